This design comes from an exercise in tuning for small area on the open sky130 flow, not from production work. The RTL was checked by simulation tests, not by an equivalence proof against the original design. Order is by start time. A run may have started before the one above it ended, and the first run may already hold edits. Not every run is shown, and edits may drop behaviour that the tests do not exercise. No activity file was given, so power comes from the tool's default toggle rates.

### design/flow/config.mk
export PLATFORM = sky130hd
export DESIGN_NAME = ahb_ic_wrap
export DESIGN_NICKNAME = ahb_ic_wrap
export VERILOG_FILES = /design/flow/design.v
export SDC_FILE = /design/flow/constraint.sdc
export NUM_CORES = 8
export LEC_CHECK = 0
export CAP_MARGIN = 20
export CORE_AREA = 10 10 690 690
export DIE_AREA = 0 0 700 700
export SLEW_MARGIN = 20
### design/flow/design.v
module ahb_ic (
  input  wire          hclk,
  input  wire          hresetn,
  input  wire [127:0]  hmaster_m,
  input  wire [7:0]    htrans_m,
  input  wire [127:0]  haddr_m,
  input  wire [11:0]   hsize_m,
  input  wire [127:0]  hwdata_m,
  input  wire [3:0]    hwrite_m,
  output reg  [127:0]  hrdata_m,
  output reg  [3:0]    hready_m,
  output reg  [3:0]    hresp_m,
  output reg  [2:0]    hsel_s,
  output reg  [50:0]   haddr_lo_s,     
  output reg  [95:0]   hmaster_s,
  output reg  [8:0]    hsize_s,
  output reg  [2:0]    hwrite_s,
  output reg  [95:0]   hwdata_s,
  input  wire [95:0]   hrdata_s,
  input  wire [2:0]    hready_s,
  input  wire [2:0]    hresp_s
);
  function automatic in_win(input integer s, input [31:0] a);
    case (s)
      0:       in_win = (a[31:16] == 16'h0000);
      1:       in_win = (a[31:17] == 15'h1000);
      default: in_win = (a[31:16] == 16'h4002);
    endcase
  endfunction
  reg  [11:0] lat;        
  reg  [11:0] dsel;       
  reg  [11:0] sel;        
  reg  [11:0] req;
  reg  [67:0] h_addr;     
  reg  [15:0] h_mid;      
  reg  [11:0] h_size;     
  reg  [3:0]  h_write;
  reg  [3:0]  any_lat;
  reg  [67:0]  e_addr;
  reg  [127:0] e_mid;
  reg  [11:0]  e_size;
  reg  [3:0]   e_write;
  integer s, m;
  reg hpm;
  always @* begin
    for (m = 0; m < 4; m = m + 1) begin
      any_lat[m] = 1'b0;
      if (m != 0)
        any_lat[m] = lat[m] | lat[4+m] | lat[8+m];
      hready_m[m] = ~any_lat[m];
      for (s = 0; s < 3; s = s + 1)
        if (dsel[s*4+m] & ~hready_s[s]) hready_m[m] = 1'b0;
      if (m != 0 && any_lat[m]) begin
        e_addr[m*17 +: 17] = h_addr[m*17 +: 17];
        e_mid[m*32 +: 32]  = {28'b0, h_mid[m*4 +: 4]};
        e_size[m*3 +: 3]   = h_size[m*3 +: 3];
        e_write[m]         = h_write[m];
      end
      else begin
        e_addr[m*17 +: 17] = haddr_m[m*32 +: 17];
        e_mid[m*32 +: 32]  = hmaster_m[m*32 +: 32];
        e_size[m*3 +: 3]   = hsize_m[m*3 +: 3];
        e_write[m]         = hwrite_m[m];
      end
    end
    for (s = 0; s < 3; s = s + 1) begin
      hpm = 1'b0;
      for (m = 0; m < 4; m = m + 1) begin
        if (m == 0)
          req[s*4+m] = in_win(s, haddr_m[m*32 +: 32]) & htrans_m[m*2+1];
        else
          req[s*4+m] = lat[s*4+m] | (in_win(s, haddr_m[m*32 +: 32]) & htrans_m[m*2+1] & hready_m[m]);
        sel[s*4+m] = req[s*4+m] & ~hpm & hready_s[s];
        hpm = hpm | sel[s*4+m];
      end
    end
    for (s = 0; s < 3; s = s + 1) begin
      hsel_s[s]               = 1'b0;
      haddr_lo_s[s*17 +: 17]  = 17'b0;
      hmaster_s[s*32 +: 32]   = 32'b0;
      hsize_s[s*3 +: 3]       = 3'b0;
      hwrite_s[s]             = 1'b0;
      hwdata_s[s*32 +: 32]    = 32'b0;
      for (m = 0; m < 4; m = m + 1) begin
        hsel_s[s]              = hsel_s[s]              | sel[s*4+m];
        haddr_lo_s[s*17 +: 17] = haddr_lo_s[s*17 +: 17] | ({17{sel[s*4+m]}} & e_addr[m*17 +: 17]);
        hmaster_s[s*32 +: 32]  = hmaster_s[s*32 +: 32]  | ({32{sel[s*4+m]}} & e_mid[m*32 +: 32]);
        hsize_s[s*3 +: 3]      = hsize_s[s*3 +: 3]      | ({3{sel[s*4+m]}}  & e_size[m*3 +: 3]);
        hwrite_s[s]            = hwrite_s[s]            | (sel[s*4+m] & e_write[m]);
        hwdata_s[s*32 +: 32]   = hwdata_s[s*32 +: 32]   | ({32{dsel[s*4+m]}} & hwdata_m[m*32 +: 32]);
      end
      if (s != 1) haddr_lo_s[s*17+16] = 1'b0;
    end
    for (m = 0; m < 4; m = m + 1) begin
      hrdata_m[m*32 +: 32] = 32'b0;
      hresp_m[m]           = 1'b0;
      for (s = 0; s < 3; s = s + 1) begin
        hrdata_m[m*32 +: 32] = hrdata_m[m*32 +: 32] | ({32{dsel[s*4+m]}} & hrdata_s[s*32 +: 32]);
        hresp_m[m]           = hresp_m[m] | (dsel[s*4+m] & hresp_s[s]);
      end
    end
  end
  integer rs, rm;
  always @(posedge hclk or negedge hresetn) begin
    if (hresetn == 1'b0) begin
      lat  <= 12'b0;
      dsel <= 12'b0;
    end
    else begin
      for (rs = 0; rs < 3; rs = rs + 1)
        for (rm = 0; rm < 4; rm = rm + 1) begin
          lat[rs*4+rm] <= (rm != 0) & req[rs*4+rm] & ~sel[rs*4+rm];
          dsel[rs*4+rm] <= sel[rs*4+rm] | (dsel[rs*4+rm] & ~hready_s[rs]);
        end
    end
  end
  always @(posedge hclk) begin
    for (rm = 1; rm < 4; rm = rm + 1)
      if (hready_m[rm]) begin
        h_addr[rm*17 +: 17] <= haddr_m[rm*32 +: 17];
        h_mid[rm*4 +: 4]    <= hmaster_m[rm*32 +: 4];
        h_size[rm*3 +: 3]   <= hsize_m[rm*3 +: 3];
        h_write[rm]         <= hwrite_m[rm];
      end
  end
endmodule
module transmonitor #(
  parameter [31:0] BASE  = 32'h2000_0000,
  parameter        ABITS = 17)
 (
  input   wire        hclk,
  input   wire        hresetn,
  input   wire [31:0] hmaster_m,
  input   wire        hsel_m,
  input   wire [16:0] haddr_lo_m,
  input   wire [2:0]  hsize_m,
  input   wire [31:0] hwdata_m,
  input   wire        hwrite_m,
  output  wire        hready_m,
  output  wire        hresp_m,
  output wire        hsel_s,
  output wire [31:0] haddr_s,
  output wire [31:0] hmaster_s,
  output wire [ 2:0] hsize_s,
  output wire [31:0] hwdata_s,
  output wire        hwrite_s,
  input  wire        hready_s,
  input  wire        hresp_s,
  input   wire [63:0] apumid,
  input   wire [63:0] apuaddr,
  input   wire [63:0] apumask,
  input   wire [63:0] apuperm,
  input   wire [63:0] dpumid,
  input   wire [63:0] dpuaddr,
  input   wire [63:0] dpudata,
  input   wire [63:0] dpumask,
  input   wire [63:0] dpuamask
);
  reg              hready_loc;
  reg              hresp_loc;
  reg [31:0]       hmaster_m_d;
  reg [ABITS-1:0]  haddr_m_d;
  reg [2:0]        hsize_m_d;
  wire dpu_check_d = ~hready_loc & ~hresp_loc;
  wire [31:0] haddr_full   = BASE | haddr_lo_m[ABITS-1:0];
  wire [31:0] haddr_full_d = BASE | haddr_m_d;
  assign hready_m = hready_s & hready_loc;
  assign hresp_m  = hresp_s  | hresp_loc;
  function automatic le32(input [31:0] x, input [31:0] b);
    integer k;
    reg e;
    begin
      e = 1'b1;
      for (k = 0; k < 32; k = k + 1)
        e = (~x[k] & b[k]) | (~x[k] & e) | (b[k] & e);
      le32 = e;
    end
  endfunction
  wire priv = ~|hmaster_m[31:1];
  reg  apu_hit;
  reg  dpu_hit;
  integer i;
  always @* begin
    apu_hit = 1'b0;
    for (i = 0; i < 2; i = i + 1)
      if ((apumid[i*32 +: 32] == hmaster_m) &&
          le32(haddr_full, apuaddr[i*32 +: 32] | apumask[i*32 +: 32]) &&
          le32(apuaddr[i*32 +: 32] & ~apumask[i*32 +: 32], haddr_full) &&
          (hwrite_m ? apuperm[i*32+1] : apuperm[i*32]))
        apu_hit = 1'b1;
    dpu_hit = 1'b0;
    for (i = 0; i < 2; i = i + 1)
      if ((dpumid[i*32 +: 32] == hmaster_m_d) &&
          ((hwdata_m & ~dpumask[i*32 +: 32]) == dpudata[i*32 +: 32]) &&
          le32(haddr_full_d, dpuaddr[i*32 +: 32] | dpuamask[i*32 +: 32]) &&
          le32(dpuaddr[i*32 +: 32] & ~dpuamask[i*32 +: 32], haddr_full_d))
        dpu_hit = 1'b1;
  end
  wire apu_err   = hsel_m & ~priv & ~apu_hit;
  wire dpu_check = hsel_m & ~priv & apu_hit & hwrite_m;
  wire pass      = hsel_m & (priv | (apu_hit & ~hwrite_m));
  wire dpu_err   = dpu_check_d & dpu_hit;
  wire dpu_pass  = dpu_check_d & ~dpu_hit;
  assign hsel_s    = pass | dpu_pass;
  assign haddr_s   = ({32{pass}} & haddr_full) | ({32{dpu_pass}} & haddr_full_d);
  assign hmaster_s = ({32{pass}} & hmaster_m)  | ({32{dpu_pass}} & hmaster_m_d);
  assign hsize_s   = ({3{pass}}  & hsize_m)    | ({3{dpu_pass}}  & hsize_m_d);
  assign hwrite_s  = (pass & hwrite_m) | dpu_pass;
  assign hwdata_s  = hwdata_m & {32{~apu_err & ~dpu_check & hready_m & ~hresp_m}};
  always @(posedge hclk or negedge hresetn) begin
    if (hresetn == 1'b0) begin
      hready_loc <= 1'b1;
      hresp_loc  <= 1'b0;
    end
    else if (apu_err | dpu_err) begin
      hready_loc <= 1'b0;
      hresp_loc  <= 1'b1;
    end
    else if (dpu_check) begin
      hready_loc <= 1'b0;
      hresp_loc  <= 1'b0;
    end
    else begin
      hready_loc <= 1'b1;
      hresp_loc  <= hresp_loc & ~hready_loc;
    end
  end
  always @(posedge hclk) begin
    hmaster_m_d <= hmaster_m;
    haddr_m_d   <= haddr_lo_m[ABITS-1:0];
    hsize_m_d   <= hsize_m;
  end
endmodule
module ahb_ic_wrap (
  input  wire           hclk,
  input  wire [127:0]   hmaster_m,
  input  wire [7:0]     htrans_m,
  input  wire [15:0]    hprot_m,
  input  wire [127:0]   haddr_m,
  input  wire [11:0]    hsize_m,
  input  wire [127:0]   hwdata_m,
  input  wire [3:0]     hwrite_m,
  output wire [127:0]   hrdata_m,
  output wire [3:0]     hready_m,
  output wire [3:0]     hresp_m,
  output wire [2:0]     hsel_s,
  output wire [95:0]    haddr_s,
  output wire [95:0]    hmaster_s,
  output wire [8:0]     hsize_s,
  output wire [2:0]     hwrite_s,
  output wire [95:0]    hwdata_s,
  input  wire [95:0]    hrdata_s,
  input  wire [2:0]     hready_s,
  input  wire [2:0]     hresp_s,
  input  wire [127:0]   apumid,
  input  wire [127:0]   apuaddr,
  input  wire [127:0]   apumask,
  input  wire [127:0]   apuperm,
  input  wire [127:0]   dpumid,
  input  wire [127:0]   dpuaddr,
  input  wire [127:0]   dpudata,
  input  wire [127:0]   dpumask,
  input  wire [127:0]   dpuamask,
  input  wire           hresetn
);
wire [2:0]   hsel_x;
wire [50:0]  haddr_lo_x;
wire [95:0]  hmaster_x;
wire [8:0]   hsize_x;
wire [2:0]   hwrite_x;
wire [95:0]  hwdata_x;
wire [2:0]   hready_x;
wire [2:0]   hresp_x;
ahb_ic u_ahb_ic_inst (
  .hclk       (hclk),
  .hresetn    (hresetn),
  .hmaster_m  (hmaster_m),
  .htrans_m   (htrans_m),
  .haddr_m    (haddr_m),
  .hsize_m    (hsize_m),
  .hwdata_m   (hwdata_m),
  .hwrite_m   (hwrite_m),
  .hrdata_m   (hrdata_m),
  .hready_m   (hready_m),
  .hresp_m    (hresp_m),
  .hsel_s     (hsel_x),
  .haddr_lo_s (haddr_lo_x),
  .hmaster_s  (hmaster_x),
  .hsize_s    (hsize_x),
  .hwrite_s   (hwrite_x),
  .hwdata_s   (hwdata_x),
  .hrdata_s   (hrdata_s),
  .hready_s   (hready_x),
  .hresp_s    (hresp_x)
);
assign hsel_s[0]          = hsel_x[0];
assign haddr_s[0 +: 32]   = {16'b0, haddr_lo_x[0 +: 16]};
assign hmaster_s[0 +: 32] = hmaster_x[0 +: 32];
assign hsize_s[0 +: 3]    = hsize_x[0 +: 3];
assign hwrite_s[0]        = hwrite_x[0];
assign hwdata_s[0 +: 32]  = hwdata_x[0 +: 32];
assign hready_x[0]        = hready_s[0];
assign hresp_x[0]         = hresp_s[0];
genvar s;
generate
  for (s = 1; s < 3; s = s + 1) begin : g_mon
    transmonitor #(
      .BASE  (s == 1 ? 32'h2000_0000 : 32'h4002_0000),
      .ABITS (s == 1 ? 17 : 16)
    ) u_transmonitor_inst (
      .hclk       (hclk),
      .hresetn    (hresetn),
      .hmaster_m  (hmaster_x[s*32 +: 32]),
      .hsel_m     (hsel_x[s]),
      .haddr_lo_m (haddr_lo_x[s*17 +: 17]),
      .hsize_m    (hsize_x[s*3 +: 3]),
      .hwdata_m   (hwdata_x[s*32 +: 32]),
      .hwrite_m   (hwrite_x[s]),
      .hready_m   (hready_x[s]),
      .hresp_m    (hresp_x[s]),
      .hsel_s     (hsel_s[s]),
      .haddr_s    (haddr_s[s*32 +: 32]),
      .hmaster_s  (hmaster_s[s*32 +: 32]),
      .hsize_s    (hsize_s[s*3 +: 3]),
      .hwdata_s   (hwdata_s[s*32 +: 32]),
      .hwrite_s   (hwrite_s[s]),
      .hready_s   (hready_s[s]),
      .hresp_s    (hresp_s[s]),
      .apumid     (apumid  [(s-1)*64 +: 64]),
      .apuaddr    (apuaddr [(s-1)*64 +: 64]),
      .apumask    (apumask [(s-1)*64 +: 64]),
      .apuperm    (apuperm [(s-1)*64 +: 64]),
      .dpumid     (dpumid  [(s-1)*64 +: 64]),
      .dpuaddr    (dpuaddr [(s-1)*64 +: 64]),
      .dpudata    (dpudata [(s-1)*64 +: 64]),
      .dpumask    (dpumask [(s-1)*64 +: 64]),
      .dpuamask   (dpuamask[(s-1)*64 +: 64])
    );
  end
endgenerate
endmodule
### design/flow/run.sh
#!/bin/bash
# synth_recipe.tcl (not shown) runs the flow's synth.tcl, then flattens the netlist and writes it again
# the make line also repeats each setting of config.mk as NAME=value (left out here)
make -C /OpenROAD-flow-scripts/flow DESIGN_CONFIG=/design/flow/config.mk WORK_HOME=/design/flow/orfs CLKGATE_MAP_FILE= SYNTH_SCRIPT=/design/flow/synth_recipe.tcl finish
### design/flow/constraint.sdc
create_clock -name core_clock -period 20.0 [get_ports {hclk}]
set_input_delay 4.0000 -clock core_clock [delete_from_list [all_inputs] [get_ports {hclk}]]
set_output_delay 4.0000 -clock core_clock [all_outputs]
set_load 0.01 [all_outputs]
==> impl_metrics.tcl, run 1 <==
set metrics [dict create \
    area_growth_pct 105 \
    die_w_um 700 \
    crit_cells 21 \
    overflow 0 \
    ff2ff_setup_slack_ns 11.92 \
    die_h_um 700 \
    post-cts-setup-buffers 0 \
    via_per_inst 3.78 \
    max_cap_violations 0 \
    crit_required_ns 16.00 \
    yosysSeqAreaShare 0.170 \
    hpwl_um 459000 \
    worst_setup_path_start_kind "input port" \
    final_util 0.129 \
    finalNetCount 7605 \
    vias 46700 \
    synth_flop_cell "dfxtp_1" \
    dpl_cell_area_mm2 0.0578 \
    avgRoutedWirePerCell_um 41.2 \
    start_util 0.0631 \
    p_sw_frac 0.326 \
    cts_made_buffers 34 \
    critical-path-top-delay-family "buffers and inverters" \
    drt_wl_total_um 508000 \
    power_mw 1.72 \
    io_buffers 1934 \
    skew_ns 0.0818 \
    grt_pass1_wl_um 606000 \
    layout_commonest_cell "clkdlybuf4s50_1" \
    crit_type "in2out" \
    postCtsHoldBufs 0 \
    timing.fmax_mhz 57.6 \
    layout_common_cells "1931 x clkdlybuf4s50_1, 349 x nor2_1, 340 x inv_1, 271 x nand2_1, 268 x buf_4" \
    critPathMaxStageDelay_ns 1.08 \
    worstReg2RegEnd "g_mon[1].u_transmonitor_inst.hready_loc$_DFF_PN1_" \
    crit_path_end_kind "primary output" \
    route.detailed.drc 0 \
    fin_ws_ns 2.64 \
    cp_num_buf_inv 8 \
    first_pass_iters 13 \
    finalSetupViolCount 0 \
    avgSynthCellArea_um2 7.35 \
    fillers 53200 \
    power.density_mw_per_mm2 28.9 \
    slew_headroom 0.114 \
    ys_warn_count 3 \
    drtAntennaViolNets 0 \
    min_period_ns 17.36 \
    drtIter0Drc 6995 \
    synth_area_leader_cell "edfxtp_1" \
    cpMostUsedCell "buf_4" \
    clkPwrFrac 0.406 \
    synth_edf_count 75 \
    cp_slowest_cell "clkdlybuf4s50_1" \
    grt_usage 0.196 \
    pre_cts_ws_ns 2.51 \
    fin_area_mm2 0.0596 \
    hp-class "reg2reg" \
    p_sw_mw 0.561 \
    antenna_found_initial 339 \
    post-route-period-util 0.868 \
    hold_violations 0 \
    layoutNonFillerInstCount 12300 \
    status "finished clean" \
    power_frac_comb 0.339 \
    whs_ns 0.604 \
    pwr-share-seq 0.255 \
    ir_worst_vdd_v 0.0000587 \
    ys_ff_latch 203 \
    synth_cells 3951 \
    h-tree-depth 2 \
    boundaryPins 2119 \
    netlist_area_mm2 0.0290 \
    grt_max_degree 48 \
    cts_resized 0 \
    p_leak_nw 20.7 \
    ys_types 103 \
    cp.arrival_ns 13.36 \
    grt_pass1_vias 44500 \
    crit_path_end "haddr_s[94]" \
    reg2regPathDepth 19 \
    cp-startpoint "hready_s[1]" \
    clk_path_buf_depth 3 \
    clock_latency_ns 0.68 \
    num_rows 249 \
    finalSetupTns_ns 0 \
    cts_root_buffer "clkbuf_16" \
    clk_pin_slew_ns 0.06 \
    drv_slew 0 \
    post-place-cells 12000 \
    yosysTopAreaCellShare 0.0775 \
    core_mm2 0.460 \
    p_int_mw 1.16 \
    crit_chain "clkdlybuf4s50_1, a21bo_2, nand4_1, clkinv_1, a41oi_2, buf_4, and4_2, buf_4, nand3_1, nand2_1, xor2_1, buf_4, or4_1, nor4_2, buf_4, nand4b_1, o32a_1, a21oi_4, buf_4, or2_2, clkdlybuf4s50_1" \
    drive_gt1_frac 0.0950 \
    cts_tree "built" \
    synthTopCellsByArea "edfxtp_1 7.8%, dfxtp_1 7.1%, xnor2_1 6.8%" \
    dieArea_mm2 0.490 \
    cts_sinks 203 \
    rsz0062_at_grt "false" \
    async_reset_ff_frac 0.123 \
    cp_max_fo 15 \
    tightest_slew_ns 1.31 \
    place_congestion 0.962 \
    r2r_start "u_ahb_ic_inst.lat[5]$_DFF_PN0_" \
]
[worst reg2reg max path, stage by stage (launching register included)]
cell,delay [ns]
dfrtp_1,0.45
nor3_4,0.40
buf_4,0.33
nand4_1,0.65
clkinv_1,0.78
a31o_2,0.73
buf_4,0.37
nor2_2,0.09
a311oi_4,0.79
buf_4,0.38
nand2_1,0.07
a2111oi_0,0.42
nand3_1,0.14
nor3_2,0.61
o311ai_0,0.32
o32a_1,0.37
buf_4,0.21
nor2b_4,0.20
buf_4,0.39
a21oi_1,0.28
[cell families after synthesis]
| kind of cell | Yosys count | synth area share |
|---|---|---|
| adder cells (fa/ha/maj) | 37 | 0.0128 |
| XOR/XNOR | 373 | 0.112 |
| flip-flops | 203 | 0.170 |
| AO/OA/AOI/OAI | 1220 | 0.342 |
| buffers and inverters | 652 | 0.0931 |
| other | 1 | 0.000129 |
| multiplexers | 75 | 0.0259 |
| AND/OR/NAND/NOR | 1390 | 0.244 |
[cell usage after synthesis, drive strengths merged (15+ instances only)]
master	number
a32o	36
or3	24
o21ai	125
nor2b	41
o22ai	73
nand4	83
a21oi	68
a2111oi	19
o221ai	54
or2	20
a211oi	25
a222oi	176
nor3	110
dfxtp	103
o2111ai	20
a22oi	129
xnor2	226
nand3	69
a32oi	26
xor2	147
nand2	276
dfrtp	23
a221oi	112
nor2	386
and2	35
mux2i	73
o31ai	15
and3	20
edfxtp	75
clkbuf	174
or4	21
a221o	23
nor4	162
nand2b	100
inv	341
a31oi	16
maj3	37
a22o	134
o211ai	22
buf	134
[sequential cells by signal, summed over array words and instances, names as in the netlist, named ones only]
register and cells:
g_mon.u_transmonitor_inst.haddr_m_d 33, g_mon.u_transmonitor_inst.hmaster_m_d 64, g_mon.u_transmonitor_inst.hready_loc 2, g_mon.u_transmonitor_inst.hresp_loc 2, g_mon.u_transmonitor_inst.hsize_m_d 6, u_ahb_ic_inst.dsel 11
u_ahb_ic_inst.h_addr 51, u_ahb_ic_inst.h_mid 12, u_ahb_ic_inst.h_size 9, u_ahb_ic_inst.h_write 3, u_ahb_ic_inst.lat 9
[power groups by stage]
stage / combinational (mW) / sequential [mW] / clock [mW]
after CTS: 0.579 / 0.439 / 0.731
after floorplan: 0.126 / 0.447 / 0
after global routing: 0.613 / 0.439 / 0.734
after detailed placement: 0.575 / 0.448 / 0
final: 0.585 / 0.439 / 0.700
after global placement: 0.575 / 0.447 / 0
[final cells by class]
cell class	instances	area, µm²	area share
diodes	247	618	0.0104
clock buffers	45	953	0.0160
clock inverters	16	241	0.00405
inverters	344	1290	0.0217
multi-input cells	3139	22400	0.376
flip-flops and latches	203	4990	0.0837
well taps	6149	7690	0.129
repair buffers	2203	21400	0.359
[worst min-delay path by stage]
stage / from / to / slack [ns] / cells past startpoint
2_1_floorplan: u_ahb_ic_inst.dsel[1]$_DFF_PN0_ / u_ahb_ic_inst.dsel[1]$_DFF_PN0_ / 0.48 / 2
3_3_place_gp: g_mon[1].u_transmonitor_inst.hready_loc$_DFF_PN1_ / g_mon[1].u_transmonitor_inst.hresp_loc$_DFF_PN0_ / 0.59 / 1
3_5_place_dp: g_mon[1].u_transmonitor_inst.hready_loc$_DFF_PN1_ / g_mon[1].u_transmonitor_inst.hresp_loc$_DFF_PN0_ / 0.61 / 1
4_1_cts: g_mon[1].u_transmonitor_inst.hready_loc$_DFF_PN1_ / g_mon[1].u_transmonitor_inst.hresp_loc$_DFF_PN0_ / 0.62 / 1
5_1_grt: g_mon[2].u_transmonitor_inst.hready_loc$_DFF_PN1_ / g_mon[2].u_transmonitor_inst.hresp_loc$_DFF_PN0_ / 0.66 / 1
6_report: g_mon[1].u_transmonitor_inst.hready_loc$_DFF_PN1_ / g_mon[1].u_transmonitor_inst.hresp_loc$_DFF_PN0_ / 0.60 / 1
[metal layers]
metal  track usage  vias to the layer above  share of wire
met2         0.316                     3531           0.45
met5             0                        -         0.0015
met3        0.0753                      860           0.11
met1         0.232                    22700           0.39
met4        0.0787                      112          0.048
li1              -                    19500              -
==> inputs of run 2 (changes only) <==
==> design/flow/flow/run.sh (new file) <==
#!/bin/bash
# Own layout flow:
#  1. the standard synthesis (bash standard.sh synth);
#  2. its combinational logic re-mapped for area with Yosys/ABC (reabc.tcl, area.abc); every
#     register keeps its instance name and cell type;
#  3. the standard layout from there on, with 1x buffers (buf_1) on the ports.
# Each tool's output goes to a log of its own in the work folder.
set -euo pipefail
W=$(pwd)
R=$W/orfs/results/$FLOW_PLATFORM/ahb_ic_wrap/base
YOSYS=yosys
[[ -x $FLOW_HOME/../tools/install/yosys/bin/yosys ]] && YOSYS=$FLOW_HOME/../tools/install/yosys/bin/yosys

bash standard.sh synth > $W/1_synth_standard.log 2>&1

cp $R/1_2_yosys.v $W/1_2_yosys_standard.v
export REABC_LIB=$FLOW_HOME/platforms/$FLOW_PLATFORM/lib/sky130_fd_sc_hd__tt_025C_1v80.lib
export REABC_IN=$W/1_2_yosys_standard.v
export REABC_OUT=$W/1_2_yosys_reabc.v
export REABC_SCRIPT=$W/flow/area.abc
export REABC_STAT=$W/1_2_reabc_stat.txt
DONT_USE_CELLS="sky130_fd_sc_hd__probe_p_8 sky130_fd_sc_hd__probec_p_8 sky130_fd_sc_hd__lpflow_*" \
  $YOSYS -c $W/flow/reabc.tcl > $W/1_2_reabc.log 2>&1
cp $REABC_OUT $R/1_2_yosys.v

bash standard.sh "BUFFER_PORTS_ARGS=-buffer_cell sky130_fd_sc_hd__buf_1" finish > $W/2_finish.log 2>&1
==> design/flow/flow/area.abc (new file) <==
&get -n
&st
&syn2
&dch
&nf -R 1000
&st
&syn2
&dch
&nf -R 1000
&put
==> design/flow/flow/reabc.tcl (new file) <==
# Re-map the combinational logic of the standard synthesis for area. Registers (their instance
# names and cell types) are kept exactly as the standard synthesis made them.
yosys -import
set lib $::env(REABC_LIB)
read_liberty -ignore_miss_func $lib
read_verilog $::env(REABC_IN)
hierarchy -top $::env(FLOW_TOP)
setattr -mod -set keep_hierarchy 1 sky130_fd_sc_hd__df* sky130_fd_sc_hd__edf* sky130_fd_sc_hd__sdf* sky130_fd_sc_hd__dl*
flatten
opt_clean
set dont_use {}
foreach c $::env(DONT_USE_CELLS) { lappend dont_use -dont_use $c }
abc -script $::env(REABC_SCRIPT) -liberty $lib {*}$dont_use
setundef -zero
splitnets
opt_clean -purge
hilomap -singleton -hicell sky130_fd_sc_hd__conb_1 HI -locell sky130_fd_sc_hd__conb_1 LO
insbuf -buf sky130_fd_sc_hd__buf_4 A X
# left out here: clean up, hide names made inside functions
tee -o $::env(REABC_STAT) stat -liberty $lib
select -module $::env(FLOW_TOP)
write_verilog -noattr -nohex -nodec -selected $::env(REABC_OUT)
==> design/flow/standard.sh (new file) <==
#!/bin/bash
# synth_recipe.tcl (not shown) runs the flow's synth.tcl, then flattens the netlist and writes it again
# the make line also repeats each setting of config.mk as NAME=value (left out here)
make -C /OpenROAD-flow-scripts/flow DESIGN_CONFIG=/design/flow/config.mk WORK_HOME=/design/flow/orfs CLKGATE_MAP_FILE= SYNTH_SCRIPT=/design/flow/synth_recipe.tcl "${@:-finish}"
removed: design/flow/run.sh
==> run 2 against run 1 <==
Effect of this change: die area unchanged; sequential power about the same; first-iteration DRC count up 5.9%; sequential cell count unchanged; clock skew down 0.036 ns; critical path depth up 9.
==> impl_metrics.tcl, run 2 <==
set metrics [dict create \
    h-tree-depth 2 \
    core_mm2 0.460 \
    antenna_found_initial 244 \
    fillers 54400 \
    max_cap_violations 0 \
    rsz0062_at_grt "false" \
    cp_slowest_cell "a21oi_4" \
    cts_sinks 203 \
    cts_resized 0 \
    largest_reg_flops 64 \
    use_met1 0.219 \
    overflow 0 \
    status "finished clean" \
    cts_made_buffers 39 \
    ys_warn_count 3 \
    hold_violations 0 \
    crit_required_ns 16.00 \
    ff2ff_setup_slack_ns 11.25 \
    dieArea_mm2 0.490 \
    num_rows 249 \
    drive_gt1_frac 0.101 \
    boundaryPins 2119 \
    route.detailed.drc 0 \
    avgRoutedWirePerCell_um 40.4 \
    postCtsHoldBufs 0 \
    p_leak_nw 14.3 \
    cts_root_buffer "clkbuf_16" \
    clk_pin_slew_ns 0.05 \
    start_util 0.0571 \
    netlist_area_mm2 0.0263 \
    cp_max_fo 34 \
    skew_ns 0.0458 \
    layout_commonest_cell "buf_1" \
    slew_headroom 0.152 \
    grt_pass1_wl_um 590000 \
    whs_ns 0.587 \
    regMostFlops "g_mon.u_transmonitor_inst.hmaster_m_d" \
    drtAntennaViolNets 0 \
    io_buffers 1934 \
    drv_slew 0 \
    reg_top3 "g_mon.u_transmonitor_inst.hmaster_m_d x64, u_ahb_ic_inst.h_addr x51, g_mon.u_transmonitor_inst.haddr_m_d x33" \
    reg2regPathDepth 26 \
    min_period_ns 17.42 \
    ir_worst_vdd_v 0.0000591 \
    hp-class "reg2reg" \
    cpMostUsedCell "buf_4" \
    finalNetCount 7604 \
    worst_setup_path_start_kind "input port" \
    finalSetupTns_ns 0 \
    clock_latency_ns 0.70 \
    r2r_start "g_mon[1].u_transmonitor_inst.hready_loc$_DFF_PN1_" \
    place_congestion 1.02 \
    cts_tree "built" \
    grt_pass1_vias 43900 \
    post-cts-setup-buffers 0 \
    via_per_inst 3.80 \
    clk_path_buf_depth 3 \
    timing.fmax_mhz 57.4 \
    post-route-period-util 0.871 \
    gr-usage-met2 0.314 \
    crit_path_end_kind "primary output" \
    area_growth_pct 78.9 \
    first_pass_iters 13 \
    hpwl_um 446000 \
    vias 46800 \
    die_w_um 700 \
    busiest_layer "met2" \
    crit_type "in2out" \
    drtIter0Drc 7410 \
    use_met3 0.0689 \
    grt_usage 0.191 \
    avgSynthCellArea_um2 7.14 \
    worstReg2RegEnd "g_mon[1].u_transmonitor_inst.hready_loc$_DFF_PN1_" \
    drt_wl_total_um 497000 \
    cp.arrival_ns 13.42 \
    critPathMaxStageDelay_ns 0.77 \
    cp-startpoint "hready_s[1]" \
    finalSetupViolCount 0 \
    die_h_um 700 \
    layout_common_cells "1845 x buf_1, 447 x nand2_1, 377 x nor2_1, 337 x clkinv_1, 298 x buf_4" \
    crit_path_end "hwdata_s[43]" \
    hp-start "g_mon[2].u_transmonitor_inst.hready_loc$_DFF_PN1_" \
    power.density_mw_per_mm2 33.8 \
    grt_max_degree 58 \
    synth_cells 3684 \
    tightest_slew_ns 1.27 \
]
run 2: critical path, delay by kind of cell:
kind / cells / cell delay (ns)
buf+inv: 10 / 2.55
compound gates: 5 / 1.76
simple gates: 15 / 4.60
run 2: worst min path at each step:
stage / to / cells after the start
after floorplan: g_mon[2].u_transmonitor_inst.hresp_loc$_DFF_PN0_ / 1
after global placement: g_mon[2].u_transmonitor_inst.hresp_loc$_DFF_PN0_ / 1
after detailed placement: g_mon[2].u_transmonitor_inst.hresp_loc$_DFF_PN0_ / 1
after CTS: g_mon[2].u_transmonitor_inst.hresp_loc$_DFF_PN0_ / 1
after global routing: g_mon[2].u_transmonitor_inst.hresp_loc$_DFF_PN0_ / 1
final: g_mon[2].u_transmonitor_inst.hresp_loc$_DFF_PN0_ / 1
run 2: cell type report:
class | count | area [µm²] | area share
Inverter | 336 | 1260 | 0.0268
Clock buffer | 47 | 1060 | 0.0225
Tap cell | 6149 | 7690 | 0.164
Clock inverter | 25 | 320 | 0.00681
Antenna cell | 198 | 495 | 0.0105
Multi-Input combinational cell | 3141 | 21000 | 0.446
Sequential cell | 203 | 4990 | 0.106
Timing Repair Buffer | 2203 | 10300 | 0.218
run 2: per-layer routing:
layer,part of all wire,up-vias
met5,0.0013,-
met4,0.058,98
met3,0.10,789
met2,0.46,3690
met1,0.38,22800
li1,-,19400
run 2: through the flow:
step	cells	total power [mW]	utilization	instance area, µm²	worst slack [ns]
final	12300	1.59	0.102	47000	2.58
after floorplan	3727	0.550	-	26500	4.47
after global routing	12200	1.66	0.102	46900	1.96
after CTS	12100	1.63	0.101	46500	2.31
after detailed placement	12000	0.798	0.0981	45200	2.34
after global placement	12000	0.795	0.0980	45100	1.91
run 2: power breakdown:
| part | switching [mW] | internal [mW] |
|---|---|---|
| Sequential | 0.00200 | 0.437 |
| Clock | 0.337 | 0.456 |
| Combinational | 0.235 | 0.125 |
==> inputs of run 3 (changes only) <==
--- a/design/flow/flow/run.sh
+++ b/design/flow/flow/run.sh
@@ -5,3 +5,4 @@
 #     register keeps its instance name and cell type;
-#  3. the standard layout from there on, with 1x buffers (buf_1) on the ports.
+#  3. the standard layout from there on, with 1x buffers (buf_1) on the ports and pins one
+#     routing track apart (so the die can be small).
 # Each tool's output goes to a log of its own in the work folder.
@@ -25,2 +26,3 @@
 
-bash standard.sh "BUFFER_PORTS_ARGS=-buffer_cell sky130_fd_sc_hd__buf_1" finish > $W/2_finish.log 2>&1
+bash standard.sh "BUFFER_PORTS_ARGS=-buffer_cell sky130_fd_sc_hd__buf_1" \
+  "PLACE_PINS_ARGS=-min_distance 1 -min_distance_in_tracks" finish > $W/2_finish.log 2>&1
--- a/design/flow/config.mk
+++ b/design/flow/config.mk
@@ -8,4 +8,4 @@
 export CAP_MARGIN = 20
-export CORE_AREA = 10 10 690 690
-export DIE_AREA = 0 0 700 700
+export CORE_AREA = 10 10 390 390
+export DIE_AREA = 0 0 400 400
 export SLEW_MARGIN = 20
==> run 3 against run 2 <==
Effect of this change: the run now fails in global routing; synthesized area unchanged; synthesized cell count unchanged.
==> impl_metrics.tcl, run 3 <==
set metrics [dict create \
    start_util 0.183 \
    post-cts-setup-buffers 0 \
    num_rows 139 \
    cts_made_buffers 34 \
    synth_cells 3684 \
    tool.error "[ERROR GRT-0116] Global routing finished with congestion. Check the congestion regions in the DRC Viewer." \
    netlist_area_mm2 0.0263 \
    h-tree-depth 2 \
    postCtsHoldBufs 0 \
    lastStage "global routing" \
    die_h_um 400 \
    grt_pass1_vias 46200 \
    place_congestion 1.14 \
    grt_max_degree 65 \
    cts_root_buffer "clkbuf_16" \
    pre_cts_ws_ns 3.28 \
    hpwl_um 263000 \
    clk_path_buf_depth 3 \
    io_buffers 1934 \
    grt_pass1_wl_um 428000 \
    status "aborted with a tool error" \
    die_w_um 400 \
    grt_usage 0.394 \
    overflow 12 \
    ys_warn_count 3 \
    avgSynthCellArea_um2 7.14 \
    cts_resized 0 \
    boundaryPins 2119 \
]
## run 3: power by group through the flow
stage,Combinational (mW),Clock [mW],Sequential (mW)
floorplan,0.103,0,0.447
CTS,0.306,0.651,0.439
global placement,0.300,0,0.447
detailed placement,0.304,0,0.447
## run 3: through the flow
| stage | instance area [µm²] | total power, mW | hold slack [ns] | std cells | util |
|---|---|---|---|---|---|
| 4_1_cts | 38600 | 1.40 | 0.543 | 7753 | 0.269 |
| 3_5_place_dp | 37400 | 0.751 | 0.535 | 7692 | 0.261 |
| 3_3_place_gp | 37400 | 0.747 | 0.519 | 7692 | 0.261 |
| 2_1_floorplan | 26500 | 0.550 | 0.492 | 3727 | - |
## run 3: worst max path at each step
stage                     slack, ns            to         from  cells after the start
after CTS                      3.24  hwdata_s[37]  hready_s[0]                     28
after floorplan                4.47   haddr_s[94]  haddr_m[26]                     20
after detailed placement       3.28  hwdata_s[37]  hready_s[0]                     28
after global placement         3.35  hwdata_s[37]  hready_s[0]                     28
## run 3: per-layer routing
| layer | overflow | global-route usage |
|---|---|---|
| met1 | 0 | 0.417 |
| met2 | 5 | 0.565 |
| met3 | 0 | 0.201 |
| met4 | 7 | 0.352 |
| met5 | 0 | 0.0635 |
==> inputs of run 4 (changes only) <==
--- a/design/flow/config.mk
+++ b/design/flow/config.mk
@@ -9,2 +9,3 @@
 export CORE_AREA = 10 10 390 390
+export CTS_BUF_LIST = sky130_fd_sc_hd__clkbuf_4
 export DIE_AREA = 0 0 400 400
==> run 4 against run 3 <==
Effect of this change: the run again fails in global routing; synthesized cell count unchanged; synthesized area unchanged.
==> impl_metrics.tcl, run 4 <==
set metrics [dict create \
    status "aborted with a tool error" \
    lastStage "global routing" \
    tool.error "[ERROR GRT-0116] Global routing finished with congestion. Check the congestion regions in the DRC Viewer." \
    grt_pass1_vias 46400 \
    place_congestion 1.14 \
    cts_root_buffer "clkbuf_4" \
    start_util 0.183 \
    post-cts-setup-buffers 0 \
    synth_cells 3684 \
    die_w_um 400 \
    avgSynthCellArea_um2 7.14 \
    postCtsHoldBufs 0 \
    cts_made_buffers 73 \
    h-tree-depth 3 \
    boundaryPins 2119 \
    grt_usage 0.395 \
    netlist_area_mm2 0.0263 \
    io_buffers 1934 \
    ys_warn_count 3 \
    overflow 11 \
    pre_cts_ws_ns 3.28 \
    clk_path_buf_depth 3 \
    num_rows 139 \
    cts_resized 0 \
    die_h_um 400 \
    grt_max_degree 65 \
    grt_pass1_wl_um 427000 \
    hpwl_um 263000 \
]
[run 4: worst max path at each step]
stage | to | start | depth (start not counted)
3_5_place_dp | hwdata_s[37] | hready_s[0] | 28
2_1_floorplan | haddr_s[94] | haddr_m[26] | 20
3_3_place_gp | hwdata_s[37] | hready_s[0] | 28
4_1_cts | hwdata_s[37] | hready_s[0] | 28
[run 4: power by group through the flow]
stage               Clock [mW]  Combinational (mW)  Sequential (mW)
CTS                      0.522               0.306            0.439
floorplan                    0               0.103            0.447
global placement             0               0.300            0.447
detailed placement           0               0.304            0.447
[run 4: metal layers]
metal  GRT usage  GRT overflow
met1       0.413             0
met2       0.558            10
met3       0.205             0
met4       0.373             1
met5      0.0608             0
[run 4: per-stage QoR]
stage / hold WS (ns) / instance area, µm² / instances
2_1_floorplan: 0.492 / 26500 / 3727
3_3_place_gp: 0.519 / 37400 / 7692
3_5_place_dp: 0.535 / 37400 / 7692
4_1_cts: 0.543 / 38400 / 7821
==> inputs of run 5 (changes only) <==
--- a/design/flow/flow/run.sh
+++ b/design/flow/flow/run.sh
@@ -6,3 +6,4 @@
 #  3. the standard layout from there on, with 1x buffers (buf_1) on the ports and pins one
-#     routing track apart (so the die can be small).
+#     routing track apart (so the die can be small), and no wider-spaced routing rule on the
+#     clock net, whose pin has other pins one track away.
 # Each tool's output goes to a log of its own in the work folder.
@@ -27,2 +28,3 @@
 bash standard.sh "BUFFER_PORTS_ARGS=-buffer_cell sky130_fd_sc_hd__buf_1" \
-  "PLACE_PINS_ARGS=-min_distance 1 -min_distance_in_tracks" finish > $W/2_finish.log 2>&1
+  "PLACE_PINS_ARGS=-min_distance 1 -min_distance_in_tracks" \
+  "CTS_ARGS=-sink_clustering_enable -repair_clock_nets -buf_list sky130_fd_sc_hd__clkbuf_4 -apply_ndr none" finish > $W/2_finish.log 2>&1
==> design/flow/flow/area.abc (replaced) <==
&get -n
&st
&syn2
&dch
&nf -R 1000
&put
mfs2 -W 4
&get -n
&st
&syn2
&dch
&nf -R 1000
&st
&syn2
&dch
&nf -R 1000
&put
--- a/design/flow/config.mk
+++ b/design/flow/config.mk
@@ -8,5 +8,5 @@
 export CAP_MARGIN = 20
-export CORE_AREA = 10 10 390 390
+export CORE_AREA = 10 10 470 470
 export CTS_BUF_LIST = sky130_fd_sc_hd__clkbuf_4
-export DIE_AREA = 0 0 400 400
+export DIE_AREA = 0 0 480 480
 export SLEW_MARGIN = 20
==> run 5 against run 4 <==
Effect of this change: the run now finishes clean; synthesized cell count is 3.1% lower; synthesized area is 2.4% lower.
==> impl_metrics.tcl, run 5 <==
set metrics [dict create \
    boundaryPins 2119 \
    ff2ff_setup_slack_ns 11.71 \
    ir_worst_vdd_v 0.0000392 \
    core_mm2 0.210 \
    skew_ns 0.111 \
    dpl_cell_area_mm2 0.0382 \
    cts_sinks 203 \
    area_growth_pct 54.3 \
    max_cap_violations 0 \
    layout_commonest_cell "buf_1" \
    drtIter0Drc 7723 \
    place_congestion 1.11 \
    timing.fmax_mhz 60.6 \
    largest_reg_flops 64 \
    crit_path_end_kind "primary output" \
    drt_wl_total_um 313000 \
    cp_slowest_cell "o221a_1" \
    regMostFlops "g_mon.u_transmonitor_inst.hmaster_m_d" \
    pre_cts_ws_ns 3.51 \
    avgRoutedWirePerCell_um 35.5 \
    cts_tree "built" \
    clock_latency_ns 1.03 \
    min_period_ns 16.49 \
    tightest_slew_ns 1.29 \
    grt_pass1_wl_um 397000 \
    hold_violations 0 \
    clk_path_buf_depth 3 \
    drv_slew 0 \
    status "finished clean" \
    power.density_mw_per_mm2 31.6 \
    hpwl_um 267000 \
    crit_required_ns 16.00 \
    power_mw 1.25 \
    grt_usage 0.250 \
    fin_ws_ns 3.51 \
    die_w_um 480 \
    reg_top3 "g_mon.u_transmonitor_inst.hmaster_m_d x64, u_ahb_ic_inst.h_addr x51, g_mon.u_transmonitor_inst.haddr_m_d x33" \
    cp_max_fo 32 \
    p_leak_nw 12.7 \
    netlist_area_mm2 0.0257 \
    fin_area_mm2 0.0396 \
    cts_root_buffer "clkbuf_4" \
    crit_type "in2out" \
    antenna_found_initial 206 \
    postCtsHoldBufs 0 \
    cts_made_buffers 69 \
    drtAntennaViolNets 0 \
    worstReg2RegEnd "g_mon[1].u_transmonitor_inst.hready_loc$_DFF_PN1_" \
    hp-start "g_mon[1].u_transmonitor_inst.hready_loc$_DFF_PN1_" \
    first_pass_iters 14 \
    dieArea_mm2 0.230 \
    synth_cells 3571 \
    finalSetupTns_ns 0 \
    die_h_um 480 \
    num_rows 168 \
    slew_headroom 0.131 \
    grt_max_degree 55 \
    via_per_inst 5.15 \
    cts_resized 0 \
    min_to "g_mon[1].u_transmonitor_inst.hresp_loc$_DFF_PN0_" \
    drive_gt1_frac 0.0670 \
    h-tree-depth 3 \
    critPathMaxStageDelay_ns 0.65 \
    whs_path_depth 1 \
    overflow 0 \
    start_util 0.122 \
    post-cts-setup-buffers 0 \
    cp.arrival_ns 12.49 \
    post-route-period-util 0.824 \
    grt_pass1_vias 42900 \
    r2r_start "g_mon[2].u_transmonitor_inst.hready_loc$_DFF_PN1_" \
    avgSynthCellArea_um2 7.18 \
    rsz0062_at_grt "false" \
    finalSetupViolCount 0 \
    route.detailed.drc 0 \
    clk_pin_slew_ns 0.06 \
    hp-class "reg2reg" \
    worst_setup_path_start_kind "input port" \
    finalNetCount 7450 \
    cpMostUsedCell "buf_4" \
    io_buffers 1934 \
    reg2regPathDepth 26 \
    vias 45500 \
    ys_warn_count 3 \
    layout_common_cells "1933 x buf_1, 404 x nand2_1, 373 x clkinv_1, 358 x nor2_1, 309 x o21ai_0" \
]
-- run 5: area by class of cell --
cell class              instances  area [µm²]
inverters                     363        1360
flip-flops and latches        203        4990
fillers                     24600      170000
well taps                    2805        3510
multi-input cells            3001       19600
repair buffers               2132        8750
clock buffers                  98         736
clock inverters                21         124
diodes                        213         533
-- run 5: stage by stage --
stage                     utilization  hold slack [ns]  cells
final                           0.189            0.565   8836
after global routing            0.188            0.581   8756
after CTS                       0.186            0.568   8620
after detailed placement        0.182            0.550   8501
after floorplan                     -            0.504   3614
after global placement          0.182            0.542   8501
-- run 5: how the worst max path moves through the flow --
stage	startpoint	end	slack, ns
floorplan	haddr_m[22]	haddr_s[94]	3.79
global route	hready_s[2]	hwdata_s[47]	3.03
CTS	hready_s[2]	hwdata_s[34]	3.46
finish	hready_s[2]	hwdata_s[34]	3.51
global placement	hready_s[2]	hwdata_s[61]	3.60
detailed placement	hready_s[2]	hwdata_s[47]	3.51
-- run 5: layer usage --
metal,GRT usage,up-vias,share of wire
li1,-,18800,-
met1,0.268,21100,0.34
met2,0.393,4266,0.44
met3,0.0818,1286,0.11
met4,0.219,36,0.11
met5,0.0139,-,0.0011
-- run 5: worst max-delay path, delay by kind of cell --
family / cells / cell delay [ns]
buffers and inverters: 6 / 1.80
AO/OA/AOI/OAI: 8 / 1.91
AND/OR/NAND/NOR: 15 / 4.31
adder cells (fa/ha/maj): 1 / 0.37
-- run 5: power by group --
part	leakage [nW]	internal, mW	switching (mW)	total (mW)
sequential	1.94	0.436	0.00199	0.438
combinational	10.3	0.122	0.197	0.318
clock	0.514	0.238	0.254	0.492
==> inputs of run 6 (changes only) <==
==> design/flow/flow/run.sh (replaced) <==
#!/bin/bash
# Own layout flow:
#  1. the standard synthesis (bash standard.sh synth);
#  2. its combinational logic re-mapped for area with Yosys/ABC (reabc.tcl), once per script in
#     abc/, keeping the smallest result; every register keeps its instance name and cell type;
#  3. the standard layout from there on, with 1x buffers (buf_1) on the ports and pins one
#     routing track apart (so the die can be small), and no wider-spaced routing rule on the
#     clock net, whose pin has other pins one track away; clock tree sinks clustered by 10 and
#     no dummy loads.
# Each tool's output goes to a log of its own in the work folder.
set -euo pipefail
W=$(pwd)
R=$W/orfs/results/$FLOW_PLATFORM/ahb_ic_wrap/base
YOSYS=yosys
[[ -x $FLOW_HOME/../tools/install/yosys/bin/yosys ]] && YOSYS=$FLOW_HOME/../tools/install/yosys/bin/yosys

bash standard.sh synth > $W/1_synth_standard.log 2>&1

cp $R/1_2_yosys.v $W/1_2_yosys_standard.v
export REABC_LIB=$FLOW_HOME/platforms/$FLOW_PLATFORM/lib/sky130_fd_sc_hd__tt_025C_1v80.lib
export REABC_IN=$W/1_2_yosys_standard.v
# one re-mapping per ABC script in flow/abc, in parallel; the smallest is kept
for s in $W/flow/abc/*.abc; do
  n=$(basename $s .abc)
  REABC_SCRIPT=$s REABC_OUT=$W/1_2_reabc_$n.v REABC_STAT=$W/1_2_reabc_$n.stat \
  DONT_USE_CELLS="sky130_fd_sc_hd__probe_p_8 sky130_fd_sc_hd__probec_p_8 sky130_fd_sc_hd__lpflow_*" \
    $YOSYS -c $W/flow/reabc.tcl > $W/1_2_reabc_$n.log 2>&1 &
done
wait
best=""; best_area=""
for s in $W/flow/abc/*.abc; do
  n=$(basename $s .abc)
  a=$(awk '/Chip area for top module/ {print $NF}' $W/1_2_reabc_$n.stat 2>/dev/null || true)
  [[ -n "$a" && -s $W/1_2_reabc_$n.v ]] || continue
  echo "$n $a" >> $W/1_2_reabc_areas.txt
  if [[ -z "$best" ]] || awk -v a=$a -v b=$best_area 'BEGIN {exit !(a < b)}'; then best=$n; best_area=$a; fi
done
[[ -n "$best" ]]
echo "kept $best $best_area" >> $W/1_2_reabc_areas.txt
cp $W/1_2_reabc_$best.v $R/1_2_yosys.v

bash standard.sh "BUFFER_PORTS_ARGS=-buffer_cell sky130_fd_sc_hd__buf_1" \
  "PLACE_PINS_ARGS=-min_distance 1 -min_distance_in_tracks" \
  "CTS_ARGS=-sink_clustering_enable -repair_clock_nets -buf_list sky130_fd_sc_hd__clkbuf_4 -apply_ndr none -sink_clustering_size 10 -sink_clustering_max_diameter 60 -dont_use_dummy_load" finish > $W/2_finish.log 2>&1
==> design/flow/flow/abc/s1.abc (new file) <==
&get -n
&st
&syn2
&dch
&nf -R 1000
&st
&syn2
&dch
&nf -R 1000
&put
==> design/flow/flow/abc/s2.abc (new file) <==
&get -n
&st
&syn2
&dch
&nf -R 1000
&st
&syn2
&dch
&nf -R 1000
&st
&syn2
&dch
&nf -R 1000
&st
&syn2
&dch
&nf -R 1000
&put
==> design/flow/flow/abc/s3.abc (new file) <==
&get -n
&st
&syn2
&dch
&nf -R 1000
&put
mfs2 -W 4
&get -n
&st
&syn2
&dch
&nf -R 1000
&st
&syn2
&dch
&nf -R 1000
&put
==> design/flow/flow/abc/s4.abc (new file) <==
&get -n
&st
&syn2
&dch
&nf -R 1000
&put
mfs2 -W 6 -M 5000
&get -n
&st
&syn2
&dch
&nf -R 1000
&st
&syn2
&dch
&nf -R 1000
&put
==> design/flow/flow/abc/s5.abc (new file) <==
&get -n
&st
&syn2
&dch
&nf -R 1000
&put
mfs2 -W 10 -M 10000
&get -n
&st
&syn2
&dch
&nf -R 1000
&st
&syn2
&dch
&nf -R 1000
&put
==> design/flow/flow/abc/s6.abc (new file) <==
&get -n
&st
&syn2
&synch2
&dch
&nf -R 1000
&st
&syn2
&synch2
&dch
&nf -R 1000
&st
&syn2
&synch2
&dch
&nf -R 1000
&put
--- a/design/flow/config.mk
+++ b/design/flow/config.mk
@@ -9,3 +9,2 @@
 export CORE_AREA = 10 10 470 470
-export CTS_BUF_LIST = sky130_fd_sc_hd__clkbuf_4
 export DIE_AREA = 0 0 480 480
removed: design/flow/flow/area.abc
==> run 6 against run 5 <==
Effect of this change: largest cell class unchanged; fmax is 2.6% lower; final cell count decreased by 1.3%; non-clock buffer count fell by 24; still clean; combinational power shrank 2%; synthesized cell count shrank 1.1%; highest routed layer unchanged.
==> impl_metrics.tcl, run 6 <==
set metrics [dict create \
    post-route-period-util 0.846 \
    cts_sinks 203 \
    die_w_um 480 \
    p_sw_mw 0.389 \
    ir_worst_vdd_v 0.0000441 \
    area_growth_pct 52.5 \
    finalNetCount 7358 \
    postCtsHoldBufs 0 \
    reg_top3 "g_mon.u_transmonitor_inst.hmaster_m_d x64, u_ahb_ic_inst.h_addr x51, g_mon.u_transmonitor_inst.haddr_m_d x33" \
    grt_usage 0.250 \
    cp.arrival_ns 12.92 \
    grt_max_degree 60 \
    timing.fmax_mhz 59.1 \
    p_sw_frac 0.375 \
    antenna_found_initial 305 \
    h-tree-depth 2 \
    cp_slowest_cell "or3_2" \
    fin_ws_ns 3.08 \
    pre_cts_ws_ns 2.77 \
    grt_pass1_vias 42000 \
    overflow 0 \
    clkPwrFrac 0.276 \
    vias 44500 \
    drt_wl_total_um 314000 \
    rsz0062_at_grt "false" \
    drive_gt1_frac 0.0557 \
    max_cap_violations 0 \
    crit_required_ns 16.00 \
    multi_input_area_mm2 0.0193 \
    crit_type "in2out" \
    synth_cells 3532 \
    route.detailed.drc 0 \
    clk_pin_slew_ns 0.07 \
    worst_setup_path_start_kind "input port" \
    hp-class "reg2reg" \
    power.density_mw_per_mm2 26.8 \
    drtIter0Drc 7299 \
    critPathMaxStageDelay_ns 0.89 \
    post-cts-setup-buffers 0 \
    hold_violations 0 \
    regMostFlops "g_mon.u_transmonitor_inst.hmaster_m_d" \
    crit_path_end_kind "primary output" \
    cp_num_buf_inv 5 \
    avgSynthCellArea_um2 7.19 \
    avgRoutedWirePerCell_um 36.0 \
    fillers 24800 \
    io_buffers 1934 \
    p_int_mw 0.647 \
    hpwl_um 269000 \
    place_congestion 1.09 \
    cts_resized 0 \
    largest_reg_flops 64 \
    final_util 0.184 \
    min_period_ns 16.92 \
    die_h_um 480 \
    drv_slew 0 \
    p_leak_nw 12.2 \
    drtAntennaViolNets 0 \
    post-place-cells 8440 \
    slew_headroom 0.0822 \
    cts_made_buffers 40 \
    start_util 0.121 \
    cp_max_fo 33 \
    clk_path_buf_depth 3 \
    cts_tree "built" \
    critical-path-top-delay-family "simple AND/OR/NAND/NOR gates" \
    first_pass_iters 12 \
    layout_common_cells "1933 x buf_1, 437 x nor2_1, 371 x clkinv_1, 306 x nand2_1, 278 x a222oi_1" \
    power_frac_comb 0.301 \
    num_rows 168 \
    skew_ns 0.141 \
    cts_root_buffer "clkbuf_4" \
    crit_chain "buf_1, nand2_1, nand2_1, and4_2, buf_4, nand4_1, nor2_1, o21ai_4, nor2_4, buf_4, a221oi_4, buf_4, a222oi_1, nand4_1, nor4_1, nand2_1, nor4_1, a32oi_1, nand2b_1, and2_2, or3_2, nor2_1, buf_1" \
    pwr-share-seq 0.423 \
    ys_warn_count 3 \
    clock_latency_ns 0.94 \
    status "finished clean" \
    netlist_area_mm2 0.0254 \
    finalSetupTns_ns 0 \
    regArea_mm2 0.00498 \
    layout_commonest_cell "buf_1" \
    via_per_inst 5.10 \
    power_mw 1.04 \
    boundaryPins 2119 \
    layoutNonFillerInstCount 8724 \
    tightest_slew_ns 1.36 \
    core_mm2 0.210 \
    finalSetupViolCount 0 \
    grt_pass1_wl_um 397000 \
    dieArea_mm2 0.230 \
]
==> run 6: metal layers <==
metal / vias up / track usage / part of all wire
met5: - / 0.0172 / 0.0021
met4: 100 / 0.232 / 0.11
met3: 1235 / 0.0910 / 0.11
met2: 3823 / 0.383 / 0.43
met1: 20800 / 0.264 / 0.34
li1: 18600 / - / -
==> run 6: path summary, 6_finish.rpt <==
path	from	to	slack [ns]	cells after the start
max	hready_s[1]	hwdata_s[54]	3.08	23
min	g_mon[1].u_transmonitor_inst.hready_loc$_DFF_PN1_	g_mon[1].u_transmonitor_inst.hready_loc$_DFF_PN1_	0.56	2
max reg2reg	g_mon[2].u_transmonitor_inst.hready_loc$_DFF_PN1_	g_mon[1].u_transmonitor_inst.hready_loc$_DFF_PN1_	11.62	20
min reg2reg	g_mon[1].u_transmonitor_inst.hready_loc$_DFF_PN1_	g_mon[1].u_transmonitor_inst.hready_loc$_DFF_PN1_	0.56	2
max in group asynchronous	hresetn	u_ahb_ic_inst.dsel[11]$_DFF_PN0_	16.15	1
min in group asynchronous	hresetn	u_ahb_ic_inst.lat[7]$_DFF_PN0_	3.17	1
==> run 6: final cells by class <==
class,instances,share of cell area
antenna,243,0.0157
clock buffer,40,0.00776
inverter,371,0.0360
multi-input combinational,2954,0.500
sequential,203,0.129
tap,2805,0.0907
timing repair buffer,2108,0.222
==> run 6: tightest hold or removal path, cell delays in order (launching register included) <==
cell and delay [ns]:
dfstp_2 0.40, nor2_1 0.09, a21oi_1 0.07
==> run 6: power by group through the flow <==
stage	Combinational, mW	Clock, mW	Sequential [mW]
final	0.312	0.286	0.438
after global routing	0.338	0.309	0.439
after CTS	0.304	0.298	0.438
after detailed placement	0.302	0	0.447
after global placement	0.302	0	0.447
after floorplan	0.101	0	0.447
==> run 6: through the flow <==
stage	instance area [µm²]	hold WS, ns
after detailed placement	37800	0.558
after CTS	38100	0.564
after global placement	37800	0.547
final	38700	0.562
after global routing	38600	0.616
after floorplan	25500	0.513
==> inputs of run 7 (changes only) <==
--- a/design/flow/flow/run.sh
+++ b/design/flow/flow/run.sh
@@ -7,3 +7,3 @@
 #     routing track apart (so the die can be small), and no wider-spaced routing rule on the
-#     clock net, whose pin has other pins one track away; clock tree sinks clustered by 10 and
+#     clock net, whose pin has other pins one track away; clock tree sinks clustered by 8 and
 #     no dummy loads.
@@ -43,2 +43,2 @@
   "PLACE_PINS_ARGS=-min_distance 1 -min_distance_in_tracks" \
-  "CTS_ARGS=-sink_clustering_enable -repair_clock_nets -buf_list sky130_fd_sc_hd__clkbuf_4 -apply_ndr none -sink_clustering_size 10 -sink_clustering_max_diameter 60 -dont_use_dummy_load" finish > $W/2_finish.log 2>&1
+  "CTS_ARGS=-sink_clustering_enable -repair_clock_nets -buf_list sky130_fd_sc_hd__clkbuf_4 -apply_ndr none -sink_clustering_size 8 -sink_clustering_max_diameter 50 -dont_use_dummy_load" finish > $W/2_finish.log 2>&1
==> run 7 against run 6 <==
Effect of this change: register-to-register slack got worse by 0.14 ns; critical endpoint is now hwdata_s[37]; clock power grew 3%; critical path type unchanged; critical path depth is the same; routed wire length shrank 0.11%; highest routed layer unchanged; sequential cell count unchanged; combinational power hardly changed; fmax is 0.68% lower.
==> impl_metrics.tcl, run 7 <==
set metrics [dict create \
    status "finished clean" \
    finalSetupTns_ns 0 \
    core_mm2 0.210 \
    crit_chain "buf_1, nand2_1, nand2_1, and4_2, buf_4, nand4_1, nor2_1, o21ai_4, nor2_4, buf_4, a221oi_4, buf_4, a222oi_1, nand4_1, nor4_1, nand2_1, nor4_1, a32oi_1, nand2b_1, and2_2, or3_2, nor2_1, buf_1" \
    grt_pass1_wl_um 396000 \
    finalNetCount 7363 \
    io_buffers 1934 \
    grt_pass1_vias 42100 \
    cts_sinks 203 \
    drtAntennaViolNets 0 \
    ys_warn_count 3 \
    power.density_mw_per_mm2 27.0 \
    worst_setup_path_start_kind "input port" \
    drtIter0Drc 7270 \
    dieArea_mm2 0.230 \
    antenna_found_initial 294 \
    grt_max_degree 60 \
    reg_top3 "g_mon.u_transmonitor_inst.hmaster_m_d x64, u_ahb_ic_inst.h_addr x51, g_mon.u_transmonitor_inst.haddr_m_d x33" \
    cp.arrival_ns 13.04 \
    fillers 24800 \
    place_congestion 1.09 \
    r2r_start "g_mon[2].u_transmonitor_inst.hready_loc$_DFF_PN1_" \
    skew_ns 0.202 \
    crit_type "in2out" \
    critPathMaxStageDelay_ns 0.87 \
    regMostFlops "g_mon.u_transmonitor_inst.hmaster_m_d" \
    clk_path_buf_depth 3 \
    hpwl_um 269000 \
    clock_latency_ns 0.99 \
    layout_common_cells "1933 x buf_1, 437 x nor2_1, 371 x clkinv_1, 306 x nand2_1, 278 x a222oi_1" \
    route.detailed.drc 0 \
    grt_usage 0.249 \
    clk_pin_slew_ns 0.08 \
    vias 44700 \
    layout_commonest_cell "buf_1" \
    avgRoutedWirePerCell_um 35.9 \
    synth_cells 3532 \
    max_cap_violations 0 \
    ff2ff_setup_slack_ns 11.48 \
    start_util 0.121 \
    boundaryPins 2119 \
    post-route-period-util 0.852 \
    area_growth_pct 52.7 \
    cts_made_buffers 45 \
    cp_slowest_cell "or3_2" \
    cp-startpoint "hready_s[1]" \
    rsz0062_at_grt "false" \
    finalSetupViolCount 0 \
    avgSynthCellArea_um2 7.19 \
    tightest_slew_ns 1.26 \
    cts_tree "built" \
    cp_max_fo 33 \
    crit_path_end "hwdata_s[37]" \
    slew_headroom 0.152 \
    drive_gt1_frac 0.0563 \
    multi_input_area_mm2 0.0193 \
    worstReg2RegEnd "g_mon[1].u_transmonitor_inst.hready_loc$_DFF_PN1_" \
    cts_resized 0 \
    via_per_inst 5.13 \
    crit_required_ns 16.00 \
    timing.fmax_mhz 58.7 \
    final_util 0.185 \
    hp-class "reg2reg" \
    postCtsHoldBufs 0 \
    post-cts-setup-buffers 0 \
    regArea_mm2 0.00498 \
    h-tree-depth 2 \
    min_period_ns 17.04 \
    overflow 0 \
    crit_path_end_kind "primary output" \
    ir_worst_vdd_v 0.0000346 \
    drt_wl_total_um 313000 \
    die_w_um 480 \
    p_leak_nw 12.2 \
    die_h_um 480 \
    reg2regPathDepth 20 \
    first_pass_iters 19 \
    hold_violations 0 \
    drv_slew 0 \
    netlist_area_mm2 0.0254 \
    num_rows 168 \
    cts_root_buffer "clkbuf_4" \
    largest_reg_flops 64 \
]
[run 7: worst min path at each step]
stage | depth (start not counted) | start | end | slack (ns)
2_1_floorplan | 2 | g_mon[1].u_transmonitor_inst.hready_loc$_DFF_PN1_ | g_mon[1].u_transmonitor_inst.hready_loc$_DFF_PN1_ | 0.51
3_3_place_gp | 2 | g_mon[1].u_transmonitor_inst.hready_loc$_DFF_PN1_ | g_mon[1].u_transmonitor_inst.hready_loc$_DFF_PN1_ | 0.55
3_5_place_dp | 2 | g_mon[1].u_transmonitor_inst.hready_loc$_DFF_PN1_ | g_mon[1].u_transmonitor_inst.hready_loc$_DFF_PN1_ | 0.56
4_1_cts | 2 | g_mon[1].u_transmonitor_inst.hready_loc$_DFF_PN1_ | g_mon[1].u_transmonitor_inst.hready_loc$_DFF_PN1_ | 0.57
5_1_grt | 2 | g_mon[1].u_transmonitor_inst.hready_loc$_DFF_PN1_ | g_mon[1].u_transmonitor_inst.hready_loc$_DFF_PN1_ | 0.62
6_report | 2 | g_mon[1].u_transmonitor_inst.hready_loc$_DFF_PN1_ | g_mon[1].u_transmonitor_inst.hready_loc$_DFF_PN1_ | 0.56
[run 7: worst max-delay path: cells and delay by family]
kind / cells / cell delay [ns]
AOI/OAI and AO/OA: 4 / 1.22
buffers and inverters: 5 / 1.57
and+or+nand+nor: 14 / 6.03
[run 7: layer usage]
| metal | wire length (µm) | vias to the layer above | share of wire | track usage |
|---|---|---|---|---|
| li1 | - | 18600 | - | - |
| met1 | 107000 | 20800 | 0.34 | 0.264 |
| met2 | 135000 | 3907 | 0.43 | 0.380 |
| met3 | 35300 | 1269 | 0.11 | 0.0893 |
| met4 | 35600 | 108 | 0.11 | 0.239 |
| met5 | 707 | - | 0.0023 | 0.0174 |
[run 7: area by class of cell]
cell class,instances,share of cell area
tap,2805,0.0906
timing repair buffer,2108,0.222
multi-input combinational,2954,0.499
clock buffer,45,0.00872
inverter,371,0.0359
sequential,203,0.128
antenna,241,0.0156
[run 7: stage by stage]
step           hold WS [ns]  worst slack [ns]  area [µm²]  std cells  power [mW]
2_1_floorplan         0.513              3.28       25500       3575       0.547
3_3_place_gp          0.547              2.86       37800       8439       0.749
3_5_place_dp          0.558              2.77       37800       8440       0.750
4_1_cts               0.565              2.76       38100       8485        1.05
5_1_grt               0.617              2.41       38600       8666        1.10
6_report              0.563              2.96       38800       8727        1.04
[run 7: where the power goes]
group	switching [mW]	internal [mW]
Sequential	0.00206	0.436
Combinational	0.191	0.120
Clock	0.193	0.101
==> inputs of run 8 (changes only) <==
==> design/flow/flow/abc/s7.abc (new file) <==
&get -n
&st
&syn2
&dch
&nf -R 1000
&put
mfs2 -W 6 -M 5000
&get -n
&st
&syn2
&dch
&nf -R 1000
&put
mfs2 -W 6 -M 5000
&get -n
&st
&syn2
&dch
&nf -R 1000
&st
&syn2
&dch
&nf -R 1000
&put
==> run 8 against run 7 <==
Effect of this change: still clean; hold slack worse by 0.029 ns; via count up 0.51%; final cell count up 0.17%; cell area down 0.20%; fmax up 2.2%; synthesized area down 0.35%; first-iteration DRC count up 2.4%; clock skew up 0.019 ns; die area unchanged; non-clock buffer count up 6; clock power up 7.5%; utilization about the same; highest routed layer unchanged.
==> impl_metrics.tcl, run 8 <==
set metrics [dict create \
    status "finished clean" \
    grt_usage 0.253 \
    worst_setup_path_start_kind "input port" \
    layoutNonFillerInstCount 8742 \
    p_leak_nw 12.3 \
    regMostFlops "g_mon.u_transmonitor_inst.hmaster_m_d" \
    layout_common_cells "1933 x buf_1, 442 x nor2_1, 377 x clkinv_1, 347 x nand2_1, 306 x o21ai_0" \
    netlist_area_mm2 0.0253 \
    hpwl_um 270000 \
    finalNetCount 7404 \
    clk_path_buf_depth 3 \
    largest_reg_flops 64 \
    power.density_mw_per_mm2 27.6 \
    post-cts-setup-buffers 0 \
    num_rows 168 \
    route.detailed.drc 0 \
    pre_cts_ws_ns 3.35 \
    tightest_slew_ns 1.44 \
    fin_area_mm2 0.0387 \
    dieArea_mm2 0.230 \
    area_growth_pct 52.9 \
    ff2ff_setup_slack_ns 11.69 \
    clock_latency_ns 0.96 \
    overflow 0 \
    cts_resized 0 \
    antenna_found_initial 249 \
    grt_pass1_wl_um 402000 \
    timing.fmax_mhz 60.0 \
    clk_pin_slew_ns 0.05 \
    first_pass_iters 15 \
    power_mw 1.07 \
    hp-class "reg2reg" \
    crit_required_ns 16.00 \
    via_per_inst 5.14 \
    cts_tree "built" \
    grt_max_degree 68 \
    dpl_cell_area_mm2 0.0377 \
    min_period_ns 16.67 \
    vias 45000 \
    place_congestion 1.09 \
    fillers 24700 \
    post-place-cells 8473 \
    io_buffers 1934 \
    layout_commonest_cell "buf_1" \
    drv_slew 0 \
    ir_worst_vdd_v 0.0000349 \
    die_w_um 480 \
    cts_sinks 203 \
    avgRoutedWirePerCell_um 36.3 \
    cp_max_fo 29 \
    rsz0062_at_grt "false" \
    finalSetupViolCount 0 \
    drt_wl_total_um 318000 \
    reg_top3 "g_mon.u_transmonitor_inst.hmaster_m_d x64, u_ahb_ic_inst.h_addr x51, g_mon.u_transmonitor_inst.haddr_m_d x33" \
    synth_cells 3561 \
    max_cap_violations 0 \
    die_h_um 480 \
    multi_input_area_mm2 0.0192 \
    crit_type "in2out" \
    skew_ns 0.222 \
    start_util 0.120 \
    h-tree-depth 2 \
    final_util 0.184 \
    core_mm2 0.210 \
    post-route-period-util 0.834 \
    whs_ns 0.533 \
    drtIter0Drc 7441 \
    cts_root_buffer "clkbuf_4" \
    slew_headroom 0.0422 \
    postCtsHoldBufs 0 \
    avgSynthCellArea_um2 7.10 \
    ys_warn_count 3 \
    cts_made_buffers 51 \
    finalSetupTns_ns 0 \
    regArea_mm2 0.00496 \
    boundaryPins 2119 \
    hold_violations 0 \
    fin_ws_ns 3.33 \
    grt_pass1_vias 42500 \
    crit_path_end_kind "primary output" \
    drtAntennaViolNets 0 \
    drive_gt1_frac 0.0571 \
    cp.arrival_ns 12.67 \
]
==> run 8: power by group <==
group / internal [mW] / switching (mW)
Sequential: 0.436 / 0.00195
Combinational: 0.120 / 0.191
Clock: 0.114 / 0.203
==> run 8: critical path: stages <==
cell and delay, ns:
buf_1 0.09, nor4_1 0.40, nand4bb_1 0.34, nor3_1 1.02, a21oi_1 0.52, and2_0 0.40, and3_1 0.25, buf_4 0.27
a222oi_1 0.54, a21boi_2 0.84, xnor2_1 0.17, nor4_2 1.00, o2111ai_1 0.22, a21oi_1 0.21, a32o_1 0.42, nor2b_2 0.71
nor2_4 0.08, buf_4 0.28, o21ai_0 0.48, buf_1 0.31
==> run 8: path summary, 6_finish.rpt <==
| kind | start | to | cells after the start |
|---|---|---|---|
| max | haddr_m[31] | hmaster_s[45] | 20 |
| min | u_ahb_ic_inst.dsel[9]$_DFF_PN0_ | u_ahb_ic_inst.dsel[9]$_DFF_PN0_ | 2 |
| max reg2reg | g_mon[2].u_transmonitor_inst.hready_loc$_DFF_PN1_ | g_mon[1].u_transmonitor_inst.hready_loc$_DFF_PN1_ | 20 |
| min reg2reg | u_ahb_ic_inst.dsel[9]$_DFF_PN0_ | u_ahb_ic_inst.dsel[9]$_DFF_PN0_ | 2 |
| max in group asynchronous | hresetn | g_mon[1].u_transmonitor_inst.hresp_loc$_DFF_PN0_ | 1 |
| min in group asynchronous | hresetn | u_ahb_ic_inst.lat[2]$_DFF_PN0_ | 1 |
==> run 8: cell type report <==
type | count | area share
multi-input combinational | 2976 | 0.497
timing repair buffer | 2114 | 0.224
sequential | 203 | 0.128
tap | 2805 | 0.0908
inverter | 378 | 0.0367
antenna | 215 | 0.0139
clock buffer | 51 | 0.00990
==> run 8: metal layers <==
| metal | vias to the layer above | share of wire | global-route usage |
|---|---|---|---|
| li1 | 18600 | - | - |
| met3 | 1252 | 0.10 | 0.0783 |
| met2 | 3827 | 0.44 | 0.392 |
| met5 | - | 0.0015 | 0.00186 |
| met1 | 21200 | 0.35 | 0.280 |
| met4 | 74 | 0.10 | 0.219 |
==> inputs of run 9 (changes only) <==
--- a/design/flow/flow/run.sh
+++ b/design/flow/flow/run.sh
@@ -8,3 +8,3 @@
 #     clock net, whose pin has other pins one track away; clock tree sinks clustered by 8 and
-#     no dummy loads.
+#     no dummy loads; cells on paths with slack downsized after global routing (RECOVER_POWER).
 # Each tool's output goes to a log of its own in the work folder.
@@ -43,2 +43,3 @@
   "PLACE_PINS_ARGS=-min_distance 1 -min_distance_in_tracks" \
-  "CTS_ARGS=-sink_clustering_enable -repair_clock_nets -buf_list sky130_fd_sc_hd__clkbuf_4 -apply_ndr none -sink_clustering_size 8 -sink_clustering_max_diameter 50 -dont_use_dummy_load" finish > $W/2_finish.log 2>&1
+  "CTS_ARGS=-sink_clustering_enable -repair_clock_nets -buf_list sky130_fd_sc_hd__clkbuf_4 -apply_ndr none -sink_clustering_size 8 -sink_clustering_max_diameter 50 -dont_use_dummy_load" \
+  RECOVER_POWER=100 finish > $W/2_finish.log 2>&1
==> run 9 against run 8 <==
Effect of this change: now fails the layout checks on max-capacitance violations, max-slew violations; die area is the same; clock power is essentially flat; cell area shrank 0.86%; sequential share of layout area increased by 0.11 points; via count grew 0.23%; critical path type unchanged; global-route usage did not move; clock skew is 0.025 ns lower; synthesized cell count did not move; largest cell class unchanged; power hardly changed.
==> impl_metrics.tcl, run 9 <==
set metrics [dict create \
    place_congestion 1.09 \
    postCtsHoldBufs 0 \
    critical-path-top-delay-family "simple AND/OR/NAND/NOR gates" \
    cts_sinks 203 \
    fillers 24800 \
    overflow 0 \
    cp_num_buf_inv 6 \
    clock_latency_ns 0.98 \
    cts_tree "built" \
    area_growth_pct 51.6 \
    start_util 0.120 \
    hp-class "reg2reg" \
    power_mw 1.06 \
    netlist_area_mm2 0.0253 \
    dieArea_mm2 0.230 \
    drv_slew 253 \
    min_period_ns 18.29 \
    ff2ff_setup_slack_ns 9.85 \
    crit_type "in2out" \
    hold_violations 0 \
    final_util 0.183 \
    rsz0062_at_grt "false" \
    clk_path_buf_depth 3 \
    crit_path_end_kind "primary output" \
    post-cts-setup-buffers 0 \
    via_per_inst 5.15 \
    layout_common_cells "1868 x buf_1, 444 x nor2_1, 377 x clkinv_1, 347 x nand2_1, 308 x o21ai_0" \
    drtAntennaViolNets 0 \
    antenna_found_initial 250 \
    timing.fmax_mhz 54.7 \
    pre_cts_ws_ns 3.35 \
    cp_slowest_cell "clkbuf_1" \
    boundaryPins 2119 \
    critPathMaxStageDelay_ns 0.88 \
    layout_commonest_cell "buf_1" \
    grt_usage 0.253 \
    post-route-period-util 0.915 \
    reg_top3 "g_mon.u_transmonitor_inst.hmaster_m_d x64, u_ahb_ic_inst.h_addr x51, g_mon.u_transmonitor_inst.haddr_m_d x33" \
    cpMostUsedCell "nand2_1" \
    core_mm2 0.210 \
    cp_max_fo 52 \
    largest_reg_flops 64 \
    avgRoutedWirePerCell_um 36.4 \
    num_rows 168 \
    drive_gt1_frac 0.0425 \
    cts_resized 0 \
    hpwl_um 270000 \
    io_buffers 1934 \
    first_pass_iters 17 \
    whs_ns 0.530 \
    drt_wl_total_um 318000 \
    cp.arrival_ns 14.29 \
    regMostFlops "g_mon.u_transmonitor_inst.hmaster_m_d" \
    status "finished with violations" \
    drtIter0Drc 7226 \
    max_cap_violations 15 \
    finalSetupTns_ns 0 \
    h-tree-depth 2 \
    grt_max_degree 68 \
    crit_required_ns 16.00 \
    route.detailed.drc 0 \
    so_faults "max-capacitance violations, max-slew violations" \
    skew_ns 0.197 \
    grt_pass1_wl_um 402000 \
    worst_setup_path_start_kind "input port" \
    ys_warn_count 3 \
    fin_ws_ns 1.71 \
    die_h_um 480 \
    finalSetupViolCount 0 \
    ir_worst_vdd_v 0.0000347 \
    clk_pin_slew_ns 0.05 \
    crit_cells 26 \
    whs_path_depth 2 \
    vias 45100 \
    synth_cells 3561 \
    cts_root_buffer "clkbuf_4" \
    finalNetCount 7404 \
    die_w_um 480 \
    tightest_slew_ns 3.08 \
    cts_made_buffers 51 \
    reg2regPathDepth 25 \
    grt_pass1_vias 42500 \
    p_leak_nw 12.1 \
    power.density_mw_per_mm2 27.8 \
    slew_headroom -1.07 \
    avgSynthCellArea_um2 7.10 \
]
[run 9: per-layer routing]
layer / track usage / wire length, µm
met1: 0.280 / 112000
met2: 0.392 / 140000
met3: 0.0783 / 33200
met4: 0.219 / 32100
met5: 0.00186 / 444
[run 9: stage by stage]
stage                     instance area [µm²]  cells
after floorplan                         25500   3604
after global placement                  37700   8472
after detailed placement                37700   8473
after CTS                               38100   8524
after global routing                    38200   8677
final                                   38300   8746
[run 9: cell type report]
class / instances / area [µm²] / share of cell area
repair buffers: 2114 / 8400 / 0.219
well taps: 2805 / 3510 / 0.0915
clock buffers: 51 / 383 / 0.00999
diodes: 219 / 548 / 0.0143
multi-input cells: 2976 / 19100 / 0.499
inverters: 378 / 1420 / 0.0370
flip-flops and latches: 203 / 4960 / 0.129
[run 9: final timing paths]
| check | startpoint | end |
|---|---|---|
| min in group asynchronous | hresetn | u_ahb_ic_inst.lat[2]$_DFF_PN0_ |
| hold reg to reg | u_ahb_ic_inst.dsel[9]$_DFF_PN0_ | u_ahb_ic_inst.dsel[9]$_DFF_PN0_ |
| setup / recovery | hready_s[2] | haddr_s[77] |
| hold / removal | u_ahb_ic_inst.dsel[9]$_DFF_PN0_ | u_ahb_ic_inst.dsel[9]$_DFF_PN0_ |
| max in group asynchronous | hresetn | async pin |
| setup reg to reg | g_mon[2].u_transmonitor_inst.hready_loc$_DFF_PN1_ | g_mon[1].u_transmonitor_inst.hready_loc$_DFF_PN1_ |
[run 9: power by group]
group	internal [mW]	switching, mW
sequential	0.436	0.00194
clock	0.114	0.202
combinational	0.120	0.191
[run 9: worst min-delay path: stages (launching register included)]
cell	delay [ns]
dfrtp_2	0.37
nand2_1	0.07
nand2_1	0.06
==> inputs of run 10 (changes only) <==
--- a/design/flow/flow/run.sh
+++ b/design/flow/flow/run.sh
@@ -7,4 +7,4 @@
 #     routing track apart (so the die can be small), and no wider-spaced routing rule on the
-#     clock net, whose pin has other pins one track away; clock tree sinks clustered by 8 and
-#     no dummy loads; cells on paths with slack downsized after global routing (RECOVER_POWER).
+#     clock net, whose pin has other pins one track away; clock tree sinks clustered by 6 and
+#     no dummy loads.
 # Each tool's output goes to a log of its own in the work folder.
@@ -41,5 +41,31 @@
 
-bash standard.sh "BUFFER_PORTS_ARGS=-buffer_cell sky130_fd_sc_hd__buf_1" \
+# the platform's don't-use cells, and buffers above 2x drive (other than the clock tree's
+# clkbuf_4) and delay buffers, so repairs use small buffers
+DONT_USE="sky130_fd_sc_hd__probe_p_8 sky130_fd_sc_hd__probec_p_8\
+  sky130_fd_sc_hd__lpflow_bleeder_1 sky130_fd_sc_hd__lpflow_clkbufkapwr_1\
+  sky130_fd_sc_hd__lpflow_clkbufkapwr_16 sky130_fd_sc_hd__lpflow_clkbufkapwr_2\
+  sky130_fd_sc_hd__lpflow_clkbufkapwr_4 sky130_fd_sc_hd__lpflow_clkbufkapwr_8\
+  sky130_fd_sc_hd__lpflow_clkinvkapwr_1 sky130_fd_sc_hd__lpflow_clkinvkapwr_16\
+  sky130_fd_sc_hd__lpflow_clkinvkapwr_2 sky130_fd_sc_hd__lpflow_clkinvkapwr_4\
+  sky130_fd_sc_hd__lpflow_clkinvkapwr_8 sky130_fd_sc_hd__lpflow_decapkapwr_12\
+  sky130_fd_sc_hd__lpflow_decapkapwr_3 sky130_fd_sc_hd__lpflow_decapkapwr_4\
+  sky130_fd_sc_hd__lpflow_decapkapwr_6 sky130_fd_sc_hd__lpflow_decapkapwr_8\
+  sky130_fd_sc_hd__lpflow_inputiso0n_1 sky130_fd_sc_hd__lpflow_inputiso0p_1\
+  sky130_fd_sc_hd__lpflow_inputiso1n_1 sky130_fd_sc_hd__lpflow_inputiso1p_1\
+  sky130_fd_sc_hd__lpflow_inputisolatch_1 sky130_fd_sc_hd__lpflow_isobufsrc_1\
+  sky130_fd_sc_hd__lpflow_isobufsrc_16 sky130_fd_sc_hd__lpflow_isobufsrc_2\
+  sky130_fd_sc_hd__lpflow_isobufsrc_4 sky130_fd_sc_hd__lpflow_isobufsrc_8\
+  sky130_fd_sc_hd__lpflow_isobufsrckapwr_16 sky130_fd_sc_hd__lpflow_lsbuf_lh_hl_isowell_tap_1\
+  sky130_fd_sc_hd__lpflow_lsbuf_lh_hl_isowell_tap_2\
+  sky130_fd_sc_hd__lpflow_lsbuf_lh_hl_isowell_tap_4 sky130_fd_sc_hd__lpflow_lsbuf_lh_isowell_4\
+  sky130_fd_sc_hd__lpflow_lsbuf_lh_isowell_tap_1 sky130_fd_sc_hd__lpflow_lsbuf_lh_isowell_tap_2\
+  sky130_fd_sc_hd__lpflow_lsbuf_lh_isowell_tap_4 sky130_fd_sc_hd__buf_4 sky130_fd_sc_hd__buf_6\
+  sky130_fd_sc_hd__buf_8 sky130_fd_sc_hd__buf_12 sky130_fd_sc_hd__buf_16\
+  sky130_fd_sc_hd__bufbuf_8 sky130_fd_sc_hd__bufbuf_16 sky130_fd_sc_hd__clkbuf_8\
+  sky130_fd_sc_hd__clkbuf_16 sky130_fd_sc_hd__clkdlybuf4s15_1 sky130_fd_sc_hd__clkdlybuf4s15_2\
+  sky130_fd_sc_hd__clkdlybuf4s18_1 sky130_fd_sc_hd__clkdlybuf4s18_2\
+  sky130_fd_sc_hd__clkdlybuf4s25_1 sky130_fd_sc_hd__clkdlybuf4s25_2\
+  sky130_fd_sc_hd__clkdlybuf4s50_1 sky130_fd_sc_hd__clkdlybuf4s50_2"
+bash standard.sh "BUFFER_PORTS_ARGS=-buffer_cell sky130_fd_sc_hd__buf_1" "DONT_USE_CELLS=$DONT_USE" \
   "PLACE_PINS_ARGS=-min_distance 1 -min_distance_in_tracks" \
-  "CTS_ARGS=-sink_clustering_enable -repair_clock_nets -buf_list sky130_fd_sc_hd__clkbuf_4 -apply_ndr none -sink_clustering_size 8 -sink_clustering_max_diameter 50 -dont_use_dummy_load" \
-  RECOVER_POWER=100 finish > $W/2_finish.log 2>&1
+  "CTS_ARGS=-sink_clustering_enable -repair_clock_nets -buf_list sky130_fd_sc_hd__clkbuf_4 -apply_ndr none -sink_clustering_size 6 -sink_clustering_max_diameter 40 -dont_use_dummy_load" finish > $W/2_finish.log 2>&1
==> run 10 against run 9 <==
Effect of this change: the run now finishes clean; setup slack improved by 0.52 ns; synthesized area is the same; synthesized cell count is the same; fmax grew 2.9%; global-route usage rose by 0.14 points; non-clock buffer count is 93 higher; via count is 0.99% higher; power increased by 2.3%; register-to-register slack better by 1.2 ns; utilization is essentially flat; largest power group unchanged; highest routed layer unchanged.
==> impl_metrics.tcl, run 10 <==
set metrics [dict create \
    largest_reg_flops 64 \
    clock_latency_ns 0.94 \
    post-cts-setup-buffers 0 \
    first_pass_iters 15 \
    pwr-share-seq 0.403 \
    layout_common_cells "2144 x buf_1, 442 x nor2_1, 377 x clkinv_1, 347 x nand2_1, 305 x o21ai_0" \
    core_mm2 0.210 \
    ir_worst_vdd_v 0.0000309 \
    cts_resized 0 \
    skew_ns 0.119 \
    reg2regPathDepth 23 \
    hpwl_um 278000 \
    clk_path_buf_depth 3 \
    layout_commonest_cell "buf_1" \
    clkPwrFrac 0.308 \
    route.detailed.drc 0 \
    cp.arrival_ns 13.77 \
    crit_cells 26 \
    finalSetupTns_ns 0 \
    p_int_mw 0.685 \
    postCtsHoldBufs 0 \
    tightest_slew_ns 1.32 \
    p_sw_mw 0.404 \
    netlist_area_mm2 0.0253 \
    ys_warn_count 3 \
    grt_pass1_wl_um 404000 \
    regMostFlops "g_mon.u_transmonitor_inst.hmaster_m_d" \
    start_util 0.120 \
    dieArea_mm2 0.230 \
    area_growth_pct 51.9 \
    grt_pass1_vias 42900 \
    avgSynthCellArea_um2 7.10 \
    overflow 0 \
    reg_top3 "g_mon.u_transmonitor_inst.hmaster_m_d x64, u_ahb_ic_inst.h_addr x51, g_mon.u_transmonitor_inst.haddr_m_d x33" \
    timing.fmax_mhz 56.3 \
    whs_ns 0.552 \
    fin_ws_ns 2.23 \
    place_congestion 1.12 \
    boundaryPins 2119 \
    max_cap_violations 0 \
    cpMostUsedCell "buf_1" \
    h-tree-depth 2 \
    min_period_ns 17.77 \
    crit_path_end_kind "primary output" \
    hp-class "reg2reg" \
    rsz0062_at_grt "false" \
    worst_setup_path_start_kind "input port" \
    regArea_mm2 0.00496 \
    slew_headroom 0.115 \
    cp_num_buf_inv 6 \
    pre_cts_ws_ns 2.02 \
    cts_made_buffers 58 \
    power.density_mw_per_mm2 28.3 \
    drtAntennaViolNets 0 \
    drtIter0Drc 7598 \
    critical-path-top-delay-family "simple AND/OR/NAND/NOR gates" \
    vias 45500 \
    avgRoutedWirePerCell_um 36.0 \
    via_per_inst 5.15 \
    drive_gt1_frac 0.0371 \
    finalNetCount 7504 \
    cts_sinks 203 \
    power_frac_comb 0.289 \
    finalSetupViolCount 0 \
    p_sw_frac 0.371 \
    cp_max_fo 21 \
    antenna_found_initial 241 \
    post-route-period-util 0.889 \
    p_leak_nw 12.0 \
    status "finished clean" \
    crit_required_ns 16.00 \
    cts_tree "built" \
    fillers 24700 \
    drt_wl_total_um 318000 \
    cts_root_buffer "clkbuf_4" \
    grt_usage 0.254 \
    clk_pin_slew_ns 0.08 \
    whs_path_depth 2 \
    die_h_um 480 \
    num_rows 168 \
    grt_max_degree 27 \
    drv_slew 0 \
    cp_slowest_cell "nor2_2" \
    die_w_um 480 \
    crit_type "in2out" \
    hold_violations 0 \
    critPathMaxStageDelay_ns 0.93 \
    synth_cells 3561 \
    io_buffers 1934 \
    multi_input_area_mm2 0.0192 \
]
[run 10: worst paths after layout]
path / startpoint / slack (ns) / to
hold reg to reg: g_mon[1].u_transmonitor_inst.hready_loc$_DFF_PN1_ / 0.55 / g_mon[1].u_transmonitor_inst.hready_loc$_DFF_PN1_
setup / recovery: hready_s[1] / 2.23 / hwdata_s[42]
setup reg to reg: g_mon[1].u_transmonitor_inst.hready_loc$_DFF_PN1_ / 11.01 / g_mon[1].u_transmonitor_inst.hready_loc$_DFF_PN1_
max in group asynchronous: hresetn / 15.88 / async pin
hold / removal: g_mon[1].u_transmonitor_inst.hready_loc$_DFF_PN1_ / 0.55 / g_mon[1].u_transmonitor_inst.hready_loc$_DFF_PN1_
min in group asynchronous: hresetn / 2.94 / u_ahb_ic_inst.lat[6]$_DFF_PN0_
[run 10: metrics by stage]
step           instances  area, µm²   util  power (mW)
4_1_cts             8624      37900  0.180        1.09
3_5_place_dp        8566      37400  0.178       0.751
6_report            8837      38400  0.183        1.09
3_3_place_gp        8565      37400  0.178       0.751
2_1_floorplan       3604      25500      -       0.547
5_1_grt             8769      38300  0.182        1.14
[run 10: worst register-to-register path, delay by kind of cell (launching register included)]
family,cells,cell delay [ns]
AND/OR/NAND/NOR,10,3.86
flip-flops,1,0.40
XOR/XNOR,1,0.21
buffers and inverters,4,1.58
AO/OA/AOI/OAI,8,2.84
[run 10: power groups by stage]
stage	registers (mW)	logic [mW]	clock network (mW)
2_1_floorplan	0.447	0.100	0
5_1_grt	0.439	0.339	0.364
6_report	0.438	0.315	0.336
4_1_cts	0.438	0.306	0.349
3_3_place_gp	0.447	0.304	0
3_5_place_dp	0.447	0.304	0
[run 10: layer usage]
layer  share of wire  wire (µm)  up-vias  track usage
li1                -          -    18800            -
met1            0.35     113000    21300        0.281
met2            0.43     136000     4043        0.388
met3            0.11      34400     1249       0.0857
met4            0.11      34400       76        0.222
met5          0.0015        471        -       0.0145
[run 10: area by class of cell]
type,count,share of cell area
sequential,203,0.129
inverter,378,0.0369
tap,2805,0.0913
clock buffer,58,0.0113
multi-input combinational,2976,0.500
antenna,210,0.0137
timing repair buffer,2207,0.218
==> inputs of run 11 (changes only) <==
--- a/design/flow/config.mk
+++ b/design/flow/config.mk
@@ -8,4 +8,4 @@
 export CAP_MARGIN = 20
-export CORE_AREA = 10 10 470 470
-export DIE_AREA = 0 0 480 480
+export CORE_AREA = 10 10 390 390
+export DIE_AREA = 0 0 400 400
 export SLEW_MARGIN = 20
==> run 11 against run 10 <==
Effect of this change: synthesized cell count is the same; the run now fails in global routing; synthesized area is the same.
==> impl_metrics.tcl, run 11 <==
set metrics [dict create \
    grt_max_degree 27 \
    status "aborted with a tool error" \
    cts_root_buffer "clkbuf_4" \
    grt_pass1_vias 45400 \
    boundaryPins 2119 \
    grt_usage 0.376 \
    clk_path_buf_depth 3 \
    start_util 0.176 \
    ys_warn_count 3 \
    num_rows 139 \
    grt_pass1_wl_um 412000 \
    io_buffers 1934 \
    tool.error "[ERROR GRT-0116] Global routing finished with congestion. Check the congestion regions in the DRC Viewer." \
    place_congestion 1.21 \
    cts_made_buffers 52 \
    lastStage "global routing" \
    synth_cells 3561 \
    postCtsHoldBufs 0 \
    die_h_um 400 \
    overflow 12 \
    netlist_area_mm2 0.0253 \
    cts_resized 0 \
    post-cts-setup-buffers 0 \
    h-tree-depth 2 \
    hpwl_um 264000 \
    die_w_um 400 \
    avgSynthCellArea_um2 7.10 \
    pre_cts_ws_ns 2.54 \
]
[run 11: worst max-delay path by stage]
stage                            from           end  slack, ns
after CTS                 hready_s[2]  hwdata_s[32]       2.52
after global placement    hready_s[2]  hwdata_s[32]       2.67
after floorplan           haddr_m[24]   haddr_s[94]       1.76
after detailed placement  hready_s[2]  hwdata_s[32]       2.54
[run 11: layer usage]
metal | GRT overflow | GRT usage
met1 | 0 | 0.404
met2 | 10 | 0.535
met3 | 0 | 0.185
met4 | 2 | 0.335
met5 | 0 | 0.0611
[run 11: through the flow]
step	std cells	power [mW]	hold WS (ns)	cell area, µm²
floorplan	3604	0.547	0.492	25500
global placement	7617	0.735	0.491	36000
detailed placement	7617	0.740	0.501	36000
CTS	7669	1.06	0.511	36400
[run 11: power groups by stage]
stage	clock, mW	combinational (mW)	sequential (mW)
4_1_cts	0.325	0.295	0.438
3_5_place_dp	0	0.293	0.447
3_3_place_gp	0	0.288	0.447
2_1_floorplan	0	0.100	0.447
==> inputs of run 12 (changes only) <==
--- a/design/flow/config.mk
+++ b/design/flow/config.mk
@@ -8,4 +8,4 @@
 export CAP_MARGIN = 20
-export CORE_AREA = 10 10 390 390
-export DIE_AREA = 0 0 400 400
+export CORE_AREA = 10 10 430 430
+export DIE_AREA = 0 0 440 440
 export SLEW_MARGIN = 20
==> run 12 against run 11 <==
Effect of this change: now clean on timing, DRC and antenna; synthesized area is the same; synthesized cell count is the same.
==> impl_metrics.tcl, run 12 <==
set metrics [dict create \
    cts_made_buffers 59 \
    cts_tree "built" \
    layout_commonest_cell "buf_1" \
    drv_slew 0 \
    crit_type "in2out" \
    slew_headroom 0.131 \
    via_per_inst 5.50 \
    finalNetCount 7464 \
    tightest_slew_ns 1.29 \
    max_cap_violations 0 \
    drtAntennaViolNets 0 \
    min_to "g_mon[1].u_transmonitor_inst.hresp_loc$_DFF_PN0_" \
    regArea_mm2 0.00499 \
    r2r_start "u_ahb_ic_inst.lat[2]$_DFF_PN0_" \
    area_growth_pct 49.9 \
    min_period_ns 17.12 \
    power_mw 1.09 \
    post-route-period-util 0.856 \
    fin_area_mm2 0.0379 \
    place_congestion 1.14 \
    vias 46200 \
    grt_pass1_wl_um 416000 \
    cts_resized 0 \
    whs_path_depth 1 \
    antenna_found_initial 303 \
    overflow 0 \
    cts_root_buffer "clkbuf_4" \
    route.detailed.drc 0 \
    cp.arrival_ns 13.12 \
    reg2regPathDepth 20 \
    timing.fmax_mhz 58.4 \
    hp-start "g_mon[1].u_transmonitor_inst.hready_loc$_DFF_PN1_" \
    post-place-cells 8060 \
    avgSynthCellArea_um2 7.10 \
    post-cts-setup-buffers 0 \
    clk_path_buf_depth 3 \
    dpl_cell_area_mm2 0.0367 \
    rsz0062_at_grt "false" \
    drive_gt1_frac 0.0389 \
    drtIter0Drc 7690 \
    grt_usage 0.314 \
    clock_latency_ns 0.99 \
    start_util 0.144 \
    ys_warn_count 3 \
    ir_worst_vdd_v 0.0000279 \
    whs_ns 0.537 \
    cts_sinks 203 \
    hold_violations 0 \
    first_pass_iters 17 \
    fillers 20600 \
    clk_pin_slew_ns 0.07 \
    crit_required_ns 16.00 \
    hp-class "reg2reg" \
    power.density_mw_per_mm2 28.7 \
    boundaryPins 2119 \
    grt_max_degree 28 \
    dieArea_mm2 0.194 \
    die_w_um 440 \
    cp_max_fo 27 \
    die_h_um 440 \
    skew_ns 0.135 \
    ff2ff_setup_slack_ns 11.37 \
    layout_common_cells "2104 x buf_1, 444 x nor2_1, 377 x clkinv_1, 347 x nand2_1, 303 x o21ai_0" \
    h-tree-depth 2 \
    layoutNonFillerInstCount 8397 \
    multi_input_area_mm2 0.0192 \
    core_mm2 0.176 \
    num_rows 154 \
    grt_pass1_vias 43100 \
    finalSetupTns_ns 0 \
    regMostFlops "g_mon.u_transmonitor_inst.hmaster_m_d" \
    reg_top3 "g_mon.u_transmonitor_inst.hmaster_m_d x64, u_ahb_ic_inst.h_addr x51, g_mon.u_transmonitor_inst.haddr_m_d x33" \
    p_leak_nw 12.0 \
    io_buffers 1934 \
    drt_wl_total_um 328000 \
    avgRoutedWirePerCell_um 39.1 \
    largest_reg_flops 64 \
    worst_setup_path_start_kind "input port" \
    postCtsHoldBufs 0 \
    finalSetupViolCount 0 \
    netlist_area_mm2 0.0253 \
    worstReg2RegEnd "g_mon[1].u_transmonitor_inst.hready_loc$_DFF_PN1_" \
    synth_cells 3561 \
    status "finished clean" \
    crit_path_end_kind "primary output" \
    hpwl_um 283000 \
]
-- run 12: layout make-up --
cell class / instances / share of cell area
diodes: 275 / 0.0182
repair buffers: 2166 / 0.217
flip-flops and latches: 203 / 0.132
well taps: 2340 / 0.0772
inverters: 378 / 0.0374
multi-input cells: 2976 / 0.507
clock buffers: 59 / 0.0117
-- run 12: how the worst max path moves through the flow --
stage | from | endpoint | slack [ns] | cells after the start
floorplan | haddr_m[24] | haddr_s[94] | 1.76 | 21
global placement | hready_s[0] | hwdata_s[45] | 2.76 | 23
detailed placement | hready_s[0] | hwdata_s[47] | 2.64 | 24
CTS | hready_s[0] | hwdata_s[47] | 2.61 | 24
global route | hready_s[0] | hwdata_s[49] | 2.38 | 24
finish | hready_s[0] | hwdata_s[39] | 2.88 | 24
-- run 12: where the power goes --
| group | switching (mW) | internal (mW) |
|---|---|---|
| logic | 0.195 | 0.119 |
| registers | 0.00196 | 0.436 |
| clock network | 0.205 | 0.131 |
-- run 12: metrics by stage --
stage	utilization	setup slack, ns
after floorplan	-	1.76
after global placement	0.209	2.76
after detailed placement	0.209	2.64
after CTS	0.212	2.61
after global routing	0.214	2.38
final	0.216	2.88
-- run 12: worst max-delay path, cell delays in order --
cell and delay [ns]:
buf_1 0.37, nand2b_1 0.20, and4_2 0.52, nand4_1 0.39, nor3_1 0.62, a21oi_1 0.30, nand3b_1 0.79, buf_2 0.69
nor2_1 0.13, a211oi_2 0.72, xor2_1 0.20, o221ai_1 0.13, a2111oi_0 0.40, nand3_1 0.21, nor4_1 0.34, o2111ai_1 0.16
a21oi_1 0.29, a32o_1 0.24, nor2b_2 0.57, nor2_4 0.29, or3_1 0.66, buf_2 0.41, nor2_1 0.21, buf_1 0.20
-- run 12: per-layer routing --
metal,GRT usage,routed length (µm),vias up
met4,0.292,37700,74
met2,0.480,142000,4151
met5,0.00471,507,-
met1,0.330,109000,21700
li1,-,-,18800
met3,0.123,38600,1387
==> inputs of run 13 (changes only) <==
--- a/design/flow/flow/run.sh
+++ b/design/flow/flow/run.sh
@@ -7,3 +7,3 @@
 #     routing track apart (so the die can be small), and no wider-spaced routing rule on the
-#     clock net, whose pin has other pins one track away; clock tree sinks clustered by 6 and
+#     clock net, whose pin has other pins one track away; clock tree sinks clustered by 8 and
 #     no dummy loads.
@@ -70,2 +70,2 @@
   "PLACE_PINS_ARGS=-min_distance 1 -min_distance_in_tracks" \
-  "CTS_ARGS=-sink_clustering_enable -repair_clock_nets -buf_list sky130_fd_sc_hd__clkbuf_4 -apply_ndr none -sink_clustering_size 6 -sink_clustering_max_diameter 40 -dont_use_dummy_load" finish > $W/2_finish.log 2>&1
+  "CTS_ARGS=-sink_clustering_enable -repair_clock_nets -buf_list sky130_fd_sc_hd__clkbuf_4 -apply_ndr none -sink_clustering_size 8 -sink_clustering_max_diameter 40 -dont_use_dummy_load" finish > $W/2_finish.log 2>&1
==> run 13 against run 12 <==
Effect of this change: still clean on timing, DRC and antenna; utilization is essentially flat; hold slack gained 0.0035 ns; routed wire length is essentially flat; sequential cell count is the same; register-to-register slack lost 0.02 ns; clock power shrank 2%; synthesized cell count is the same; critical path depth is the same; count of clock-buffer cells in the layout shrank 2; cell area is essentially flat; clock skew grew 0.045 ns; sequential power is essentially flat.
==> impl_metrics.tcl, run 13 <==
set metrics [dict create \
    place_congestion 1.14 \
    ir_worst_vdd_v 0.0000298 \
    fillers 20600 \
    p_sw_frac 0.368 \
    crit_type "in2out" \
    grt_usage 0.314 \
    avgRoutedWirePerCell_um 39.0 \
    die_w_um 440 \
    die_h_um 440 \
    power_mw 1.08 \
    min_period_ns 17.17 \
    boundaryPins 2119 \
    critPathMaxStageDelay_ns 0.81 \
    io_buffers 1934 \
    finalSetupTns_ns 0 \
    tightest_slew_ns 1.26 \
    largest_reg_flops 64 \
    ff2ff_setup_slack_ns 11.35 \
    p_leak_nw 12.0 \
    power.density_mw_per_mm2 28.5 \
    postCtsHoldBufs 0 \
    post-cts-setup-buffers 0 \
    p_sw_mw 0.397 \
    wl_met3_um 38800 \
    hold_violations 0 \
    crit_chain "buf_1, nand2b_1, and4_2, nand4_1, nor3_1, a21oi_1, nand3b_1, buf_2, nor2_1, a211oi_2, xor2_1, o221ai_1, a2111oi_0, nand3_1, nor4_1, o2111ai_1, a21oi_1, a32o_1, nor2b_2, nor2_4, or3_1, buf_2, nor2_1, buf_1" \
    rsz0062_at_grt "false" \
    slew_headroom 0.162 \
    crit_required_ns 16.00 \
    pwr-share-seq 0.406 \
    grt_pass1_wl_um 416000 \
    cts_made_buffers 57 \
    route.detailed.drc 0 \
    cts_sinks 203 \
    whs_ns 0.541 \
    p_int_mw 0.683 \
    cts_root_buffer "clkbuf_4" \
    clk_pin_slew_ns 0.09 \
    netlist_area_mm2 0.0253 \
    post-route-period-util 0.859 \
    worst_setup_path_start_kind "input port" \
    drtAntennaViolNets 0 \
    cp_max_fo 27 \
    cts_tree "built" \
    cp.arrival_ns 13.17 \
    antenna_found_initial 317 \
    finalSetupViolCount 0 \
    worstReg2RegEnd "g_mon[1].u_transmonitor_inst.hready_loc$_DFF_PN1_" \
    h-tree-depth 2 \
    vias 46200 \
    dr_wl_met2_um 142000 \
    clock_latency_ns 1.01 \
    clkPwrFrac 0.303 \
    cp_slowest_cell "nand3b_1" \
    regMostFlops "g_mon.u_transmonitor_inst.hmaster_m_d" \
    hpwl_um 283000 \
    drive_gt1_frac 0.0386 \
    reg2regPathDepth 20 \
    drt-met1-wl_um 109000 \
    critical-path-top-delay-family "simple AND/OR/NAND/NOR gates" \
    whs_path_depth 1 \
    timing.fmax_mhz 58.2 \
    avgSynthCellArea_um2 7.10 \
    crit_path_end_kind "primary output" \
    ys_warn_count 3 \
    finalNetCount 7462 \
    min_to "g_mon[1].u_transmonitor_inst.hresp_loc$_DFF_PN0_" \
    reg_top3 "g_mon.u_transmonitor_inst.hmaster_m_d x64, u_ahb_ic_inst.h_addr x51, g_mon.u_transmonitor_inst.haddr_m_d x33" \
    grt_max_degree 28 \
    highest_layer "met5" \
    drt_wl_total_um 328000 \
    dpl_cell_area_mm2 0.0367 \
    drv_slew 0 \
    hp-class "reg2reg" \
    dieArea_mm2 0.194 \
    clk_path_buf_depth 3 \
    status "finished clean" \
    via_per_inst 5.50 \
    skew_ns 0.180 \
    start_util 0.144 \
    synth_cells 3561 \
    first_pass_iters 15 \
    num_rows 154 \
    fin_area_mm2 0.0379 \
    grt_pass1_vias 43000 \
    cp_num_buf_inv 4 \
    hp-start "g_mon[1].u_transmonitor_inst.hready_loc$_DFF_PN1_" \
    area_growth_pct 49.8 \
    r2r_start "u_ahb_ic_inst.lat[2]$_DFF_PN0_" \
    drtIter0Drc 7789 \
    core_mm2 0.176 \
    layout_commonest_cell "buf_1" \
    overflow 0 \
    cts_resized 0 \
    layout_common_cells "2104 x buf_1, 444 x nor2_1, 377 x clkinv_1, 347 x nand2_1, 303 x o21ai_0" \
    max_cap_violations 0 \
    power_frac_comb 0.291 \
    post-place-cells 8060 \
    layoutNonFillerInstCount 8400 \
]
-- run 13: cell count changes in the layout (fill, tap and decap cells not counted), sizes merged --
cell    previous run  this run
diode            275       280
clkbuf            63        60
buf             2162      2163
-- run 13: how the worst max path moves through the flow --
stage                 from            to  slack [ns]  depth (start not counted)
2_1_floorplan  haddr_m[24]   haddr_s[94]        1.76                         21
3_3_place_gp   hready_s[0]  hwdata_s[45]        2.76                         23
3_5_place_dp   hready_s[0]  hwdata_s[47]        2.64                         24
4_1_cts        hready_s[0]  hwdata_s[47]        2.61                         24
5_1_grt        hready_s[0]  hwdata_s[59]        2.34                         24
6_report       hready_s[0]  hwdata_s[47]        2.83                         24
-- run 13: routing by layer --
metal	up-vias	track usage
met5	-	0.00968
met1	21900	0.330
met3	1358	0.125
li1	18800	-
met2	4096	0.475
met4	72	0.297
-- run 13: power by group through the flow --
stage,sequential (mW),combinational [mW],clock (mW)
floorplan,0.447,0.100,0
global placement,0.447,0.298,0
detailed placement,0.447,0.301,0
CTS,0.438,0.303,0.340
global route,0.439,0.341,0.355
finish,0.438,0.314,0.328
-- run 13: cell type report --
type                    count  area, µm²  area share
diodes                    280        701      0.0185
clock buffers              57        428      0.0113
inverters                 378       1420      0.0374
multi-input cells        2976      19200       0.507
flip-flops and latches    203       4990       0.132
well taps                2340       2930      0.0773
repair buffers           2166       8210       0.217
-- run 13: through the flow --
step	worst slack, ns	utilization
after global routing	2.34	0.214
after detailed placement	2.64	0.209
after floorplan	1.76	-
after CTS	2.61	0.211
after global placement	2.76	0.209
final	2.83	0.216
-- run 13: worst reg2reg max path, cell delays in order (launching register included) --
cell and delay (ns):
dfrtp_1 0.41, nor3_2 0.67, and4_2 0.64, nand4_1 0.41, nor3_1 0.62, a21oi_1 0.30, nand3b_1 0.81, buf_2 0.70
nor2_1 0.14, a211oi_2 0.74, xor2_1 0.20, o221ai_1 0.13, a2111oi_0 0.41, nand3_1 0.22, nor4_1 0.34, o2111ai_1 0.16
a21oi_1 0.27, a32o_1 0.24, nor2b_2 0.58, nor2_4 0.30, a21oi_1 0.21

[afterwards: timing with drivers on the ports]
The results above use ideal ports. As a check the final layouts listed here were re-extracted and re-timed, cells and wires unchanged.
Step 1 assumes that a clkbuf_16 drives the clock port and a buf_2 every other input.
Step 2 moves the port delays by t, midway between the first and last clock arrival at a register: inputs arrive t later, outputs are due t later. That takes back most of the time a late clock gives input paths.
a / b / c = ideal ports / drivers / drivers and shift; a / b = the first two.
run | t, ns | slack for setup (ns) | hold slack, ns | worst setup path at the end | cell pins on the clock port's net
run 1 | 0.726 | 2.639 / 2.419 / 2.419 | 0.604 / 0.604 / 0.604 | input to output | 1
run 2 | 0.760 | 2.585 / 2.423 / 2.423 | 0.587 / 0.587 / 0.587 | input to output | 1
run 5 | 1.039 | 3.512 / 3.420 / 3.420 | 0.565 / 0.565 / 0.565 | input to output | 1
run 6 | 0.946 | 3.075 / 2.910 / 2.910 | 0.562 / 0.562 / 0.562 | input to output | 1
run 7 | 0.933 | 2.959 / 2.860 / 2.860 | 0.563 / 0.563 / 0.563 | input to output | 1
run 8 | 0.927 | 3.325 / 3.261 / 3.261 | 0.533 / 0.533 / 0.533 | input to output | 1
run 9 | 0.948 | 1.706 / 1.562 / 1.562 | 0.530 / 0.530 / 0.530 | input to output | 1
run 10 | 0.946 | 2.226 / 2.171 / 2.171 | 0.552 / 0.552 / 0.552 | input to output | 1
run 12 | 0.991 | 2.882 / 2.613 / 2.613 | 0.537 / 0.537 / 0.537 | input to output | 1
run 13 | 0.994 | 2.828 / 2.554 / 2.554 | 0.541 / 0.541 / 0.541 | input to output | 1
The setup slack of run 13, which loses most, moves by -0.274 ns with the drivers and by -0.274 ns with both steps.
